Context: an optimization exercise on an open-source flow, tuned for small area, a short achievable clock period and few clock cycles. The choices shown serve that exercise and are no tape-out recipe.
Only simulation tests tie the RTL to the original design; equivalence was not proved.
Order is by start time. A run may have started before the one above it ended, and the first run may already hold edits.
Not every run is shown, and edits may drop behaviour that the tests do not exercise.
Power and IR drop assume default switching activity.

**flow/config.mk**
```make
export PLATFORM = sky130hd
export DESIGN_NAME = FemtoRV32
export DESIGN_NICKNAME = FemtoRV32
export VERILOG_FILES = /design/flow/design.v
export SDC_FILE = /design/flow/constraint.sdc
export NUM_CORES = 4
export LEC_CHECK = 0
export CAP_MARGIN = 20
export CORE_MARGIN = 2
export CORE_UTILIZATION = 45
export PLACE_DENSITY = 0.6
export SLEW_MARGIN = 20
```
**flow/constraint.sdc**
```tcl
create_clock -name core_clock -period 8.5 [get_ports {clk}]
set_input_delay 1.7000 -clock core_clock [delete_from_list [all_inputs] [get_ports {clk}]]
set_output_delay 1.7000 -clock core_clock [all_outputs]
set_load 0.01 [all_outputs]
```
**flow/design.v**
```verilog
module FemtoRV32(
   input  wire        clk,
   output wire [31:0] mem_addr,   
   output wire [31:0] mem_wdata,  
   output wire [3:0]  mem_wmask,  
   input  wire [31:0] mem_rdata,  
   output wire        mem_rstrb,  
   input  wire        mem_rbusy,  
   input  wire        mem_wbusy,  
   input  wire        reset       
);
   parameter RESET_ADDR       = 32'h00000000;
   parameter ADDR_WIDTH       = 24;
 wire [4:0] rdId = instr[11:7];
 (* onehot *)
 wire [7:0] funct3Is = 8'b00000001 << instr[14:12];
 wire [31:0] Uimm = {    instr[31],   instr[30:12], {12{1'b0}}};
 wire [31:0] Iimm = {{21{instr[31]}}, instr[30:20]};
 /*verilator lint_off UNUSED*/  
 wire [31:0] Simm = {{21{instr[31]}}, instr[30:25],instr[11:7]};
 wire [31:0] Bimm = {{20{instr[31]}}, instr[7],instr[30:25],instr[11:8],1'b0};
 wire [31:0] Jimm = {{12{instr[31]}}, instr[19:12],instr[20],instr[30:21],1'b0};
 /*verilator lint_on UNUSED*/
   wire isLoad    =  (instr[6:2] == 5'b00000);  
   wire isALUimm  =  (instr[6:2] == 5'b00100);  
   wire isAUIPC   =  (instr[6:2] == 5'b00101);  
   wire isStore   =  (instr[6:2] == 5'b01000);  
   wire isALUreg  =  (instr[6:2] == 5'b01100);  
   wire isLUI     =  (instr[6:2] == 5'b01101);  
   wire isBranch  =  (instr[6:2] == 5'b11000);  
   wire isJALR    =  (instr[6:2] == 5'b11001);  
   wire isJAL     =  (instr[6:2] == 5'b11011);  
   wire isSYSTEM  =  (instr[6:2] == 5'b11100);  
   wire isALU = isALUimm | isALUreg;
   reg [31:0] rs1;
   reg [31:0] rs2;
   (* ram_style = "logic" *)
   reg [31:0] registerFile [31:0];
   always @(posedge clk) begin
     if (writeBack)
       if (rdId != 0)
         registerFile[rdId] <= writeBackData;
   end
   wire [31:0] aluIn1 = rs1;
   wire [31:0] aluIn2 = isALUreg | isBranch ? rs2 : Iimm;
   reg  [31:0] aluReg;        
   reg  [4:0]  aluShamt;      
   wire aluBusy = |aluShamt;  
   wire aluWr;                
   wire [31:0] aluPlus = aluIn1 + aluIn2;
   wire [32:0] aluMinus = {1'b1, ~aluIn2} + {1'b0,aluIn1} + 33'b1;
   wire        LT  = (aluIn1[31] ^ aluIn2[31]) ? aluIn1[31] : aluMinus[32];
   wire        LTU = aluMinus[32];
   wire        EQ  = (aluMinus[31:0] == 0);
   wire [31:0] aluOut =
     (funct3Is[0]  ? instr[30] & instr[5] ? aluMinus[31:0] : aluPlus : 32'b0) |
     (funct3Is[2]  ? {31'b0, LT}                                     : 32'b0) |
     (funct3Is[3]  ? {31'b0, LTU}                                    : 32'b0) |
     (funct3Is[4]  ? aluIn1 ^ aluIn2                                 : 32'b0) |
     (funct3Is[6]  ? aluIn1 | aluIn2                                 : 32'b0) |
     (funct3Is[7]  ? aluIn1 & aluIn2                                 : 32'b0) |
     (funct3IsShift ? aluReg                                         : 32'b0) ;
   wire funct3IsShift = funct3Is[1] | funct3Is[5];
   always @(posedge clk) begin
      if(!reset) begin
         aluShamt <= 0;
      end else begin
      if(aluWr) begin
         if (funct3IsShift) begin   
            aluReg <= aluIn1;
            aluShamt <= aluIn2[4:0];
         end
      end
      if (|aluShamt) begin
         aluShamt <= aluShamt - 1;
         aluReg <= funct3Is[1] ? aluReg << 1 :               
                   {instr[30] & aluReg[31], aluReg[31:1]};   
      end
      end
   end
   wire predicate =
        funct3Is[0] &  EQ  |  
        funct3Is[1] & !EQ  |  
        funct3Is[4] &  LT  |  
        funct3Is[5] & !LT  |  
        funct3Is[6] &  LTU |  
        funct3Is[7] & !LTU ;  
   reg  [ADDR_WIDTH-1:0] PC;  
   reg  [31:2] instr;         
   wire [ADDR_WIDTH-1:0] PCplus4 = PC + 4;
   wire [ADDR_WIDTH-1:0] PCplusImm = PC + ( instr[3] ? Jimm[ADDR_WIDTH-1:0] :
                                            instr[4] ? Uimm[ADDR_WIDTH-1:0] :
                                                       Bimm[ADDR_WIDTH-1:0] );
   wire [ADDR_WIDTH-1:0] loadstore_addr = rs1[ADDR_WIDTH-1:0] +
                   (instr[5] ? Simm[ADDR_WIDTH-1:0] : Iimm[ADDR_WIDTH-1:0]);
   /*verilator lint_off WIDTH*/
   assign mem_addr = state[WAIT_INSTR_bit] | state[FETCH_INSTR_bit] ?
                     PC : loadstore_addr ;
   wire [31:0] writeBackData  =
      (isSYSTEM            ? cycles     : 32'b0) |   
      (isLUI               ? Uimm       : 32'b0) |   
      (isALU               ? aluOut     : 32'b0) |   
      (isAUIPC             ? PCplusImm  : 32'b0) |   
      (isJALR   | isJAL    ? PCplus4    : 32'b0) |   
      (isLoad              ? LOAD_data  : 32'b0) ;   
   /*verilator lint_on WIDTH*/
   wire mem_byteAccess     = instr[13:12] == 2'b00;  
   wire mem_halfwordAccess = instr[13:12] == 2'b01;  
   wire LOAD_sign =
        !instr[14] & (mem_byteAccess ? LOAD_byte[7] : LOAD_halfword[15]);
   wire [31:0] LOAD_data =
         mem_byteAccess ? {{24{LOAD_sign}},     LOAD_byte} :
     mem_halfwordAccess ? {{16{LOAD_sign}}, LOAD_halfword} :
                          mem_rdata ;
   wire [15:0] LOAD_halfword =
               loadstore_addr[1] ? mem_rdata[31:16] : mem_rdata[15:0];
   wire  [7:0] LOAD_byte =
               loadstore_addr[0] ? LOAD_halfword[15:8] : LOAD_halfword[7:0];
   assign mem_wdata[ 7: 0] = rs2[7:0];
   assign mem_wdata[15: 8] = loadstore_addr[0] ? rs2[7:0]  : rs2[15: 8];
   assign mem_wdata[23:16] = loadstore_addr[1] ? rs2[7:0]  : rs2[23:16];
   assign mem_wdata[31:24] = loadstore_addr[0] ? rs2[7:0]  :
                             loadstore_addr[1] ? rs2[15:8] : rs2[31:24];
   wire [3:0] STORE_wmask =
              mem_byteAccess      ?
                    (loadstore_addr[1] ?
                          (loadstore_addr[0] ? 4'b1000 : 4'b0100) :
                          (loadstore_addr[0] ? 4'b0010 : 4'b0001)
                    ) :
              mem_halfwordAccess ?
                    (loadstore_addr[1] ? 4'b1100 : 4'b0011) :
              4'b1111;
   localparam FETCH_INSTR_bit     = 0;
   localparam WAIT_INSTR_bit      = 1;
   localparam EXECUTE_bit         = 2;
   localparam WAIT_ALU_OR_MEM_bit = 3;
   localparam NB_STATES           = 4;
   localparam FETCH_INSTR     = 1 << FETCH_INSTR_bit;
   localparam WAIT_INSTR      = 1 << WAIT_INSTR_bit;
   localparam EXECUTE         = 1 << EXECUTE_bit;
   localparam WAIT_ALU_OR_MEM = 1 << WAIT_ALU_OR_MEM_bit;
   (* onehot *)
   reg [NB_STATES-1:0] state;
   wire writeBack = ~(isBranch | isStore ) &
                    (state[EXECUTE_bit] | state[WAIT_ALU_OR_MEM_bit]);
   assign mem_rstrb = state[EXECUTE_bit] & isLoad | state[FETCH_INSTR_bit];
   assign mem_wmask = {4{state[EXECUTE_bit] & isStore}} & STORE_wmask;
   assign aluWr = state[EXECUTE_bit] & isALU;
   wire jumpToPCplusImm = isJAL | (isBranch & predicate);
   wire needToWait = isLoad | isStore | isALU & funct3IsShift;
   always @(posedge clk) begin
      if(!reset) begin
         state      <= WAIT_ALU_OR_MEM;  
         PC         <= RESET_ADDR[ADDR_WIDTH-1:0];
      end else
      case(1'b1)
        state[WAIT_INSTR_bit]: begin
           if(!mem_rbusy) begin  
              rs1 <= (mem_rdata[19:15] == 0) ? 32'b0 : registerFile[mem_rdata[19:15]];
              rs2 <= (mem_rdata[24:20] == 0) ? 32'b0 : registerFile[mem_rdata[24:20]];
              instr <= mem_rdata[31:2];  
              state <= EXECUTE;          
           end
        end
        state[EXECUTE_bit]: begin
           PC <= isJALR          ? {aluPlus[ADDR_WIDTH-1:1],1'b0} :
                 jumpToPCplusImm ? PCplusImm :
                 PCplus4;
           state <= needToWait ? WAIT_ALU_OR_MEM : FETCH_INSTR;
        end
        state[WAIT_ALU_OR_MEM_bit]: begin
           if(!aluBusy & !mem_rbusy & !mem_wbusy) state <= FETCH_INSTR;
        end
        default: begin  
          state <= WAIT_INSTR;
        end
      endcase
   end
   reg [31:0]  cycles;
   always @(posedge clk) begin
      if(!reset) cycles <= 0;
      else cycles <= cycles + 1;
   end
endmodule
```
**flow/run.sh**
```bash
#!/bin/bash
# synth_recipe.tcl (not shown) runs the flow's synth.tcl, then flattens the netlist and writes it again
# the make line also repeats each setting of config.mk as NAME=value (left out here)
make -C /OpenROAD-flow-scripts/flow DESIGN_CONFIG=/design/flow/config.mk WORK_HOME=/design/flow/orfs CLKGATE_MAP_FILE= SYNTH_SCRIPT=/design/flow/synth_recipe.tcl finish
```
==> results.sh, run 1 <==
export IMPL_status="finished clean"
export IMPL_crit_type="reg -> out"
export IMPL_core_um2=145000
export IMPL_r2r_start="instr[3]"
export IMPL_rsz0062_at_grt="false"
export IMPL_fin_crit_sh_pct=94.5
export IMPL_slowest_stage="a21boi_0"
export IMPL_path_cells="mux2_2 > ha_1 > fa_2 > a21o_1 > a21oi_1 > o21ba_2 > o21ai_0 > a21boi_0 > o21ai_0 > o41ai_1 > o211ai_1 > or4_1 > a31oi_1 > xor2_1 > o21ai_0 > clkdlybuf4s50_1"
export IMPL_crit_path_start="instr[5]"
export IMPL_arrival_ns=6.33
export IMPL_grt_first_pass_wirelength_um=338000
export IMPL_dp_cells=6174
export IMPL_drtAntennaViolNets=0
export IMPL_synthCells=4302
export IMPL_setup_tns_ns=0
export IMPL_holdWs_ns=0.480
export IMPL_grtUsageTotal_pct=33.0
export IMPL_ctsResizeCount=0
export IMPL_dr_pass1_iters=9
export IMPL_antenna_found_initial=10
export IMPL_yosys_warnings=1
export IMPL_hold_viol=0
export IMPL_final_cell_count_no_fill=6422
export IMPL_synth_ff_latch_count=1214
export IMPL_vias=43500
export IMPL_cts_tree="yes"
export IMPL_cts_sinks=1214
export IMPL_root_buffer="clkbuf_16"
export IMPL_ys_seq_area_share_pct=54.5
export IMPL_start_kind="flop"
export IMPL_ctsLongestPathBuffers=3
export IMPL_hp_class="reg -> reg"
export IMPL_grt_pass1_vias=42200
export IMPL_nNetsFinal=4578
export IMPL_p_leak_uw=0.0248
export IMPL_die_area_um2=149000
export IMPL_synth_edf_count=1150
export IMPL_rrSetupSlack_ns=1.16
export IMPL_initial_utilization_pct=45.2
export IMPL_cts_setup_buffers=0
export IMPL_clkSlewWorstSetupHoldPaths_ns=0.07
export IMPL_async_flop_share_pct=0
export IMPL_io_pins=105
export IMPL_die_h_um=386
export IMPL_cp_common_cell="o21ai_0"
export IMPL_fin_worst_skew_ns=0.0443
export IMPL_max_stage_delay_ns=0.69
export IMPL_cap_violations=0
export IMPL_power_density_nw_per_um2=201
export IMPL_setup_viol=0
export IMPL_fin_util_pct=50.9
export IMPL_required_ns=6.80
export IMPL_worst_pin_slew_ns=1.24
export IMPL_cp_max_fo=15
export IMPL_yosysTopAreaCellShare_pct=52.5
export IMPL_wl_per_cell_um=38.2
export IMPL_hold_start="cycles[0]"
export IMPL_cts_hold_buf=0
export IMPL_die_width_um=386
export IMPL_wl_um=245000
export IMPL_finalMaxSlewViolations=0
export IMPL_max_vdd_ir_drop_v=0.000207
export IMPL_drt_iter0_drc=6023
export IMPL_crit_buf_inv=1
export IMPL_slew_headroom_pct=17.6
export IMPL_critical_path_endpoint_type="primary output"
export IMPL_clock_fmax_ghz=0.125
export IMPL_port_buffers=96
export IMPL_final_min_clock_period_ns=8.03
export IMPL_insertion_delay_ns=0.80
export IMPL_syn_cell_area_um2=65700
export IMPL_rows=140
export IMPL_yosys_top_cells_count="edfxtp_1 (1150), mux4_2 (640), nor2_1 (249), nand2_1 (226), clkbuf_1 (207)"
export IMPL_cts_inserted_buffers=135
export IMPL_synth_cell_type_count=101
export IMPL_place_congestion=1.06
export IMPL_dp_hpwl_um=161000
export IMPL_layout_area_overhead_vs_synth_pct=12.5
export IMPL_yosysMostFrequentCell="edfxtp_1"
export IMPL_grt_max_degree=107
export IMPL_drcViolationCount=0
export IMPL_drive_above_1_share_pct=25.1
export IMPL_synth_main_ff_cell="edfxtp_1"
export IMPL_crit_family="compound AO/OA/AOI/OAI gates"
export IMPL_power_uw=14900
export IMPL_synth_area_leaders="edfxtp_1 (53%), mux4_2 (22%), ha_1 (2.7%)"
export IMPL_avgViaCountPerCell=6.77
export IMPL_avgSynthCellArea_um2=15.3
export IMPL_synth_area_leader_cell="edfxtp_1"
export IMPL_htree_num_levels=4
export IMPL_grt_overflow_total=0
==> worst paths after layout <==
| check | endpoint | cells after the start |
|---|---|---|
| worst min register to register | cycles[0] | 1 |
| worst max-delay path | mem_addr[22] | 16 |
| worst min-delay path | cycles[0] | 1 |
| worst max register to register | PC[21] | 19 |
==> report_power, final <==
| group | switching [uW] | leakage [uW] | internal [uW] | total, uW |
|---|---|---|---|---|
| logic | 1260 | 0.0115 | 819 | 2080 |
| clock network | 2520 | 0.00213 | 3330 | 5850 |
| registers | 181 | 0.0112 | 6760 | 6940 |
| total | 3960 | 0.0248 | 10900 | 14900 |
==> registers in the layout, summed over array words and instances, names as in the netlist <==
name,flops
state,4
PC,23
registerFile,1024
aluShamt,5
instr,30
rs2,32
cycles,32
aluReg,32
rs1,32
==> cells in the final DEF (no fill, tap or decap), types with 40 or more instances in the layout <==
cell,Yosys,layout
o211ai_1,45,45
mux2_2,43,43
nor2_1,249,213
mux4_2,640,640
inv_1,130,130
and2_1,53,53
conb_1,1,40
clkdlybuf4s50_1,0,85
buf_4,16,126
a21o_1,53,53
edfxtp_1,1150,1150
dfxtp_1,64,64
ha_1,144,144
xor2_1,43,43
nor3_1,47,42
nand2_1,226,226
o21ai_0,188,177
mux2i_1,119,119
clkbuf_16,0,135
a21oi_1,127,127
xnor2_1,105,105
nand3_1,65,65
==> cell type report <==
type | count | area [um2]
timing repair buffer | 228 | 2080
fill | 12100 | 71500
clock buffer | 155 | 3470
sequential | 1214 | 35800
antenna | 5 | 12.5
multi-input combinational | 2681 | 28700
tap | 1917 | 2400
inverter | 134 | 503
clock inverter | 88 | 946
==> logic make-up after synthesis <==
logic type | count (synthesis) | synth area share, %
AO/OA/AOI/OAI | 708 | 7.33
other | 1 | 0.00570
XOR/XNOR | 148 | 1.97
flip-flops | 1214 | 54.5
adder cells (fa/ha/maj) | 148 | 2.86
multiplexers | 803 | 24.5
AND/OR/NAND/NOR | 834 | 6.17
buffers and inverters | 446 | 2.68
==> per-stage QoR <==
stage	worst slack, ns	cell area [um2]
3_3_place_gp	1.26	69500
3_5_place_dp	1.24	69500
4_1_cts	0.575	73900
2_1_floorplan	1.80	65900
5_1_grt	0.109	73900
6_report	0.471	73900
==> per-layer routing <==
metal	vias to the layer above	share of wire, %	wire length [um]	global-route usage (%)
met2	2487	46	113000	51.1
met4	2	5.5	13500	15.6
met3	486	9.5	23400	7.42
met1	22900	39	95200	44.3
li1	17600	-	-	-
met5	-	0.0049	12	0
Testbench counts, summed over its fixed seeds: cycles 101,780.
==> run 2, diff against run 1 <==
==> flow/design.v (replaced) <==
module FemtoRV32(
   input  wire        clk,
   output wire [31:0] mem_addr,   
   output wire [31:0] mem_wdata,  
   output wire [3:0]  mem_wmask,  
   input  wire [31:0] mem_rdata,  
   output wire        mem_rstrb,  
   input  wire        mem_rbusy,  
   input  wire        mem_wbusy,  
   input  wire        reset       
);
   parameter RESET_ADDR       = 32'h00000000;
   parameter ADDR_WIDTH       = 24;
   localparam AW = ADDR_WIDTH;
   reg [AW-1:0] fpc;       
   reg [AW-1:0] dpc;       
   reg          f_pend;    
   reg          f_kill;    
   reg          ev;        
   reg [31:2]   ei;        
   reg [31:0]   e_rs1;
   reg [31:0]   e_rs2;
   reg [AW-1:0] e_pc;
   reg [AW-1:0] e_link;    
   reg e_isLoad, e_isStore, e_isBranch, e_isJAL, e_isJALR;
   reg e_isLUI, e_isAUIPC, e_isALUreg, e_isALUimm, e_isSYS;
   reg e_wr;               
   reg e_sub;              
   reg          wv;
   reg [4:0]    w_rd;
   reg [2:0]    w_f3;
   reg [1:0]    w_a;
   reg [31:0]   cycles;
   reg [31:0] registerFile [31:0];
   wire        rf_we;
   wire [4:0]  rf_wa;
   wire [31:0] rf_wd;
   always @(posedge clk) begin
      if (rf_we)
         registerFile[rf_wa] <= rf_wd;
   end
   wire [4:0] e_rd = ei[11:7];
   wire [2:0] e_f3 = ei[14:12];
   wire [31:0] Uimm = {    ei[31],   ei[30:12], {12{1'b0}}};
   wire [31:0] Iimm = {{21{ei[31]}}, ei[30:20]};
   wire [31:0] Simm = {{21{ei[31]}}, ei[30:25],ei[11:7]};
   wire [31:0] Bimm = {{20{ei[31]}}, ei[7],ei[30:25],ei[11:8],1'b0};
   wire [31:0] Jimm = {{12{ei[31]}}, ei[19:12],ei[20],ei[30:21],1'b0};
   wire e_isMem = e_isLoad | e_isStore;
   wire e_isCT  = e_isBranch | e_isJAL | e_isJALR;
   wire [31:0] aluIn2 = (e_isALUreg | e_isBranch) ? e_rs2 : Iimm;
   wire [32:0] addsub = {1'b0, e_rs1} + {1'b0, aluIn2 ^ {32{e_sub}}} + {32'b0, e_sub};
   wire LTU = ~addsub[32];
   wire LT  = (e_rs1[31] ^ aluIn2[31]) ? e_rs1[31] : LTU;
   wire EQ  = (e_rs1 == e_rs2);
   wire        shl = ~e_f3[2];
   wire [31:0] rs1_rev;
   genvar gi;
   generate for (gi = 0; gi < 32; gi = gi + 1) begin : REV1
      assign rs1_rev[gi] = e_rs1[31-gi];
   end endgenerate
   wire [31:0] sh_in  = shl ? rs1_rev : e_rs1;
   wire        sh_fill = ei[30] & e_rs1[31] & ~shl;    
   wire [31:0] sh_s0 = aluIn2[0] ? {{ 1{sh_fill}}, sh_in[31: 1]} : sh_in;
   wire [31:0] sh_s1 = aluIn2[1] ? {{ 2{sh_fill}}, sh_s0[31: 2]} : sh_s0;
   wire [31:0] sh_s2 = aluIn2[2] ? {{ 4{sh_fill}}, sh_s1[31: 4]} : sh_s1;
   wire [31:0] sh_s3 = aluIn2[3] ? {{ 8{sh_fill}}, sh_s2[31: 8]} : sh_s2;
   wire [31:0] sh_r  = aluIn2[4] ? {{16{sh_fill}}, sh_s3[31:16]} : sh_s3;
   wire [31:0] sh_rev;
   generate for (gi = 0; gi < 32; gi = gi + 1) begin : REV2
      assign sh_rev[gi] = sh_r[31-gi];
   end endgenerate
   wire [31:0] sh_out = shl ? sh_rev : sh_r[31:0];
   reg [31:0] aluOut;
   always @(*) begin
      case (e_f3)
        3'd0: aluOut = addsub[31:0];
        3'd2: aluOut = {31'b0, LT};
        3'd3: aluOut = {31'b0, LTU};
        3'd4: aluOut = e_rs1 ^ aluIn2;
        3'd6: aluOut = e_rs1 | aluIn2;
        3'd7: aluOut = e_rs1 & aluIn2;
        default: aluOut = sh_out;
      endcase
   end
   wire [AW-1:0] pcimm = e_pc + ( ei[3] ? Jimm[AW-1:0] :
                                  ei[4] ? Uimm[AW-1:0] :
                                          Bimm[AW-1:0] );
   wire [AW-1:0] lsa = e_rs1[AW-1:0] + (e_isStore ? Simm[AW-1:0] : Iimm[AW-1:0]);
   /*verilator lint_off WIDTH*/
   wire [31:0] eres =
      (e_isSYS              ? cycles : 32'b0) |
      (e_isLUI              ? Uimm   : 32'b0) |
      ((e_isALUreg|e_isALUimm) ? aluOut : 32'b0) |
      (e_isAUIPC            ? pcimm  : 32'b0) |
      ((e_isJAL|e_isJALR)   ? e_link : 32'b0);
   /*verilator lint_on WIDTH*/
   wire predicate =
        (e_f3 == 3'd0) &  EQ  |
        (e_f3 == 3'd1) & !EQ  |
        (e_f3 == 3'd4) &  LT  |
        (e_f3 == 3'd5) & !LT  |
        (e_f3 == 3'd6) &  LTU |
        (e_f3 == 3'd7) & !LTU ;
   wire taken = e_isJAL | e_isJALR | (e_isBranch & predicate);
   wire bus_free = ~mem_rbusy & ~mem_wbusy;
   wire e_act  = ev & ~wv;              
   wire e_memw = e_act & e_isMem;       
   wire e_go   = e_act & (~e_isMem | bus_free);
   wire f_issue = bus_free & ~e_memw;   
   wire spec    = e_act & e_isCT;       
   wire [AW-1:0] tgt   = e_isJALR ? {lsa[AW-1:1], 1'b0} : pcimm;
   wire [AW-1:0] faddr = spec ? tgt : fpc;
   wire f_arr  = f_pend & ~mem_rbusy;   
   wire e_free = ~ev | e_go;
   wire d_load = f_arr & e_free;
   wire d_valid = d_load & ~f_kill & ~(e_go & taken);
   wire w_done = wv & ~mem_rbusy;
   /*verilator lint_off WIDTH*/
   assign mem_addr  = e_memw ? lsa : faddr;
   /*verilator lint_on WIDTH*/
   assign mem_rstrb = bus_free & (e_memw ? e_isLoad : 1'b1);
   wire [1:0] la = lsa[1:0];
   wire [3:0] STORE_wmask =
              (e_f3[1:0] == 2'b00) ? (la[1] ? (la[0] ? 4'b1000 : 4'b0100) :
                                              (la[0] ? 4'b0010 : 4'b0001)) :
              (e_f3[1:0] == 2'b01) ? (la[1] ? 4'b1100 : 4'b0011) :
                                     4'b1111;
   assign mem_wmask = {4{bus_free & e_memw & e_isStore}} & STORE_wmask;
   assign mem_wdata = (e_f3[1:0] == 2'b00) ? {4{e_rs2[7:0]}} :
                      (e_f3[1:0] == 2'b01) ? {2{e_rs2[15:0]}} :
                                             e_rs2;
   wire [15:0] LOAD_halfword = w_a[1] ? mem_rdata[31:16] : mem_rdata[15:0];
   wire  [7:0] LOAD_byte     = w_a[0] ? LOAD_halfword[15:8] : LOAD_halfword[7:0];
   wire LOAD_sign = ~w_f3[2] & ((w_f3[1:0] == 2'b00) ? LOAD_byte[7] : LOAD_halfword[15]);
   wire [31:0] LOAD_data =
         (w_f3[1:0] == 2'b00) ? {{24{LOAD_sign}}, LOAD_byte} :
         (w_f3[1:0] == 2'b01) ? {{16{LOAD_sign}}, LOAD_halfword} :
                                mem_rdata;
   assign rf_we = wv ? (w_done & (w_rd != 5'd0)) : (e_go & e_wr);
   assign rf_wa = wv ? w_rd : e_rd;
   assign rf_wd = wv ? LOAD_data : eres;
   wire [4:0] d_op  = mem_rdata[6:2];
   wire [2:0] d_f3  = mem_rdata[14:12];
   wire [4:0] d_rd  = mem_rdata[11:7];
   wire [4:0] d_rs1 = mem_rdata[19:15];
   wire [4:0] d_rs2 = mem_rdata[24:20];
   wire d_isLoad   = (d_op == 5'b00000);
   wire d_isALUimm = (d_op == 5'b00100);
   wire d_isAUIPC  = (d_op == 5'b00101);
   wire d_isStore  = (d_op == 5'b01000);
   wire d_isALUreg = (d_op == 5'b01100);
   wire d_isLUI    = (d_op == 5'b01101);
   wire d_isBranch = (d_op == 5'b11000);
   wire d_isJALR   = (d_op == 5'b11001);
   wire d_isJAL    = (d_op == 5'b11011);
   wire d_isSYS    = (d_op == 5'b11100);
   wire d_sub = d_isBranch |
                ((d_isALUreg | d_isALUimm) & (d_f3[2:1] == 2'b01)) |
                (d_isALUreg & (d_f3 == 3'd0) & mem_rdata[30]);
   wire d_wr  = (d_rd != 5'd0) & ~(d_isLoad | d_isStore | d_isBranch);
   wire byp1 = ev & e_wr & (e_rd == d_rs1);
   wire byp2 = ev & e_wr & (e_rd == d_rs2);
   wire [31:0] rf1 = (d_rs1 == 5'd0) ? 32'b0 : registerFile[d_rs1];
   wire [31:0] rf2 = (d_rs2 == 5'd0) ? 32'b0 : registerFile[d_rs2];
   wire patch1 = w_done & (w_rd != 5'd0) & (w_rd == ei[19:15]);
   wire patch2 = w_done & (w_rd != 5'd0) & (w_rd == ei[24:20]);
   always @(posedge clk) begin
      if (d_load) begin
         ei    <= mem_rdata[31:2];
         e_rs1 <= byp1 ? eres : rf1;
         e_rs2 <= byp2 ? eres : rf2;
         e_pc  <= dpc;
         e_link <= fpc;
         e_isLoad   <= d_isLoad;
         e_isStore  <= d_isStore;
         e_isBranch <= d_isBranch;
         e_isJAL    <= d_isJAL;
         e_isJALR   <= d_isJALR;
         e_isLUI    <= d_isLUI;
         e_isAUIPC  <= d_isAUIPC;
         e_isALUreg <= d_isALUreg;
         e_isALUimm <= d_isALUimm;
         e_isSYS    <= d_isSYS;
         e_wr  <= d_wr;
         e_sub <= d_sub;
      end else begin
         if (patch1) e_rs1 <= LOAD_data;
         if (patch2) e_rs2 <= LOAD_data;
      end
      if (e_go & e_isLoad) begin
         w_rd <= e_rd;
         w_f3 <= e_f3;
         w_a  <= la;
      end
   end
   always @(posedge clk) begin
      if (!reset) begin
         fpc    <= RESET_ADDR[AW-1:0];
         f_pend <= 1'b0;
         f_kill <= 1'b0;
         ev     <= 1'b0;
         wv     <= 1'b0;
      end else begin
         if (f_issue) begin
            f_pend <= 1'b1;
            f_kill <= spec & ~taken;
            dpc    <= faddr;
            if (~(spec & ~taken)) fpc <= faddr + 4;
         end else begin
            if (f_arr & (e_free | f_kill)) f_pend <= 1'b0;
            if (e_go & taken) begin
               f_kill <= 1'b1;
               fpc    <= tgt;
            end
         end
         if (d_load)    ev <= d_valid;
         else if (e_go) ev <= 1'b0;
         if (e_go & e_isLoad) wv <= 1'b1;
         else if (w_done)     wv <= 1'b0;
      end
   end
   always @(posedge clk) begin
      if(!reset) cycles <= 0;
      else cycles <= cycles + 1;
   end
endmodule
==> results.sh, run 2 <==
export IMPL_status="finished clean"
export IMPL_r2r_start="e_isBranch"
export IMPL_drt_iter0_drc=7499
export IMPL_setup_viol=0
export IMPL_synth_area_leaders="edfxtp_1 (51%), mux4_2 (17%), mux2i_1 (3.6%)"
export IMPL_regMostFlops="registerFile"
export IMPL_cts_inserted_buffers=141
export IMPL_hold_viol=0
export IMPL_dr_pass1_iters=7
export IMPL_dp_cells=7159
export IMPL_crit_type="reg -> out"
export IMPL_ctsResizeCount=0
export IMPL_drcViolationCount=0
export IMPL_vias=51200
export IMPL_synth_edf_count=1209
export IMPL_slowest_stage="edfxtp_1"
export IMPL_clock_fmax_ghz=0.136
export IMPL_hold_path_endpoint="e_pc[1]"
export IMPL_rows=145
export IMPL_holdWs_ns=0.387
export IMPL_drive_above_1_share_pct=21.0
export IMPL_core_um2=157000
export IMPL_wl_per_cell_um=37.1
export IMPL_layout_area_overhead_vs_synth_pct=11.6
export IMPL_mostFrequentLayoutCell="edfxtp_1"
export IMPL_fin_crit_sh_pct=86.4
export IMPL_avgViaCountPerCell=6.90
export IMPL_start_kind="flop"
export IMPL_setup_tns_ns=0
export IMPL_cap_violations=0
export IMPL_synthCells=5217
export IMPL_syn_cell_area_um2=71100
export IMPL_drtAntennaViolNets=0
export IMPL_cts_setup_buffers=0
export IMPL_avgSynthCellArea_um2=13.6
export IMPL_max_stage_delay_ns=0.73
export IMPL_nNetsFinal=5425
export IMPL_die_area_um2=161000
export IMPL_slew_headroom_pct=13.4
export IMPL_final_cell_mix="edfxtp_1 (1209), mux4_2 (543), nand2_1 (338)"
export IMPL_max_vdd_ir_drop_v=0.000209
export IMPL_hp_class="reg -> reg"
export IMPL_ys_seq_area_share_pct=52.8
export IMPL_insertion_delay_ns=0.80
export IMPL_grtUsageTotal_pct=33.7
export IMPL_whs_path_depth=0
export IMPL_wl_um=275000
export IMPL_synth_area_leader_cell="edfxtp_1"
export IMPL_yosys_top_cells_count="edfxtp_1 (1209), mux4_2 (543), nand2_1 (338), a21oi_1 (328), nor2_1 (313)"
export IMPL_io_pins=105
export IMPL_initial_utilization_pct=45.4
export IMPL_yosysTopAreaCellShare_pct=51.1
export IMPL_ff2ff_path_depth=17
export IMPL_ctsLongestPathBuffers=3
export IMPL_crit_buf_inv=2
export IMPL_die_h_um=401
export IMPL_p_leak_uw=0.0267
export IMPL_final_cell_count_no_fill=7418
export IMPL_htree_num_levels=4
export IMPL_finalMaxSlewViolations=0
export IMPL_synth_ff_latch_count=1269
export IMPL_place_congestion=1.04
export IMPL_power_density_nw_per_um2=182
export IMPL_cts_hold_buf=0
export IMPL_arrival_ns=5.65
export IMPL_r2r_end="registerFile[7][18]"
export IMPL_die_width_um=401
export IMPL_antenna_found_initial=9
export IMPL_synth_cell_type_count=96
export IMPL_rrSetupSlack_ns=1.84
export IMPL_async_flop_share_pct=0
export IMPL_critical_path_endpoint_type="primary output"
export IMPL_synth_main_ff_cell="edfxtp_1"
export IMPL_yosysMostFrequentCell="edfxtp_1"
export IMPL_root_buffer="clkbuf_16"
export IMPL_rsz0062_at_grt="false"
export IMPL_cp_depth=14
export IMPL_path_cells="inv_1 > nor2_1 > a21o_1 > ha_1 > a21oi_1 > o21ai_0 > a31oi_1 > a21oi_1 > o41ai_1 > xor2_1 > a221oi_2 > nand2_1 > o21ai_0 > clkdlybuf4s50_1"
export IMPL_cts_sinks=1269
export IMPL_cts_tree="yes"
export IMPL_power_uw=14500
export IMPL_clkSlewWorstSetupHoldPaths_ns=0.06
export IMPL_final_min_clock_period_ns=7.35
export IMPL_dp_hpwl_um=180000
export IMPL_worst_pin_slew_ns=1.30
export IMPL_grt_overflow_total=0
export IMPL_grt_pass1_vias=48900
export IMPL_required_ns=6.80
export IMPL_fin_util_pct=50.7
export IMPL_grt_first_pass_wirelength_um=382000
export IMPL_grt_max_degree=104
export IMPL_port_buffers=96
export IMPL_hold_start="dpc[1]"
export IMPL_fin_worst_skew_ns=0.0460
export IMPL_crit_family="compound AO/OA/AOI/OAI gates"
export IMPL_yosys_warnings=1
export IMPL_largest_reg_flops=1024
export IMPL_cp_max_fo=15
==> run 2: cell type report <==
class | instances | area [um2]
Fill cell | 13200 | 77200
Clock inverter | 70 | 603
Tap cell | 2058 | 2570
Multi-Input combinational cell | 3438 | 32100
Sequential cell | 1269 | 37500
Inverter | 127 | 482
Antenna cell | 6 | 15.0
Clock buffer | 183 | 3770
Timing Repair Buffer | 267 | 2350
==> run 2: worst max-delay path by stage <==
stage                     from              endpoint  slack [ns]
detailed placement  e_isBranch  registerFile[27][10]        2.00
CTS                  e_isStore          mem_addr[23]        1.24
global placement    e_isBranch  registerFile[31][18]        2.10
global route            ei[31]          mem_addr[20]        0.81
floorplan            mem_rbusy             e_rs2[13]        2.33
finish                  ei[31]          mem_addr[20]        1.15
==> run 2: through the flow <==
step / cell area, um2 / setup slack, ns
floorplan: 71100 / 2.33
global placement: 74900 / 2.10
detailed placement: 75000 / 2.00
CTS: 79300 / 1.24
global route: 79300 / 0.812
finish: 79400 / 1.15
==> run 2: layer usage <==
metal	track usage [%]	wire length (um)	vias up
li1	-	-	21000
met1	45.1	104000	26200
met2	51.4	124000	3323
met3	7.37	29000	659
met4	18.0	16900	2
met5	0	13	-
==> run 2: worst reg2reg max path, delay by kind of cell (launching register included) <==
| kind | cells | cell delay (ns) |
|---|---|---|
| adders and majority gates | 1 | 0.45 |
| muxes | 1 | 0.72 |
| xor gates and xnor gates | 2 | 0.47 |
| buffers and inverters | 3 | 1.06 |
| DFF | 1 | 0.48 |
| AOI/OAI and AO/OA | 8 | 2.86 |
| and+or+nand+nor | 2 | 0.35 |
==> run 2: cells by family after synthesis <==
kind of cell / after synthesis / share of synthesized area [%]
buf+inv: 517 / 2.87
xor+xnor: 179 / 2.20
fa+ha+maj: 145 / 2.58
compound gates: 1215 / 11.0
mux: 876 / 22.0
flops: 1269 / 52.8
other cells: 1 / 0.00527
simple gates: 1015 / 6.52
==> run 2: power breakdown <==
group,switching [uW],internal (uW)
clock network,2580,3320
registers,53.2,6890
logic,1020,594
total,3650,10800
Testbench counts for the RTL of run 2, summed over its fixed seeds: cycles 30,791.
==> run 3, diff against run 2 <==
--- a/flow/design.v
+++ b/flow/design.v
@@ -19,9 +19,13 @@
    reg          ev;        
    reg [31:2]   ei;        
    reg [31:0]   e_rs1;
-   reg [31:0]   e_rs2;
-   reg [AW-1:0] e_pc;
+   reg [31:0]   e_rs2;     
+   reg          e_useRs2;
+   reg [AW-1:0] e_pcimm;   
    reg [AW-1:0] e_link;    
+   reg [11:0]   e_lsimm;   
+   reg [AW-1:0] e_lsa;     
+   reg          e_lsok;    
    reg e_isLoad, e_isStore, e_isBranch, e_isJAL, e_isJALR;
    reg e_isLUI, e_isAUIPC, e_isALUreg, e_isALUimm, e_isSYS;
    reg e_wr;               
@@ -31,14 +35,49 @@
    reg [2:0]    w_f3;
    reg [1:0]    w_a;
    reg [31:0]   cycles;
-   reg [31:0] registerFile [31:0];
    wire        rf_we;
    wire [4:0]  rf_wa;
    wire [31:0] rf_wd;
-   always @(posedge clk) begin
-      if (rf_we)
-         registerFile[rf_wa] <= rf_wd;
-   end
+   wire [32*32-1:0] rf_q;
+   assign rf_q[31:0] = 32'b0;
+   genvar gi;
+   generate for (gi = 1; gi < 32; gi = gi + 1) begin : RF
+      reg [31:0] x;
+      always @(posedge clk) begin
+         if (rf_we & (rf_wa == gi))
+            x <= rf_wd;
+      end
+      assign rf_q[32*gi +: 32] = x;
+   end endgenerate
+   function [31:0] rf_read;
+      input [4:0] idx;
+      input [32*32-1:0] q;
+      integer k;
+      begin
+         rf_read = 32'b0;
+         for (k = 1; k < 32; k = k + 1)
+            rf_read = rf_read | ({32{idx == k}} & q[32*k +: 32]);
+      end
+   endfunction
+   function [32:0] fast_add;
+      input [31:0] a;
+      input [31:0] b;
+      input        cin;
+      reg   [32:0] g, p;
+      integer l, i, j;
+      begin
+         g = {a & b, cin};      
+         p = {a ^ b, 1'b0};
+         for (l = 0; l < 6; l = l + 1)
+            for (i = 0; i < 33; i = i + 1)
+               if ((i >> l) & 1) begin
+                  j = ((i >> l) << l) - 1;
+                  g[i] = g[i] | (p[i] & g[j]);
+                  p[i] = p[i] & p[j];
+               end
+         fast_add = {g[32], (a ^ b) ^ g[31:0]};
+      end
+   endfunction
    wire [4:0] e_rd = ei[11:7];
    wire [2:0] e_f3 = ei[14:12];
    wire [31:0] Uimm = {    ei[31],   ei[30:12], {12{1'b0}}};
@@ -48,14 +87,13 @@
    wire [31:0] Jimm = {{12{ei[31]}}, ei[19:12],ei[20],ei[30:21],1'b0};
    wire e_isMem = e_isLoad | e_isStore;
    wire e_isCT  = e_isBranch | e_isJAL | e_isJALR;
-   wire [31:0] aluIn2 = (e_isALUreg | e_isBranch) ? e_rs2 : Iimm;
-   wire [32:0] addsub = {1'b0, e_rs1} + {1'b0, aluIn2 ^ {32{e_sub}}} + {32'b0, e_sub};
+   wire [31:0] aluIn2 = e_rs2;
+   wire [32:0] addsub = fast_add(e_rs1, aluIn2, e_sub);
    wire LTU = ~addsub[32];
-   wire LT  = (e_rs1[31] ^ aluIn2[31]) ? e_rs1[31] : LTU;
-   wire EQ  = (e_rs1 == e_rs2);
+   wire LT  = (e_rs1[31] ^ ~aluIn2[31]) ? e_rs1[31] : LTU;    
+   wire EQ  = &(e_rs1 ^ e_rs2);                             
    wire        shl = ~e_f3[2];
    wire [31:0] rs1_rev;
-   genvar gi;
    generate for (gi = 0; gi < 32; gi = gi + 1) begin : REV1
       assign rs1_rev[gi] = e_rs1[31-gi];
    end endgenerate
@@ -83,10 +121,8 @@
         default: aluOut = sh_out;
       endcase
    end
-   wire [AW-1:0] pcimm = e_pc + ( ei[3] ? Jimm[AW-1:0] :
-                                  ei[4] ? Uimm[AW-1:0] :
-                                          Bimm[AW-1:0] );
-   wire [AW-1:0] lsa = e_rs1[AW-1:0] + (e_isStore ? Simm[AW-1:0] : Iimm[AW-1:0]);
+   wire [AW-1:0] pcimm = e_pcimm;
+   wire [AW-1:0] lsa = e_lsa;
    /*verilator lint_off WIDTH*/
    wire [31:0] eres =
       (e_isSYS              ? cycles : 32'b0) |
@@ -104,10 +140,11 @@
         (e_f3 == 3'd7) & !LTU ;
    wire taken = e_isJAL | e_isJALR | (e_isBranch & predicate);
    wire bus_free = ~mem_rbusy & ~mem_wbusy;
-   wire e_act  = ev & ~wv;              
+   wire e_recalc = ev & ~wv & ~e_lsok;   
+   wire e_act  = ev & ~wv & e_lsok;     
    wire e_memw = e_act & e_isMem;       
    wire e_go   = e_act & (~e_isMem | bus_free);
-   wire f_issue = bus_free & ~e_memw;   
+   wire f_issue = bus_free & ~e_memw & ~(e_recalc & f_pend);   
    wire spec    = e_act & e_isCT;       
    wire [AW-1:0] tgt   = e_isJALR ? {lsa[AW-1:1], 1'b0} : pcimm;
    wire [AW-1:0] faddr = spec ? tgt : fpc;
@@ -116,10 +153,13 @@
    wire d_load = f_arr & e_free;
    wire d_valid = d_load & ~f_kill & ~(e_go & taken);
    wire w_done = wv & ~mem_rbusy;
+   wire          sel_lsa = e_act & (e_isMem | e_isJALR);
+   wire [AW-1:0] addr_nl = (e_act & (e_isBranch | e_isJAL)) ? pcimm : fpc;
+   wire [AW-1:0] addr_o  = sel_lsa ? {lsa[AW-1:1], lsa[0] & ~e_isJALR} : addr_nl;
    /*verilator lint_off WIDTH*/
-   assign mem_addr  = e_memw ? lsa : faddr;
+   assign mem_addr  = addr_o;
    /*verilator lint_on WIDTH*/
-   assign mem_rstrb = bus_free & (e_memw ? e_isLoad : 1'b1);
+   assign mem_rstrb = bus_free & (e_memw ? e_isLoad : ~(e_recalc & f_pend));
    wire [1:0] la = lsa[1:0];
    wire [3:0] STORE_wmask =
               (e_f3[1:0] == 2'b00) ? (la[1] ? (la[0] ? 4'b1000 : 4'b0100) :
@@ -155,23 +195,43 @@
    wire d_isJALR   = (d_op == 5'b11001);
    wire d_isJAL    = (d_op == 5'b11011);
    wire d_isSYS    = (d_op == 5'b11100);
+   wire [31:0] d_Uimm = {    mem_rdata[31],   mem_rdata[30:12], {12{1'b0}}};
+   wire [31:0] d_Bimm = {{20{mem_rdata[31]}}, mem_rdata[7],mem_rdata[30:25],mem_rdata[11:8],1'b0};
+   wire [31:0] d_Jimm = {{12{mem_rdata[31]}}, mem_rdata[19:12],mem_rdata[20],mem_rdata[30:21],1'b0};
+   wire [31:0] d_imm = mem_rdata[3] ? d_Jimm : mem_rdata[4] ? d_Uimm : d_Bimm;
+   wire [32:0] d_pcimm_sum = fast_add({{(32-AW){1'b0}}, dpc}, d_imm, 1'b0);
+   wire [AW-1:0] d_pcimm = d_pcimm_sum[AW-1:0];
+   wire [11:0] d_lsimm = d_isStore ? {mem_rdata[31:25], mem_rdata[11:7]} : mem_rdata[31:20];
    wire d_sub = d_isBranch |
                 ((d_isALUreg | d_isALUimm) & (d_f3[2:1] == 2'b01)) |
                 (d_isALUreg & (d_f3 == 3'd0) & mem_rdata[30]);
+   wire d_useRs2 = d_isALUreg | d_isBranch | d_isStore;
+   wire [31:0] d_Iimm = {{21{mem_rdata[31]}}, mem_rdata[30:20]};
    wire d_wr  = (d_rd != 5'd0) & ~(d_isLoad | d_isStore | d_isBranch);
    wire byp1 = ev & e_wr & (e_rd == d_rs1);
    wire byp2 = ev & e_wr & (e_rd == d_rs2);
-   wire [31:0] rf1 = (d_rs1 == 5'd0) ? 32'b0 : registerFile[d_rs1];
-   wire [31:0] rf2 = (d_rs2 == 5'd0) ? 32'b0 : registerFile[d_rs2];
+   wire [31:0] rf1 = rf_read(d_rs1, rf_q);
+   wire [31:0] rf2 = rf_read(d_rs2, rf_q);
    wire patch1 = w_done & (w_rd != 5'd0) & (w_rd == ei[19:15]);
-   wire patch2 = w_done & (w_rd != 5'd0) & (w_rd == ei[24:20]);
+   wire patch2 = w_done & (w_rd != 5'd0) & (w_rd == ei[24:20]) & e_useRs2;
+   wire [31:0] d_rs1v   = byp1 ? eres : rf1;
+   wire [31:0] lsa_rs1  = e_recalc ? e_rs1 : rf1;
+   wire [11:0] lsa_imm  = e_recalc ? e_lsimm : d_lsimm;
+   wire d_useLsa = d_isLoad | d_isStore | d_isJALR;
+   wire [32:0] lsa_sum  = fast_add({{(32-AW){1'b0}}, lsa_rs1[AW-1:0]},
+                                   {{(32-12){lsa_imm[11]}}, lsa_imm}, 1'b0);
+   wire [AW-1:0] lsa_next = lsa_sum[AW-1:0];
    always @(posedge clk) begin
       if (d_load) begin
          ei    <= mem_rdata[31:2];
-         e_rs1 <= byp1 ? eres : rf1;
-         e_rs2 <= byp2 ? eres : rf2;
-         e_pc  <= dpc;
-         e_link <= fpc;
+         e_rs1 <= d_rs1v;
+         e_lsa <= lsa_next;
+         e_lsok <= ~(byp1 & d_useLsa);
+         e_rs2 <= (~d_useRs2 ? d_Iimm : byp2 ? eres : rf2) ^ {32{d_sub}};
+         e_useRs2 <= d_useRs2;
+         e_pcimm <= d_pcimm;
+         e_link  <= fpc;
+         e_lsimm <= d_lsimm;
          e_isLoad   <= d_isLoad;
          e_isStore  <= d_isStore;
          e_isBranch <= d_isBranch;
@@ -185,8 +245,15 @@
          e_wr  <= d_wr;
          e_sub <= d_sub;
       end else begin
-         if (patch1) e_rs1 <= LOAD_data;
-         if (patch2) e_rs2 <= LOAD_data;
+         if (patch1) begin
+            e_rs1 <= LOAD_data;
+            if (e_isMem | e_isJALR) e_lsok <= 1'b0;
+         end
+         if (e_recalc) begin
+            e_lsa  <= lsa_next;
+            e_lsok <= 1'b1;
+         end
+         if (patch2) e_rs2 <= LOAD_data ^ {32{e_sub}};
       end
       if (e_go & e_isLoad) begin
          w_rd <= e_rd;
--- a/flow/config.mk
+++ b/flow/config.mk
@@ -5,8 +5,10 @@
 export SDC_FILE = /design/flow/constraint.sdc
 export NUM_CORES = 4
 export LEC_CHECK = 0
+export ABC_CLOCK_PERIOD_IN_PS = 3500
 export CAP_MARGIN = 20
 export CORE_MARGIN = 2
-export CORE_UTILIZATION = 45
-export PLACE_DENSITY = 0.6
+export CORE_UTILIZATION = 35
+export PLACE_DENSITY = 0.5
+export SETUP_SLACK_MARGIN = 4.0
 export SLEW_MARGIN = 20
==> results.sh, run 3 <==
export IMPL_status="finished clean"
export IMPL_cts_inserted_buffers=144
export IMPL_antenna_found_initial=16
export IMPL_yosys_top_cells_count="edfxtp_1 (1206), a22oi_1 (852), nand2_1 (537), nor2_1 (445), clkbuf_1 (311)"
export IMPL_vias=60600
export IMPL_place_congestion=1.02
export IMPL_grt_overflow_total=0
export IMPL_yosysTopAreaCellShare_pct=55.1
export IMPL_dp_hpwl_um=242000
export IMPL_slew_headroom_pct=17.1
export IMPL_multi_input_area_um2=28500
export IMPL_ctsLongestPathBuffers=3
export IMPL_cp_max_fo=17
export IMPL_cts_sinks=1266
export IMPL_busiest_layer="met2"
export IMPL_met3_usage_pct=12.5
export IMPL_critical_path_endpoint_type="flop"
export IMPL_regMostFlops="RF.x"
export IMPL_wl_per_cell_um=43.0
export IMPL_setup_tns_ns=0
export IMPL_largest_reg_flops=992
export IMPL_ys_seq_area_share_pct=57.0
export IMPL_root_buffer="clkbuf_16"
export IMPL_drive_above_1_share_pct=22.1
export IMPL_rows=159
export IMPL_register_area_um2=37400
export IMPL_initial_utilization_pct=35.1
export IMPL_final_cell_mix="edfxtp_1 (1206), a22oi_1 (848), nand2_1 (522)"
export IMPL_synth_edf_count=1206
export IMPL_arrival_ns=5.74
export IMPL_drcViolationCount=0
export IMPL_hp_class="reg -> reg"
export IMPL_avgViaCountPerCell=6.92
export IMPL_grt_pass1_vias=56500
export IMPL_cts_tree="yes"
export IMPL_fin_crit_sh_pct=61.1
export IMPL_yosys_warnings=1
export IMPL_port_buffers=96
export IMPL_pwr_share_seq_pct=45.7
export IMPL_worst_pin_slew_ns=1.24
export IMPL_yosysMostFrequentCell="edfxtp_1"
export IMPL_power_density_nw_per_um2=187
export IMPL_grt_max_degree=112
export IMPL_synth_fa_ha_area_share_pct=2.55
export IMPL_synthSimpleGateAreaFrac_pct=10.8
export IMPL_wl_um=377000
export IMPL_avgSynthCellArea_um2=11.6
export IMPL_p_leak_uw=0.0284
export IMPL_synth_main_ff_cell="edfxtp_1"
export IMPL_rsz0062_at_grt="true"
export IMPL_start_kind="input pin"
export IMPL_fill_cells=17300
export IMPL_clkSlewWorstSetupHoldPaths_ns=0.06
export IMPL_synth_area_leaders="edfxtp_1 (55%), a22oi_1 (9.7%), nand2_1 (3.1%)"
export IMPL_cap_violations=0
export IMPL_p_int_uw=11200
export IMPL_htree_num_levels=4
export IMPL_synth_xor_area_share_pct=2.07
export IMPL_holdWs_ns=0.453
export IMPL_io_pins=105
export IMPL_drtAntennaViolNets=0
export IMPL_core_um2=187000
export IMPL_power_switching_uw=4090
export IMPL_grt_first_pass_wirelength_um=500000
export IMPL_pwr_share_comb_pct=12.5
export IMPL_synth_cell_type_count=96
export IMPL_layout_area_overhead_vs_synth_pct=24.6
export IMPL_async_flop_share_pct=0
export IMPL_grtUsageTotal_pct=38.2
export IMPL_nNetsFinal=6306
export IMPL_setup_viol=0
export IMPL_max_stage_delay_ns=0.47
export IMPL_synth_mux_area_share_pct=4.63
export IMPL_switching_share_pct=26.7
export IMPL_required_ns=9.05
export IMPL_clock_fmax_ghz=0.193
export IMPL_drt_iter0_drc=11500
export IMPL_mostFrequentLayoutCell="edfxtp_1"
export IMPL_p_clk_share_pct=41.7
export IMPL_hold_viol=0
export IMPL_cts_hold_buf=0
export IMPL_die_width_um=437
export IMPL_die_area_um2=191000
export IMPL_power_uw=15300
export IMPL_syn_cell_area_um2=65700
export IMPL_synth_top_family_by_area="compound AO/OA/AOI/OAI gates"
export IMPL_crit_type="in -> reg"
export IMPL_max_vdd_ir_drop_v=0.000165
export IMPL_slowest_stage="or4_1"
export IMPL_finalMaxSlewViolations=0
export IMPL_met1_usage_pct=47.4
export IMPL_final_min_clock_period_ns=5.19
export IMPL_path_cells="buf_12 > buf_12 > or2_4 > buf_6 > nor2_4 > buf_6 > buf_4 > a22oi_1 > and4_1 > nand4_1 > or4_1 > nor2_1 > a21oi_1 > ha_1 > nand3_1 > nand2_1 > nor3_2 > o21bai_1 > a21oi_1 > xnor2_1"
export IMPL_synth_ff_latch_count=1266
export IMPL_fin_worst_skew_ns=0.0508
export IMPL_insertion_delay_ns=0.83
export IMPL_synthCells=5669
export IMPL_die_h_um=437
export IMPL_dr_pass1_iters=14
export IMPL_synth_area_leader_cell="edfxtp_1"
export IMPL_use_met2_pct=56.5
export IMPL_synth_compound_area_share_pct=19.4
==> run 3: worst max-delay path, delay by kind of cell <==
kind / cells / cell delay [ns]
AOI/OAI and AO/OA: 4 / 0.81
xor gates and xnor gates: 1 / 0.08
adders and majority gates: 1 / 0.36
buffers and inverters: 5 / 1.08
and+or+nand+nor: 9 / 1.65
==> run 3: through the flow <==
step	area [um2]	util, %	cells	worst slack (ns)
2_1_floorplan	66200	-	5676	3.11
3_3_place_gp	71400	38.1	8114	1.35
3_5_place_dp	71700	38.3	8126	1.34
4_1_cts	80400	42.9	8683	3.39
5_1_grt	81800	43.7	8756	3.23
6_report	81800	43.7	8760	3.31
==> run 3: final cells by class <==
class | instances | share of cell area [%]
sequential | 1266 | 45.7
multi-input combinational | 3846 | 34.8
timing repair buffer | 745 | 9.19
clock buffer | 177 | 4.67
tap | 2495 | 3.82
clock inverter | 85 | 1.12
inverter | 141 | 0.680
antenna | 4 | 0.0122
timing repair inverter | 1 | 0.00612
==> run 3: repair_timing <==
item                                    in CTS  in global routing
endpoints found under the setup margin    1358                507
pin swaps                                  122                 82
setup buffers                              277                 65
cloned                                      18                  4
gates resized for setup                    403                178
==> run 3: metal layers <==
| metal | share of wire [%] | vias to the layer above |
|---|---|---|
| met1 | 36 | 30000 |
| met5 | 0.088 | - |
| met2 | 42 | 5571 |
| li1 | - | 23400 |
| met4 | 8.8 | 20 |
| met3 | 13 | 1591 |
==> run 3: power groups by stage <==
| stage | registers [uW] | clock network, uW | logic (uW) |
|---|---|---|---|
| floorplan | 7090 | 0 | 861 |
| global placement | 7140 | 0 | 1540 |
| detailed placement | 7140 | 0 | 1540 |
| CTS | 6990 | 6390 | 1740 |
| global route | 7000 | 6640 | 1970 |
| finish | 7000 | 6390 | 1920 |
==> run 3: cells by family (layout without fill, tap and decap cells) <==
logic type | count (synthesis) | in the layout
simple gates | 1539 | 1543
compound gates | 1797 | 1803
other cells | 1 | 12
mux | 212 | 212
flops | 1266 | 1266
xor+xnor | 155 | 155
fa+ha+maj | 125 | 125
buf+inv | 574 | 1149
==> run 3: final timing paths <==
check / from / cells after the start / slack, ns / endpoint
min reg2reg: dpc[0] / 0 / 0.45 / e_pcimm[0]
max: mem_rdata[16] / 20 / 3.31 / e_lsa[23]
max reg2reg: e_rs1[17] / 20 / 3.80 / RF[20].x[31]
min: dpc[0] / 0 / 0.45 / e_pcimm[0]
Testbench counts for the RTL of run 3, summed over its fixed seeds: cycles 31,047.
==> run 4, diff against run 3 <==
--- a/flow/design.v
+++ b/flow/design.v
@@ -148,6 +148,7 @@
    wire spec    = e_act & e_isCT;       
    wire [AW-1:0] tgt   = e_isJALR ? {lsa[AW-1:1], 1'b0} : pcimm;
    wire [AW-1:0] faddr = spec ? tgt : fpc;
+   wire [32:0]   faddr_p4 = fast_add({{(32-AW){1'b0}}, faddr}, 32'd4, 1'b0);
    wire f_arr  = f_pend & ~mem_rbusy;   
    wire e_free = ~ev | e_go;
    wire d_load = f_arr & e_free;
@@ -218,9 +219,15 @@
    wire [31:0] lsa_rs1  = e_recalc ? e_rs1 : rf1;
    wire [11:0] lsa_imm  = e_recalc ? e_lsimm : d_lsimm;
    wire d_useLsa = d_isLoad | d_isStore | d_isJALR;
-   wire [32:0] lsa_sum  = fast_add({{(32-AW){1'b0}}, lsa_rs1[AW-1:0]},
-                                   {{(32-12){lsa_imm[11]}}, lsa_imm}, 1'b0);
-   wire [AW-1:0] lsa_next = lsa_sum[AW-1:0];
+   wire [32:0] lsa_lo   = fast_add({20'b0, lsa_rs1[11:0]}, {20'b0, lsa_imm}, 1'b0);
+   wire [AW-13:0] lsa_hi   = lsa_rs1[AW-1:12];
+   wire [32:0] lsa_hi_p = fast_add({{(44-AW){1'b0}}, lsa_hi}, 32'b0, 1'b1);
+   wire [32:0] lsa_hi_m = fast_add({{(44-AW){1'b0}}, lsa_hi}, 32'hffffffff, 1'b0);
+   wire [AW-13:0] lsa_hip1 = lsa_hi_p[AW-13:0];
+   wire [AW-13:0] lsa_him1 = lsa_hi_m[AW-13:0];
+   wire [AW-13:0] lsa_hsel = (lsa_lo[12] == lsa_imm[11]) ? lsa_hi :
+                             lsa_lo[12] ? lsa_hip1 : lsa_him1;
+   wire [AW-1:0] lsa_next = {lsa_hsel, lsa_lo[11:0]};
    always @(posedge clk) begin
       if (d_load) begin
          ei    <= mem_rdata[31:2];
@@ -273,7 +280,7 @@
             f_pend <= 1'b1;
             f_kill <= spec & ~taken;
             dpc    <= faddr;
-            if (~(spec & ~taken)) fpc <= faddr + 4;
+            if (~(spec & ~taken)) fpc <= faddr_p4[AW-1:0];
          end else begin
             if (f_arr & (e_free | f_kill)) f_pend <= 1'b0;
             if (e_go & taken) begin
==> flow/config.mk (replaced) <==
export PLATFORM = sky130hd
export DESIGN_NAME = FemtoRV32
export DESIGN_NICKNAME = FemtoRV32
export VERILOG_FILES = /design/flow/design.v
export SDC_FILE = /design/flow/constraint.sdc
export NUM_CORES = 4
export LEC_CHECK = 0
export CAP_MARGIN = 20
export CORE_MARGIN = 2
export CORE_UTILIZATION = 35
export PLACE_DENSITY = 0.5
export SETUP_SLACK_MARGIN = 3.8
export SLEW_MARGIN = 20
==> results.sh, run 4 <==
export IMPL_antenna_found_initial=29
export IMPL_yosys_warnings=1
export IMPL_drtAntennaViolNets=0
export IMPL_clkSlewWorstSetupHoldPaths_ns=0.06
export IMPL_power_density_nw_per_um2=186
export IMPL_wl_per_cell_um=45.4
export IMPL_grt_pass1_vias=57200
export IMPL_rrSetupSlack_ns=3.73
export IMPL_max_stage_delay_ns=0.69
export IMPL_dr_pass1_iters=10
export IMPL_final_cell_mix="edfxtp_1 (1206), a22oi_1 (753), nand2_1 (524)"
export IMPL_cts_hold_buf=0
export IMPL_cts_tree="yes"
export IMPL_setup_tns_ns=0
export IMPL_mostFrequentLayoutCell="edfxtp_1"
export IMPL_yosysTopAreaCellShare_pct=54.2
export IMPL_drcViolationCount=0
export IMPL_crit_type="in -> reg"
export IMPL_slew_headroom_pct=-22.7
export IMPL_synth_top_family_by_area="compound AO/OA/AOI/OAI gates"
export IMPL_die_width_um=441
export IMPL_cts_inserted_buffers=146
export IMPL_layout_area_overhead_vs_synth_pct=22.5
export IMPL_synthSimpleGateAreaFrac_pct=12.3
export IMPL_rsz0062_at_grt="true"
export IMPL_cap_violations=1
export IMPL_so_faults="capacitance limit, slew limit"
export IMPL_drive_above_1_share_pct=20.7
export IMPL_critical_path_endpoint_type="flop"
export IMPL_cp_common_cell="buf_6"
export IMPL_root_buffer="clkbuf_16"
export IMPL_slowest_stage="or4_1"
export IMPL_die_h_um=441
export IMPL_grtUsageTotal_pct=39.7
export IMPL_vias=61700
export IMPL_synth_mux_area_share_pct=5.20
export IMPL_hp_class="reg -> reg"
export IMPL_fin_util_pct=43.1
export IMPL_synth_main_ff_cell="edfxtp_1"
export IMPL_start_kind="input pin"
export IMPL_ctsLongestPathBuffers=3
export IMPL_dp_cells=8226
export IMPL_status="finished with violations"
export IMPL_r2r_start="e_rs2[2]"
export IMPL_nNetsFinal=6327
export IMPL_required_ns=9.05
export IMPL_crit_path_start="mem_rdata[17]"
export IMPL_fin_crit_sh_pct=61.6
export IMPL_r2r_end="fpc[23]"
export IMPL_ys_seq_area_share_pct=56.0
export IMPL_synth_area_leaders="edfxtp_1 (54%), a22oi_1 (8.7%), nand2_1 (3.0%)"
export IMPL_synth_ff_latch_count=1266
export IMPL_largest_reg_flops=992
export IMPL_place_congestion=1.01
export IMPL_core_um2=190000
export IMPL_final_cell_count_no_fill=8809
export IMPL_synth_area_leader_cell="edfxtp_1"
export IMPL_grt_overflow_total=0
export IMPL_worst_pin_slew_ns=1.84
export IMPL_path_cells="buf_6 > buf_6 > and3b_2 > and3_1 > a2111oi_0 > nand3_1 > or4_1 > o21ai_2 > nor3b_1 > and4b_1 > mux2i_1 > xnor2_1"
export IMPL_setup_slack_ns=3.27
export IMPL_dp_hpwl_um=255000
export IMPL_arrival_ns=5.78
export IMPL_max_vdd_ir_drop_v=0.000168
export IMPL_hold_viol=0
export IMPL_p_leak_uw=0.0288
export IMPL_cp_max_fo=35
export IMPL_final_min_clock_period_ns=5.23
export IMPL_die_area_um2=194000
export IMPL_syn_cell_area_um2=66800
export IMPL_critPathCapture="e_lsa[23]"
export IMPL_crit_family="simple AND/OR/NAND/NOR gates"
export IMPL_insertion_delay_ns=0.83
export IMPL_port_buffers=96
export IMPL_clock_fmax_ghz=0.191
export IMPL_htree_num_levels=4
export IMPL_yosys_top_cells_count="edfxtp_1 (1206), a22oi_1 (770), nand2_1 (538), nor2_1 (352), clkbuf_1 (289)"
export IMPL_regMostFlops="RF.x"
export IMPL_synthCells=5762
export IMPL_setup_viol=0
export IMPL_wl_um=399000
export IMPL_drt_iter0_drc=11300
export IMPL_synth_xor_area_share_pct=1.94
export IMPL_avgViaCountPerCell=7.01
export IMPL_synth_cell_type_count=103
export IMPL_fin_worst_skew_ns=0.0657
export IMPL_ff2ff_path_depth=24
export IMPL_grt_first_pass_wirelength_um=522000
export IMPL_io_pins=105
export IMPL_async_flop_share_pct=0
export IMPL_cts_sinks=1266
export IMPL_synth_compound_area_share_pct=18.6
export IMPL_cp_depth=12
export IMPL_grt_max_degree=106
export IMPL_initial_utilization_pct=35.2
export IMPL_power_uw=15200
export IMPL_avgSynthCellArea_um2=11.6
export IMPL_synth_edf_count=1206
export IMPL_yosysMostFrequentCell="edfxtp_1"
export IMPL_synth_fa_ha_area_share_pct=2.42
export IMPL_crit_buf_inv=2
export IMPL_finalMaxSlewViolations=5
export IMPL_rows=160
export IMPL_post_place_ws_ns=0.751
-- run 4: changes by cell type after synthesis, moves of 22 or more --
| cell | delta |
|---|---|
| nor2_1 | -93 |
| a22oi_1 | -82 |
| and3_1 | +66 |
| nand3_1 | +63 |
| and2_1 | +46 |
| nor4_1 | +29 |
| a21oi_1 | -27 |
| o21ai_0 | +26 |
| buf_2 | +25 |
| mux2_2 | +23 |
| o21ai_1 | -23 |
| a211oi_1 | -22 |
| clkbuf_1 | -22 |
-- run 4: timing repair --
action                      CTS  global route
gates cloned                 22             6
setup buffers               209            67
pin swaps                    81            78
setup endpoints to repair  1470           683
resized for setup           253           178
-- run 4: area by class of cell --
type | instances | area [um2]
Antenna cell | 12 | 30.0
Clock buffer | 174 | 3870
Clock inverter | 90 | 866
Fill cell | 17800 | 108000
Inverter | 140 | 553
Multi-Input combinational cell | 3944 | 29200
Sequential cell | 1266 | 37400
Tap cell | 2511 | 3140
Timing Repair Buffer | 672 | 6740
-- run 4: where the power goes --
part	switching [uW]	leakage (uW)	internal, uW
clock network	2810	0.00232	3640
logic	1210	0.0151	596
registers	75.7	0.0114	6920
total	4090	0.0288	11100
-- run 4: how the worst min path moves through the flow --
stage,startpoint,to,cells after the start,slack [ns]
5_1_grt,dpc[0],e_pcimm[0],0,0.42
3_3_place_gp,dpc[0],e_pcimm[0],0,0.40
4_1_cts,dpc[0],e_pcimm[0],0,0.42
3_5_place_dp,dpc[0],e_pcimm[0],0,0.41
2_1_floorplan,dpc[0],e_pcimm[0],0,0.40
6_report,dpc[0],e_pcimm[0],0,0.42
-- run 4: stage by stage --
step           hold WS (ns)  cell area [um2]
2_1_floorplan         0.400            67200
3_3_place_gp          0.403            72300
3_5_place_dp          0.410            72400
4_1_cts               0.424            80400
5_1_grt               0.424            81800
6_report              0.425            81800
-- run 4: logic make-up (layout without fill, tap and decap cells) --
kind of cell	after synthesis	count (layout)
multiplexers	244	245
AND/OR/NAND/NOR	1672	1683
flip-flops	1266	1266
AO/OA/AOI/OAI	1733	1739
adder cells (fa/ha/maj)	121	121
buffers and inverters	577	1076
XOR/XNOR	148	148
other	1	20
-- run 4: routing by layer --
layer	GRT usage [%]	wire (um)	up-vias	part of all wire (%)
met2	58.9	169000	5550	42
met5	0.769	339	-	0.085
li1	-	-	23600	-
met4	26.7	34300	22	8.6
met1	49.8	145000	30900	36
met3	12.1	50400	1652	13
-- run 4: worst register-to-register path: cells and delay by family, from the launching register on --
kind            cells  cell delay, ns
compound gates     11            2.02
simple gates        4            0.58
buf+inv             6            0.84
xor+xnor            1            0.14
fa+ha+maj           2            0.61
flops               1            0.48
Testbench counts for the RTL of run 4, summed over its fixed seeds: cycles 31,047.
==> run 5, diff against run 4 <==
--- a/flow/design.v
+++ b/flow/design.v
@@ -23,12 +23,12 @@
    reg          e_useRs2;
    reg [AW-1:0] e_pcimm;   
    reg [AW-1:0] e_link;    
-   reg [11:0]   e_lsimm;   
    reg [AW-1:0] e_lsa;     
    reg          e_lsok;    
    reg e_isLoad, e_isStore, e_isBranch, e_isJAL, e_isJALR;
    reg e_isLUI, e_isAUIPC, e_isALUreg, e_isALUimm, e_isSYS;
    reg e_wr;               
+   reg r_add, r_lt, r_ltu, r_xor, r_or, r_and, r_sh;    
    reg e_sub;              
    reg          wv;
    reg [4:0]    w_rd;
@@ -78,6 +78,19 @@
          fast_add = {g[32], (a ^ b) ^ g[31:0]};
       end
    endfunction
+   function [AW-1:0] rs1_plus_imm;
+      input [AW-1:0] r;
+      input [11:0]   imm;
+      reg   [32:0]   lo, hp, hm;
+      begin
+         lo = fast_add({20'b0, r[11:0]}, {20'b0, imm}, 1'b0);
+         hp = fast_add({{(44-AW){1'b0}}, r[AW-1:12]}, 32'b0, 1'b1);
+         hm = fast_add({{(44-AW){1'b0}}, r[AW-1:12]}, 32'hffffffff, 1'b0);
+         rs1_plus_imm[11:0] = lo[11:0];
+         rs1_plus_imm[AW-1:12] = (lo[12] == imm[11]) ? r[AW-1:12] :
+                                 lo[12] ? hp[AW-13:0] : hm[AW-13:0];
+      end
+   endfunction
    wire [4:0] e_rd = ei[11:7];
    wire [2:0] e_f3 = ei[14:12];
    wire [31:0] Uimm = {    ei[31],   ei[30:12], {12{1'b0}}};
@@ -109,27 +122,21 @@
       assign sh_rev[gi] = sh_r[31-gi];
    end endgenerate
    wire [31:0] sh_out = shl ? sh_rev : sh_r[31:0];
-   reg [31:0] aluOut;
-   always @(*) begin
-      case (e_f3)
-        3'd0: aluOut = addsub[31:0];
-        3'd2: aluOut = {31'b0, LT};
-        3'd3: aluOut = {31'b0, LTU};
-        3'd4: aluOut = e_rs1 ^ aluIn2;
-        3'd6: aluOut = e_rs1 | aluIn2;
-        3'd7: aluOut = e_rs1 & aluIn2;
-        default: aluOut = sh_out;
-      endcase
-   end
    wire [AW-1:0] pcimm = e_pcimm;
    wire [AW-1:0] lsa = e_lsa;
    /*verilator lint_off WIDTH*/
    wire [31:0] eres =
-      (e_isSYS              ? cycles : 32'b0) |
-      (e_isLUI              ? Uimm   : 32'b0) |
-      ((e_isALUreg|e_isALUimm) ? aluOut : 32'b0) |
-      (e_isAUIPC            ? pcimm  : 32'b0) |
-      ((e_isJAL|e_isJALR)   ? e_link : 32'b0);
+      ({32{r_add}}  & addsub[31:0])      |
+      {31'b0, r_lt  & LT}                |
+      {31'b0, r_ltu & LTU}               |
+      ({32{r_xor}}  & (e_rs1 ^ aluIn2))  |
+      ({32{r_or}}   & (e_rs1 | aluIn2))  |
+      ({32{r_and}}  & (e_rs1 & aluIn2))  |
+      ({32{r_sh}}   & sh_out)            |
+      ({32{e_isSYS}}   & cycles)         |
+      ({32{e_isLUI}}   & Uimm)           |
+      ({32{e_isAUIPC}} & pcimm)          |
+      ({32{e_isJAL | e_isJALR}} & e_link);
    /*verilator lint_on WIDTH*/
    wire predicate =
         (e_f3 == 3'd0) &  EQ  |
@@ -168,9 +175,7 @@
               (e_f3[1:0] == 2'b01) ? (la[1] ? 4'b1100 : 4'b0011) :
                                      4'b1111;
    assign mem_wmask = {4{bus_free & e_memw & e_isStore}} & STORE_wmask;
-   assign mem_wdata = (e_f3[1:0] == 2'b00) ? {4{e_rs2[7:0]}} :
-                      (e_f3[1:0] == 2'b01) ? {2{e_rs2[15:0]}} :
-                                             e_rs2;
+   assign mem_wdata = e_rs2;    
    wire [15:0] LOAD_halfword = w_a[1] ? mem_rdata[31:16] : mem_rdata[15:0];
    wire  [7:0] LOAD_byte     = w_a[0] ? LOAD_halfword[15:8] : LOAD_halfword[7:0];
    wire LOAD_sign = ~w_f3[2] & ((w_f3[1:0] == 2'b00) ? LOAD_byte[7] : LOAD_halfword[15]);
@@ -203,6 +208,7 @@
    wire [32:0] d_pcimm_sum = fast_add({{(32-AW){1'b0}}, dpc}, d_imm, 1'b0);
    wire [AW-1:0] d_pcimm = d_pcimm_sum[AW-1:0];
    wire [11:0] d_lsimm = d_isStore ? {mem_rdata[31:25], mem_rdata[11:7]} : mem_rdata[31:20];
+   wire d_isALU = d_isALUreg | d_isALUimm;
    wire d_sub = d_isBranch |
                 ((d_isALUreg | d_isALUimm) & (d_f3[2:1] == 2'b01)) |
                 (d_isALUreg & (d_f3 == 3'd0) & mem_rdata[30]);
@@ -216,29 +222,27 @@
    wire patch1 = w_done & (w_rd != 5'd0) & (w_rd == ei[19:15]);
    wire patch2 = w_done & (w_rd != 5'd0) & (w_rd == ei[24:20]) & e_useRs2;
    wire [31:0] d_rs1v   = byp1 ? eres : rf1;
-   wire [31:0] lsa_rs1  = e_recalc ? e_rs1 : rf1;
-   wire [11:0] lsa_imm  = e_recalc ? e_lsimm : d_lsimm;
+   wire [11:0] e_lsimm  = e_isStore ? {ei[31:25], ei[11:7]} : ei[31:20];
    wire d_useLsa = d_isLoad | d_isStore | d_isJALR;
-   wire [32:0] lsa_lo   = fast_add({20'b0, lsa_rs1[11:0]}, {20'b0, lsa_imm}, 1'b0);
-   wire [AW-13:0] lsa_hi   = lsa_rs1[AW-1:12];
-   wire [32:0] lsa_hi_p = fast_add({{(44-AW){1'b0}}, lsa_hi}, 32'b0, 1'b1);
-   wire [32:0] lsa_hi_m = fast_add({{(44-AW){1'b0}}, lsa_hi}, 32'hffffffff, 1'b0);
-   wire [AW-13:0] lsa_hip1 = lsa_hi_p[AW-13:0];
-   wire [AW-13:0] lsa_him1 = lsa_hi_m[AW-13:0];
-   wire [AW-13:0] lsa_hsel = (lsa_lo[12] == lsa_imm[11]) ? lsa_hi :
-                             lsa_lo[12] ? lsa_hip1 : lsa_him1;
-   wire [AW-1:0] lsa_next = {lsa_hsel, lsa_lo[11:0]};
+   wire [AW-1:0] lsa_d = rs1_plus_imm(rf1[AW-1:0], d_lsimm);
+   wire [AW-1:0] lsa_e = rs1_plus_imm(e_rs1[AW-1:0], e_lsimm);
+   wire [31:0] d_rs2v = ~d_useRs2 ? d_Iimm : byp2 ? eres : rf2;
+   function [31:0] store_lanes;
+      input [31:0] v;
+      input [1:0]  sz;
+      store_lanes = (sz == 2'b00) ? {4{v[7:0]}} :
+                    (sz == 2'b01) ? {2{v[15:0]}} : v;
+   endfunction
    always @(posedge clk) begin
       if (d_load) begin
          ei    <= mem_rdata[31:2];
          e_rs1 <= d_rs1v;
-         e_lsa <= lsa_next;
+         e_lsa <= lsa_d;
          e_lsok <= ~(byp1 & d_useLsa);
-         e_rs2 <= (~d_useRs2 ? d_Iimm : byp2 ? eres : rf2) ^ {32{d_sub}};
+         e_rs2 <= d_isStore ? store_lanes(d_rs2v, d_f3[1:0]) : d_rs2v ^ {32{d_sub}};
          e_useRs2 <= d_useRs2;
          e_pcimm <= d_pcimm;
          e_link  <= fpc;
-         e_lsimm <= d_lsimm;
          e_isLoad   <= d_isLoad;
          e_isStore  <= d_isStore;
          e_isBranch <= d_isBranch;
@@ -251,16 +255,23 @@
          e_isSYS    <= d_isSYS;
          e_wr  <= d_wr;
          e_sub <= d_sub;
+         r_add <= d_isALU & (d_f3 == 3'd0);
+         r_lt  <= d_isALU & (d_f3 == 3'd2);
+         r_ltu <= d_isALU & (d_f3 == 3'd3);
+         r_xor <= d_isALU & (d_f3 == 3'd4);
+         r_or  <= d_isALU & (d_f3 == 3'd6);
+         r_and <= d_isALU & (d_f3 == 3'd7);
+         r_sh  <= d_isALU & (d_f3[1:0] == 2'b01);
       end else begin
          if (patch1) begin
             e_rs1 <= LOAD_data;
             if (e_isMem | e_isJALR) e_lsok <= 1'b0;
          end
          if (e_recalc) begin
-            e_lsa  <= lsa_next;
+            e_lsa  <= lsa_e;
             e_lsok <= 1'b1;
          end
-         if (patch2) e_rs2 <= LOAD_data ^ {32{e_sub}};
+         if (patch2) e_rs2 <= e_isStore ? store_lanes(LOAD_data, e_f3[1:0]) : LOAD_data ^ {32{e_sub}};
       end
       if (e_go & e_isLoad) begin
          w_rd <= e_rd;
==> flow/config.mk (replaced) <==
export PLATFORM = sky130hd
export DESIGN_NAME = FemtoRV32
export DESIGN_NICKNAME = FemtoRV32
export VERILOG_FILES = /design/flow/design.v
export SDC_FILE = /design/flow/constraint.sdc
export NUM_CORES = 4
export LEC_CHECK = 0
export CAP_MARGIN = 30
export CORE_MARGIN = 2
export CORE_UTILIZATION = 35
export PLACE_DENSITY = 0.5
export SETUP_SLACK_MARGIN = 4.0
export SLEW_MARGIN = 30
export TNS_END_PERCENT = 5
==> results.sh, run 5 <==
export IMPL_status="finished clean"
export IMPL_die_h_um=447
export IMPL_grtUsageTotal_pct=42.2
export IMPL_cp_max_fo=7
export IMPL_final_cell_mix="edfxtp_1 (1206), a22oi_1 (653), buf_4 (505)"
export IMPL_mostFrequentLayoutCell="edfxtp_1"
export IMPL_dr_pass1_iters=13
export IMPL_power_density_nw_per_um2=180
export IMPL_fin_crit_sh_pct=60.7
export IMPL_clock_fmax_ghz=0.194
export IMPL_cts_sinks=1266
export IMPL_power_switching_uw=4150
export IMPL_die_area_um2=200000
export IMPL_io_pins=105
export IMPL_synth_area_leaders="edfxtp_1 (53%), a22oi_1 (7.2%), nand2_1 (2.6%)"
export IMPL_synth_edf_count=1206
export IMPL_nNetsFinal=6737
export IMPL_pwr_share_comb_pct=12.0
export IMPL_wl_met1_um=150000
export IMPL_fin_worst_skew_ns=0.100
export IMPL_wl_per_cell_um=46.5
export IMPL_arrival_ns=5.72
export IMPL_wl_met3_um=56100
export IMPL_synth_cell_type_count=95
export IMPL_start_kind="input pin"
export IMPL_place_area_um2=75100
export IMPL_critical_path_endpoint_type="flop"
export IMPL_yosys_top_cells_count="edfxtp_1 (1206), a22oi_1 (660), nand2_1 (482), nor2_1 (366), nand3_1 (356)"
export IMPL_register_area_um2=37400
export IMPL_grt_pass1_vias=61200
export IMPL_fin_util_pct=43.8
export IMPL_syn_cell_area_um2=68800
export IMPL_antenna_found_initial=36
export IMPL_cap_violations=0
export IMPL_grt_overflow_total=0
export IMPL_avgViaCountPerCell=7.10
export IMPL_insertion_delay_ns=0.87
export IMPL_final_min_clock_period_ns=5.16
export IMPL_drt_iter0_drc=12000
export IMPL_synth_ff_latch_count=1266
export IMPL_setup_viol=0
export IMPL_hp_class="reg -> reg"
export IMPL_switching_share_pct=26.9
export IMPL_port_buffers=96
export IMPL_required_ns=9.05
export IMPL_highest_layer="met5"
export IMPL_regMostFlops="RF.x"
export IMPL_synthCells=6100
export IMPL_initial_utilization_pct=35.2
export IMPL_layout_area_overhead_vs_synth_pct=24.3
export IMPL_p_clk_share_pct=43.0
export IMPL_post_place_ws_ns=0.976
export IMPL_root_buffer="clkbuf_16"
export IMPL_ctsLongestPathBuffers=3
export IMPL_multi_input_area_um2=31500
export IMPL_cts_inserted_buffers=148
export IMPL_rsz0062_at_grt="true"
export IMPL_clkSlewWorstSetupHoldPaths_ns=0.06
export IMPL_avgSynthCellArea_um2=11.3
export IMPL_cts_tree="yes"
export IMPL_core_um2=195000
export IMPL_postLayoutCellArea_um2=85500
export IMPL_ys_seq_area_share_pct=54.4
export IMPL_drcViolationCount=0
export IMPL_finalMaxSlewViolations=0
export IMPL_wl_um=434000
export IMPL_synth_main_ff_cell="edfxtp_1"
export IMPL_p_leak_uw=0.0302
export IMPL_drive_above_1_share_pct=21.9
export IMPL_worst_pin_slew_ns=1.18
export IMPL_crit_type="in -> reg"
export IMPL_htree_num_levels=4
export IMPL_async_flop_share_pct=0
export IMPL_vias=66300
export IMPL_pwr_share_seq_pct=45.0
export IMPL_place_congestion=1.03
export IMPL_grt_first_pass_wirelength_um=567000
export IMPL_fill_cells=18200
export IMPL_p_int_uw=11300
export IMPL_setup_tns_ns=0
export IMPL_synth_area_leader_cell="edfxtp_1"
export IMPL_drtAntennaViolNets=0
export IMPL_max_vdd_ir_drop_v=0.000273
export IMPL_rows=162
export IMPL_dp_hpwl_um=283000
export IMPL_dr_wl_met2_um=184000
export IMPL_slew_headroom_pct=21.3
export IMPL_yosysTopAreaCellShare_pct=52.6
export IMPL_yosys_warnings=1
export IMPL_die_width_um=447
export IMPL_setup_slack_ns=3.34
export IMPL_power_uw=15400
export IMPL_grt_max_degree=65
export IMPL_hold_viol=0
export IMPL_largest_reg_flops=992
export IMPL_yosysMostFrequentCell="edfxtp_1"
-- run 5: power by group through the flow --
stage          logic, uW  registers (uW)  clock network (uW)
6_report            1850            6940                6630
5_1_grt             1880            6930                6880
4_1_cts             1730            6940                6620
3_5_place_dp        1500            7070                   0
3_3_place_gp        1500            7070                   0
2_1_floorplan        804            7030                   0
-- run 5: worst paths after layout --
| kind | startpoint | endpoint | slack, ns | cells after the start |
|---|---|---|---|---|
| hold reg to reg | dpc[0] | e_pcimm[0] | 0.42 | 0 |
| setup reg to reg | e_rs1[24] | fpc[14] | 3.64 | 18 |
| setup / recovery | mem_rdata[17] | e_lsa[21] | 3.34 | 20 |
| hold / removal | dpc[0] | e_pcimm[0] | 0.42 | 0 |
-- run 5: area by class of cell --
class	instances	share of cell area, %
diodes	32	0.0937
clock buffers	185	4.69
clock inverters	84	1.08
inverters	133	0.675
multi-input cells	4243	36.9
flip-flops and latches	1266	43.8
well taps	2624	3.84
repair buffers	765	8.97
repair inverters	2	0.0205
-- run 5: what timing repair did --
item	in CTS	in global routing
setup buffers	304	24
gates cloned	19	6
setup endpoints to repair	1566	846
hold buffers	0	0
resized for setup	442	53
pin swaps	163	29
-- run 5: worst max-delay path, stage by stage --
cell and delay (ns):
buf_12 0.12, buf_12 0.13, nand3b_1 0.12, buf_6 0.18, nor2_4 0.09, buf_6 0.13, a222oi_1 0.42, nand3_1 0.15
nor2_2 0.15, nand2_2 0.18, ha_4 0.35, nand2_2 0.05, o211ai_1 0.27, or3b_4 0.46, a31oi_4 0.21, buf_12 0.15
buf_8 0.12, nand4_1 0.13, o2111a_1 0.31, a221o_1 0.26
-- run 5: layer usage --
metal / vias up / GRT usage (%)
met5: - / 0.0488
met1: 33000 / 50.1
li1: 25200 / -
met4: 24 / 32.9
met3: 1932 / 14.2
met2: 6147 / 62.7
-- run 5: cell families after synthesis --
| kind of cell | share of synthesized area, % |
|---|---|
| buffers and inverters | 3.54 |
| AND/OR/NAND/NOR | 14.4 |
| XOR/XNOR | 1.79 |
| multiplexers | 5.39 |
| other | 0.00545 |
| flip-flops | 54.4 |
| AO/OA/AOI/OAI | 17.7 |
| adder cells (fa/ha/maj) | 2.77 |
-- run 5: metrics by stage --
step | hold WS, ns | instances
2_1_floorplan | 0.400 | 6107
3_3_place_gp | 0.403 | 8664
3_5_place_dp | 0.407 | 8675
4_1_cts | 0.421 | 9267
5_1_grt | 0.437 | 9311
6_report | 0.418 | 9334
Testbench counts for the RTL of run 5, summed over its fixed seeds: cycles 31,047.
==> run 6, diff against run 5 <==
--- a/flow/design.v
+++ b/flow/design.v
@@ -23,7 +23,8 @@
    reg          e_useRs2;
    reg [AW-1:0] e_pcimm;   
    reg [AW-1:0] e_link;    
-   reg [AW-1:0] e_lsa;     
+   localparam LW = 2 + 3*(AW-12) + 12;
+   reg [LW-1:0] e_lsp;
    reg          e_lsok;    
    reg e_isLoad, e_isStore, e_isBranch, e_isJAL, e_isJALR;
    reg e_isLUI, e_isAUIPC, e_isALUreg, e_isALUimm, e_isSYS;
@@ -78,7 +79,7 @@
          fast_add = {g[32], (a ^ b) ^ g[31:0]};
       end
    endfunction
-   function [AW-1:0] rs1_plus_imm;
+   function [LW-1:0] rs1_plus_imm;
       input [AW-1:0] r;
       input [11:0]   imm;
       reg   [32:0]   lo, hp, hm;
@@ -86,9 +87,8 @@
          lo = fast_add({20'b0, r[11:0]}, {20'b0, imm}, 1'b0);
          hp = fast_add({{(44-AW){1'b0}}, r[AW-1:12]}, 32'b0, 1'b1);
          hm = fast_add({{(44-AW){1'b0}}, r[AW-1:12]}, 32'hffffffff, 1'b0);
-         rs1_plus_imm[11:0] = lo[11:0];
-         rs1_plus_imm[AW-1:12] = (lo[12] == imm[11]) ? r[AW-1:12] :
-                                 lo[12] ? hp[AW-13:0] : hm[AW-13:0];
+         rs1_plus_imm = {lo[12] & ~imm[11], ~lo[12] & imm[11],
+                         hp[AW-13:0], hm[AW-13:0], r[AW-1:12], lo[11:0]};
       end
    endfunction
    wire [4:0] e_rd = ei[11:7];
@@ -123,7 +123,12 @@
    end endgenerate
    wire [31:0] sh_out = shl ? sh_rev : sh_r[31:0];
    wire [AW-1:0] pcimm = e_pcimm;
-   wire [AW-1:0] lsa = e_lsa;
+   wire          lsa_selp = e_lsp[LW-1];
+   wire          lsa_selm = e_lsp[LW-2];
+   wire [AW-13:0] lsa_hp  = e_lsp[12+3*(AW-12)-1 : 12+2*(AW-12)];
+   wire [AW-13:0] lsa_hm  = e_lsp[12+2*(AW-12)-1 : 12+(AW-12)];
+   wire [AW-13:0] lsa_h0  = e_lsp[12+(AW-12)-1 : 12];
+   wire [AW-1:0] lsa = {lsa_selp ? lsa_hp : lsa_selm ? lsa_hm : lsa_h0, e_lsp[11:0]};
    /*verilator lint_off WIDTH*/
    wire [31:0] eres =
       ({32{r_add}}  & addsub[31:0])      |
@@ -224,8 +229,8 @@
    wire [31:0] d_rs1v   = byp1 ? eres : rf1;
    wire [11:0] e_lsimm  = e_isStore ? {ei[31:25], ei[11:7]} : ei[31:20];
    wire d_useLsa = d_isLoad | d_isStore | d_isJALR;
-   wire [AW-1:0] lsa_d = rs1_plus_imm(rf1[AW-1:0], d_lsimm);
-   wire [AW-1:0] lsa_e = rs1_plus_imm(e_rs1[AW-1:0], e_lsimm);
+   wire [LW-1:0] lsa_d = rs1_plus_imm(rf1[AW-1:0], d_lsimm);
+   wire [LW-1:0] lsa_e = rs1_plus_imm(e_rs1[AW-1:0], e_lsimm);
    wire [31:0] d_rs2v = ~d_useRs2 ? d_Iimm : byp2 ? eres : rf2;
    function [31:0] store_lanes;
       input [31:0] v;
@@ -237,7 +242,7 @@
       if (d_load) begin
          ei    <= mem_rdata[31:2];
          e_rs1 <= d_rs1v;
-         e_lsa <= lsa_d;
+         e_lsp <= lsa_d;
          e_lsok <= ~(byp1 & d_useLsa);
          e_rs2 <= d_isStore ? store_lanes(d_rs2v, d_f3[1:0]) : d_rs2v ^ {32{d_sub}};
          e_useRs2 <= d_useRs2;
@@ -268,7 +273,7 @@
             if (e_isMem | e_isJALR) e_lsok <= 1'b0;
          end
          if (e_recalc) begin
-            e_lsa  <= lsa_e;
+            e_lsp  <= lsa_e;
             e_lsok <= 1'b1;
          end
          if (patch2) e_rs2 <= e_isStore ? store_lanes(LOAD_data, e_f3[1:0]) : LOAD_data ^ {32{e_sub}};
--- a/flow/config.mk
+++ b/flow/config.mk
@@ -8,6 +8,8 @@
 export CAP_MARGIN = 30
 export CORE_MARGIN = 2
 export CORE_UTILIZATION = 35
+export CTS_BUF_LIST = sky130_fd_sc_hd__clkbuf_8
+export CTS_CLUSTER_SIZE = 20
 export PLACE_DENSITY = 0.5
 export SETUP_SLACK_MARGIN = 4.0
 export SLEW_MARGIN = 30
==> results.sh, run 6 <==
export IMPL_dr_pass1_iters=10
export IMPL_postLayoutCellArea_um2=84500
export IMPL_htree_num_levels=4
export IMPL_io_pins=105
export IMPL_top_regs="RF.x: 992 flops, e_lsp: 49 flops"
export IMPL_cts_sinks=1291
export IMPL_vias=66300
export IMPL_worst_pin_slew_ns=1.11
export IMPL_holdWs_ns=0.430
export IMPL_grt_pass1_vias=61600
export IMPL_synth_main_ff_cell="edfxtp_1"
export IMPL_synthCells=6196
export IMPL_yosysMostFrequentCell="edfxtp_1"
export IMPL_rsz0062_at_grt="true"
export IMPL_hp_class="reg -> reg"
export IMPL_hold_viol=0
export IMPL_rrSetupSlack_ns=3.37
export IMPL_clock_fmax_ghz=0.195
export IMPL_ctsLongestPathBuffers=3
export IMPL_register_area_um2=38200
export IMPL_synth_edf_count=1231
export IMPL_arrival_ns=5.95
export IMPL_ff2ff_path_depth=21
export IMPL_p_leak_uw=0.0294
export IMPL_insertion_delay_ns=1.11
export IMPL_yosysTopAreaCellShare_pct=52.9
export IMPL_nNetsFinal=6781
export IMPL_drt_iter0_drc=12300
export IMPL_cts_tree="yes"
export IMPL_drive_above_1_share_pct=20.3
export IMPL_multi_input_area_um2=31300
export IMPL_whs_path_depth=0
export IMPL_cp_max_fo=7
export IMPL_initial_utilization_pct=35.1
export IMPL_final_min_clock_period_ns=5.13
export IMPL_finalMaxSlewViolations=0
export IMPL_regMostFlops="RF.x"
export IMPL_largest_reg_flops=992
export IMPL_grt_max_degree=86
export IMPL_place_congestion=1.05
export IMPL_required_ns=9.32
export IMPL_cts_inserted_buffers=222
export IMPL_wl_um=418000
export IMPL_power_density_nw_per_um2=177
export IMPL_antenna_found_initial=26
export IMPL_die_h_um=451
export IMPL_synth_ff_latch_count=1291
export IMPL_status="finished clean"
export IMPL_syn_cell_area_um2=69900
export IMPL_yosys_warnings=1
export IMPL_wl_per_cell_um=44.1
export IMPL_core_um2=199000
export IMPL_die_area_um2=203000
export IMPL_r2r_start="e_rs1[22]"
export IMPL_post_place_ws_ns=1.20
export IMPL_final_cell_mix="edfxtp_1 (1231), a22oi_1 (702), nand2_1 (494)"
export IMPL_grt_first_pass_wirelength_um=549000
export IMPL_port_buffers=96
export IMPL_die_width_um=451
export IMPL_place_area_um2=75900
export IMPL_setup_slack_ns=3.37
export IMPL_ys_seq_area_share_pct=54.6
export IMPL_rows=164
export IMPL_hold_start="dpc[0]"
export IMPL_mostFrequentLayoutCell="edfxtp_1"
export IMPL_async_flop_share_pct=0
export IMPL_slew_headroom_pct=25.5
export IMPL_crit_type="reg -> reg"
export IMPL_fin_crit_sh_pct=60.4
export IMPL_root_buffer="clkbuf_8"
export IMPL_dp_hpwl_um=276000
export IMPL_r2r_end="e_rs2[24]"
export IMPL_max_vdd_ir_drop_v=0.000181
export IMPL_grtUsageTotal_pct=39.4
export IMPL_cap_violations=0
export IMPL_avgViaCountPerCell=7.00
export IMPL_drtAntennaViolNets=0
export IMPL_hold_path_endpoint="e_pcimm[0]"
export IMPL_critical_path_endpoint_type="flop"
export IMPL_avgSynthCellArea_um2=11.3
export IMPL_start_kind="flop"
export IMPL_grt_overflow_total=0
export IMPL_synth_area_leaders="edfxtp_1 (53%), a22oi_1 (7.5%), nand2_1 (2.7%)"
export IMPL_synth_cell_type_count=110
export IMPL_layout_area_overhead_vs_synth_pct=20.8
export IMPL_fin_worst_skew_ns=0.107
export IMPL_clkSlewWorstSetupHoldPaths_ns=0.06
export IMPL_yosys_top_cells_count="edfxtp_1 (1231), a22oi_1 (702), nand2_1 (499), nor2_1 (345), nand3_1 (319)"
export IMPL_setup_tns_ns=0
export IMPL_drcViolationCount=0
export IMPL_setup_viol=0
export IMPL_cts_hold_buf=0
export IMPL_synth_area_leader_cell="edfxtp_1"
export IMPL_fill_cells=18800
-- run 6: cell types whose count changed after synthesis, sizes merged, moves of 16 or more --
cell / change
buf: +60
clkbuf: -52
o21ai: +52
a22oi: +42
and3: -38
nand3: -37
edfxtp: +25
a21o: +22
mux4: -18
nand2: +18
a211oi: +17
nor2: -16
-- run 6: routing by layer --
| metal | GRT usage [%] | wire length, um |
|---|---|---|
| met5 | 0 | 149 |
| met2 | 58.4 | 176000 |
| met4 | 28.5 | 38300 |
| met3 | 12.5 | 54700 |
| met1 | 48.4 | 148000 |
-- run 6: area by class of cell --
class,instances,area share [%]
antenna,20,0.0593
clock buffer,230,3.75
clock inverter,190,1.65
inverter,141,0.707
multi-input combinational,4297,37.1
sequential,1291,45.2
tap,2656,3.93
timing repair buffer,650,7.62
-- run 6: worst max path at each step --
stage,startpoint,end,slack (ns),depth (start not counted)
2_1_floorplan,mem_rdata[15],e_lsp[49],3.21,21
3_3_place_gp,mem_rdata[17],e_lsp[49],1.31,18
3_5_place_dp,mem_rdata[17],e_lsp[49],1.20,18
4_1_cts,mem_rdata[23],e_rs2[28],3.41,11
5_1_grt,e_rs1[23],e_rs2[8],3.25,20
6_report,e_rs1[22],e_rs2[24],3.37,21
-- run 6: per-stage QoR --
step                      total power (uW)  util [%]  instances
after floorplan                       8050         -       6203
after global placement                8800      37.9       8780
after detailed placement              8810      38.2       8800
after CTS                            14800      41.9       9403
after global routing                 15200      42.4       9460
final                                14900      42.4       9475
-- run 6: power breakdown --
| group | internal [uW] | switching (uW) | total [uW] |
|---|---|---|---|
| clock | 3050 | 2940 | 5980 |
| combinational | 596 | 1250 | 1850 |
| sequential | 7000 | 78.9 | 7080 |
| total | 10600 | 4270 | 14900 |
-- run 6: repair_timing --
item / in CTS / in global routing
setup buffers: 168 / 43
setup endpoints to repair: 1056 / 1016
endpoints found under the hold margin: 0 / 0
gates resized for setup: 335 / 125
gates cloned: 15 / 4
pin swaps: 63 / 28
-- run 6: cells by family after synthesis --
kind of cell	after synthesis	synth area share, %
buf+inv	625	3.75
mux	246	4.50
other cells	1	0.00536
flops	1291	54.6
simple gates	1958	14.1
xor+xnor	151	1.89
fa+ha+maj	142	2.72
compound gates	1782	18.4
-- run 6: critical path, stage by stage, from the launching register on --
cell,delay [ns]
edfxtp_1,0.42
clkinvlp_4,0.25
ha_4,0.40
nand4_1,0.17
nor4_2,0.32
nand4_1,0.18
o21ai_4,0.26
o41ai_4,0.10
o21bai_1,0.14
a21o_1,0.18
inv_2,0.05
fa_2,0.35
a22o_1,0.21
a221oi_2,0.26
o211ai_1,0.16
a211oi_2,0.33
o2111ai_2,0.26
a31oi_4,0.34
buf_4,0.17
nand2_1,0.06
a21oi_2,0.19
nor4_2,0.10
Testbench counts for the RTL of run 6, summed over its fixed seeds: cycles 31,047.
==> run 7, diff against run 6 <==
==> flow/design.v: back to that of run 3 <==
--- a/flow/config.mk
+++ b/flow/config.mk
@@ -5,6 +5,7 @@
 export SDC_FILE = /design/flow/constraint.sdc
 export NUM_CORES = 4
 export LEC_CHECK = 0
+export ABC_CLOCK_PERIOD_IN_PS = 3500
 export CAP_MARGIN = 30
 export CORE_MARGIN = 2
 export CORE_UTILIZATION = 35
==> results.sh, run 7 <==
export IMPL_finalMaxSlewViolations=0
export IMPL_initial_utilization_pct=35.1
export IMPL_cts_sinks=1266
export IMPL_status="finished clean"
export IMPL_grt_pass1_vias=57000
export IMPL_insertion_delay_ns=1.04
export IMPL_required_ns=9.25
export IMPL_layout_area_overhead_vs_synth_pct=21.8
export IMPL_cts_tree="yes"
export IMPL_setup_slack_ns=3.55
export IMPL_ys_seq_area_share_pct=57.0
export IMPL_avgSynthCellArea_um2=11.6
export IMPL_port_buffers=96
export IMPL_synthCells=5669
export IMPL_hold_start="dpc[0]"
export IMPL_drcViolationCount=0
export IMPL_final_cell_mix="edfxtp_1 (1206), a22oi_1 (846), nand2_1 (530)"
export IMPL_syn_cell_area_um2=65700
export IMPL_post_place_ws_ns=0.940
export IMPL_final_min_clock_period_ns=4.95
export IMPL_async_flop_share_pct=0
export IMPL_synth_ff_latch_count=1266
export IMPL_dr_pass1_iters=12
export IMPL_arrival_ns=5.70
export IMPL_antenna_found_initial=14
export IMPL_regMostFlops="RF.x"
export IMPL_grt_overflow_total=0
export IMPL_synth_area_leaders="edfxtp_1 (55%), a22oi_1 (9.7%), nand2_1 (3.1%)"
export IMPL_synth_main_ff_cell="edfxtp_1"
export IMPL_crit_type="in -> reg"
export IMPL_grt_first_pass_wirelength_um=493000
export IMPL_power_uw=14400
export IMPL_die_area_um2=191000
export IMPL_drive_above_1_share_pct=20.6
export IMPL_grtUsageTotal_pct=37.4
export IMPL_avgViaCountPerCell=6.84
export IMPL_p_leak_uw=0.0278
export IMPL_clkSlewWorstSetupHoldPaths_ns=0.07
export IMPL_place_congestion=1.01
export IMPL_holdWs_ns=0.410
export IMPL_power_density_nw_per_um2=180
export IMPL_nNetsFinal=6307
export IMPL_rows=159
export IMPL_critical_path_endpoint_type="flop"
export IMPL_clock_fmax_ghz=0.202
export IMPL_max_vdd_ir_drop_v=0.000186
export IMPL_fin_util_pct=42.7
export IMPL_cap_violations=0
export IMPL_grt_max_degree=90
export IMPL_ff2ff_path_depth=12
export IMPL_synth_area_leader_cell="edfxtp_1"
export IMPL_worst_pin_slew_ns=1.16
export IMPL_synth_edf_count=1206
export IMPL_wl_per_cell_um=42.0
export IMPL_cp_max_fo=9
export IMPL_rsz0062_at_grt="true"
export IMPL_yosysMostFrequentCell="edfxtp_1"
export IMPL_dp_hpwl_um=245000
export IMPL_rrSetupSlack_ns=3.66
export IMPL_vias=60400
export IMPL_slew_headroom_pct=22.7
export IMPL_wl_um=371000
export IMPL_drtAntennaViolNets=0
export IMPL_io_pins=105
export IMPL_whs_path_depth=0
export IMPL_setup_tns_ns=0
export IMPL_yosys_warnings=1
export IMPL_ctsLongestPathBuffers=3
export IMPL_mostFrequentLayoutCell="edfxtp_1"
export IMPL_synth_cell_type_count=96
export IMPL_hold_path_endpoint="e_pcimm[0]"
export IMPL_largest_reg_flops=992
export IMPL_yosysTopAreaCellShare_pct=55.1
export IMPL_r2r_start="ei[14]"
export IMPL_die_width_um=437
export IMPL_setup_viol=0
export IMPL_die_h_um=437
export IMPL_cts_inserted_buffers=217
export IMPL_fin_worst_skew_ns=0.116
export IMPL_yosys_top_cells_count="edfxtp_1 (1206), a22oi_1 (852), nand2_1 (537), nor2_1 (445), clkbuf_1 (311)"
export IMPL_start_kind="input pin"
export IMPL_htree_num_levels=4
export IMPL_fin_crit_sh_pct=58.3
export IMPL_core_um2=187000
export IMPL_drt_iter0_drc=11700
export IMPL_r2r_end="RF[29].x[30]"
export IMPL_cts_hold_buf=0
export IMPL_fill_cells=17600
export IMPL_root_buffer="clkbuf_8"
export IMPL_hold_viol=0
export IMPL_hp_class="reg -> reg"
-- run 7: cell count changes after synthesis, sizes merged, moves of 47 or more --
cell	delta
a2111oi	-47
a22oi	+150
and3	-177
buf	-63
nand3	-200
nand4	-53
nor2	+97
-- run 7: worst max-delay path by stage --
stage,from,cells after the start,endpoint
2_1_floorplan,e_rs2[2],19,RF[10].x[0]
3_3_place_gp,mem_rdata[16],20,e_lsa[23]
3_5_place_dp,mem_rdata[16],20,e_lsa[18]
4_1_cts,e_isJALR,6,mem_addr[12]
5_1_grt,mem_rdata[15],24,e_lsa[23]
6_report,mem_rdata[15],24,e_lsa[16]
-- run 7: cells by family after synthesis --
kind of cell             count (synthesis)  synth area share (%)
multiplexers                           212                  4.63
XOR/XNOR                               155                  2.07
adder cells (fa/ha/maj)                125                  2.55
buffers and inverters                  574                  3.58
other                                    1               0.00571
flip-flops                            1266                  57.0
AO/OA/AOI/OAI                         1797                  19.4
AND/OR/NAND/NOR                       1539                  10.8
-- run 7: worst max-delay path: stages --
cell and delay, ns:
buf_12 0.10, buf_8 0.13, or2_4 0.17, buf_4 0.13, buf_12 0.10, nor2_4 0.04, buf_4 0.18, buf_4 0.22
a22oi_1 0.21, nand2_1 0.08, nor2_1 0.11, nand4_1 0.09, or4_4 0.47, nor2_1 0.10, a21oi_1 0.10, ha_1 0.38
and3_1 0.17, nand3_2 0.09, o21ai_4 0.22, o21a_1 0.16, a21oi_2 0.06, buf_4 0.13, fa_1 0.39, xnor2_1 0.14
-- run 7: stage by stage --
stage / instances / instance area (um2)
final: 8835 / 80000
after global routing: 8825 / 80000
after CTS: 8792 / 79300
after detailed placement: 8165 / 72100
after global placement: 8143 / 71500
after floorplan: 5676 / 66000
-- run 7: repair_timing --
| action | CTS | global route |
|---|---|---|
| gates resized for setup | 259 | 88 |
| cloned | 4 | 4 |
| pin swaps | 104 | 34 |
| buffers inserted | 222 | 19 |
| endpoints found under the setup margin | 1085 | 692 |
-- run 7: final cells by class --
cell class / count / area (um2) / area share [%]
clock buffer: 219 / 3010 / 3.77
tap: 2495 / 3120 / 3.90
clock inverter: 182 / 1210 / 1.52
timing repair inverter: 1 / 5.00 / 0.00625
multi-input combinational: 3837 / 27800 / 34.8
antenna: 12 / 30.0 / 0.0375
timing repair buffer: 682 / 6850 / 8.56
inverter: 141 / 556 / 0.694
sequential: 1266 / 37400 / 46.8
-- run 7: metal layers --
layer  global-route usage, %  vias to the layer above  share of wire (%)
li1                        -                    23400                  -
met4                    25.5                       12                9.1
met2                    55.2                     5606                 42
met5                   0.706                        -              0.065
met3                    12.1                     1705                 13
met1                    46.6                    29700                 36
-- run 7: power breakdown --
| group | total (uW) | switching (uW) | internal (uW) | leakage [uW] |
|---|---|---|---|---|
| combinational | 1800 | 1190 | 608 | 0.0141 |
| clock | 5590 | 2770 | 2820 | 0.00234 |
| sequential | 6990 | 66.7 | 6930 | 0.0114 |
| total | 14400 | 4030 | 10400 | 0.0278 |
Testbench counts for the RTL of run 7, summed over its fixed seeds: cycles 31,047.
==> run 8, diff against run 7 <==
--- a/flow/design.v
+++ b/flow/design.v
@@ -23,7 +23,6 @@
    reg          e_useRs2;
    reg [AW-1:0] e_pcimm;   
    reg [AW-1:0] e_link;    
-   reg [11:0]   e_lsimm;   
    reg [AW-1:0] e_lsa;     
    reg          e_lsok;    
    reg e_isLoad, e_isStore, e_isBranch, e_isJAL, e_isJALR;
@@ -216,6 +215,7 @@
    wire patch2 = w_done & (w_rd != 5'd0) & (w_rd == ei[24:20]) & e_useRs2;
    wire [31:0] d_rs1v   = byp1 ? eres : rf1;
    wire [31:0] lsa_rs1  = e_recalc ? e_rs1 : rf1;
+   wire [11:0] e_lsimm  = e_isStore ? {ei[31:25], ei[11:7]} : ei[31:20];   
    wire [11:0] lsa_imm  = e_recalc ? e_lsimm : d_lsimm;
    wire d_useLsa = d_isLoad | d_isStore | d_isJALR;
    wire [32:0] lsa_sum  = fast_add({{(32-AW){1'b0}}, lsa_rs1[AW-1:0]},
@@ -231,7 +231,6 @@
          e_useRs2 <= d_useRs2;
          e_pcimm <= d_pcimm;
          e_link  <= fpc;
-         e_lsimm <= d_lsimm;
          e_isLoad   <= d_isLoad;
          e_isStore  <= d_isStore;
          e_isBranch <= d_isBranch;
==> results.sh, run 8 <==
export IMPL_whs_path_depth=0
export IMPL_avgSynthCellArea_um2=11.6
export IMPL_synthCells=5651
export IMPL_nNetsFinal=6263
export IMPL_die_width_um=437
export IMPL_hold_start="dpc[0]"
export IMPL_synth_area_leaders="edfxtp_1 (55%), a22oi_1 (9.8%), nand2_1 (2.9%)"
export IMPL_max_vdd_ir_drop_v=0.000122
export IMPL_grt_max_degree=97
export IMPL_finalMaxSlewViolations=0
export IMPL_mostFrequentLayoutCell="edfxtp_1"
export IMPL_worst_pin_slew_ns=1.15
export IMPL_core_um2=187000
export IMPL_cts_hold_buf=0
export IMPL_async_flop_share_pct=0
export IMPL_wl_met1_um=132000
export IMPL_hold_path_endpoint="e_pcimm[0]"
export IMPL_wl_per_cell_um=42.1
export IMPL_arrival_ns=5.48
export IMPL_cp_max_fo=22
export IMPL_final_min_clock_period_ns=4.88
export IMPL_place_congestion=1.00
export IMPL_crit_path_start="mem_wbusy"
export IMPL_dp_hpwl_um=239000
export IMPL_synth_edf_count=1201
export IMPL_cts_tree="yes"
export IMPL_power_density_nw_per_um2=179
export IMPL_synth_ff_latch_count=1261
export IMPL_largest_reg_flops=992
export IMPL_post_place_ws_ns=1.01
export IMPL_critical_path_endpoint_type="flop"
export IMPL_highest_layer="met5"
export IMPL_clkSlewWorstSetupHoldPaths_ns=0.06
export IMPL_avgViaCountPerCell=6.87
export IMPL_antenna_found_initial=29
export IMPL_hold_viol=0
export IMPL_htree_num_levels=4
export IMPL_final_cell_mix="edfxtp_1 (1201), a22oi_1 (848), nand2_1 (498)"
export IMPL_synth_cell_type_count=94
export IMPL_die_h_um=437
export IMPL_cts_sinks=1261
export IMPL_drt_iter0_drc=11800
export IMPL_crit_type="in -> reg"
export IMPL_port_buffers=96
export IMPL_yosysMostFrequentCell="edfxtp_1"
export IMPL_drcViolationCount=0
export IMPL_regMostFlops="RF.x"
export IMPL_grt_pass1_vias=55900
export IMPL_rsz0062_at_grt="true"
export IMPL_ff2ff_path_depth=16
export IMPL_fin_crit_sh_pct=57.4
export IMPL_grt_overflow_total=0
export IMPL_drtAntennaViolNets=0
export IMPL_grt_first_pass_wirelength_um=490000
export IMPL_p_leak_uw=0.0277
export IMPL_clock_fmax_ghz=0.205
export IMPL_required_ns=9.10
export IMPL_slew_headroom_pct=23.3
export IMPL_setup_tns_ns=0
export IMPL_insertion_delay_ns=1.05
export IMPL_synth_area_leader_cell="edfxtp_1"
export IMPL_cts_inserted_buffers=215
export IMPL_yosys_warnings=1
export IMPL_io_pins=105
export IMPL_yosys_top_cells_count="edfxtp_1 (1201), a22oi_1 (857), nand2_1 (507), nor2_1 (423), clkbuf_1 (283)"
export IMPL_die_area_um2=191000
export IMPL_status="finished clean"
export IMPL_wl_um=370000
export IMPL_syn_cell_area_um2=65700
export IMPL_rows=159
export IMPL_root_buffer="clkbuf_8"
export IMPL_yosysTopAreaCellShare_pct=54.9
export IMPL_r2r_start="e_rs1[6]"
export IMPL_rrSetupSlack_ns=3.65
export IMPL_cap_violations=0
export IMPL_ys_seq_area_share_pct=56.7
export IMPL_hp_class="reg -> reg"
export IMPL_layout_area_overhead_vs_synth_pct=21.9
export IMPL_dr_wl_met2_um=156000
export IMPL_start_kind="input pin"
export IMPL_dr_pass1_iters=13
export IMPL_synth_main_ff_cell="edfxtp_1"
export IMPL_drive_above_1_share_pct=21.0
export IMPL_vias=60300
export IMPL_ctsLongestPathBuffers=3
export IMPL_r2r_end="RF[11].x[16]"
export IMPL_wl_met3_um=49500
export IMPL_setup_slack_ns=3.62
export IMPL_initial_utilization_pct=35.1
export IMPL_fin_worst_skew_ns=0.128
export IMPL_setup_viol=0
export IMPL_grtUsageTotal_pct=37.2
## run 8: layer usage
metal / up-vias / GRT usage [%]
li1: 23300 / -
met1: 29600 / 46.4
met2: 5735 / 55.6
met3: 1687 / 11.9
met4: 24 / 24.0
met5: - / 0.0252
## run 8: what timing repair did
item	4_1_cts	5_1_grt
setup endpoints to repair	1277	967
gates cloned	16	3
pin swaps	101	71
gates resized for setup	333	115
buffers inserted	200	60
## run 8: final cells by class
| type | instances | area, um2 |
|---|---|---|
| multi-input combinational | 3845 | 28300 |
| timing repair buffer | 645 | 6670 |
| inverter | 134 | 527 |
| fill | 17500 | 107000 |
| sequential | 1261 | 37300 |
| clock inverter | 166 | 1060 |
| clock buffer | 226 | 3110 |
| tap | 2495 | 3120 |
| antenna | 8 | 20.0 |
## run 8: cells by family after synthesis
| family | synth area share [%] |
|---|---|
| buf+inv | 3.52 |
| simple gates | 10.7 |
| xor+xnor | 1.99 |
| fa+ha+maj | 2.55 |
| flops | 56.7 |
| other cells | 0.00571 |
| mux | 5.32 |
| compound gates | 19.2 |
## run 8: how the worst max path moves through the flow
stage / to / slack, ns / cells after the start
detailed placement: e_lsa[23] / 1.01 / 17
floorplan: e_lsa[23] / 3.15 / 22
global route: e_lsa[23] / 3.56 / 21
finish: RF[24].x[6] / 3.62 / 10
CTS: mem_wdata[24] / 3.70 / 5
global placement: e_lsa[23] / 0.94 / 20
## run 8: critical path: stages
cell	delay, ns
clkdlybuf4s50_1	0.44
nor2_4	0.16
buf_4	0.15
nor2_1	0.05
nor2_1	0.31
nand2_1	0.09
o32ai_1	0.36
nand2_1	0.49
nor2_4	0.94
buf_4	0.75
## run 8: power by group
| part | leakage, uW | internal, uW | switching (uW) |
|---|---|---|---|
| Combinational | 0.0140 | 621 | 1200 |
| Clock | 0.00232 | 2760 | 2760 |
| Sequential | 0.0113 | 6900 | 77.0 |
## run 8: through the flow
| stage | power [uW] | area, um2 | hold WS [ns] | instances | util, % |
|---|---|---|---|---|---|
| floorplan | 7910 | 66100 | 0.400 | 5658 | - |
| global placement | 8610 | 71100 | 0.402 | 8079 | 38.0 |
| detailed placement | 8620 | 71500 | 0.428 | 8100 | 38.2 |
| CTS | 14200 | 79100 | 0.431 | 8708 | 42.2 |
| global route | 14600 | 80100 | 0.452 | 8774 | 42.8 |
| finish | 14300 | 80100 | 0.424 | 8780 | 42.8 |
Testbench counts for the RTL of run 8, summed over its fixed seeds: cycles 31,047.
==> run 9, diff against run 8 <==
--- a/flow/design.v
+++ b/flow/design.v
@@ -23,6 +23,7 @@
    reg          e_useRs2;
    reg [AW-1:0] e_pcimm;   
    reg [AW-1:0] e_link;    
+   reg [11:0]   e_lsimm;   
    reg [AW-1:0] e_lsa;     
    reg          e_lsok;    
    reg e_isLoad, e_isStore, e_isBranch, e_isJAL, e_isJALR;
@@ -215,7 +216,6 @@
    wire patch2 = w_done & (w_rd != 5'd0) & (w_rd == ei[24:20]) & e_useRs2;
    wire [31:0] d_rs1v   = byp1 ? eres : rf1;
    wire [31:0] lsa_rs1  = e_recalc ? e_rs1 : rf1;
-   wire [11:0] e_lsimm  = e_isStore ? {ei[31:25], ei[11:7]} : ei[31:20];   
    wire [11:0] lsa_imm  = e_recalc ? e_lsimm : d_lsimm;
    wire d_useLsa = d_isLoad | d_isStore | d_isJALR;
    wire [32:0] lsa_sum  = fast_add({{(32-AW){1'b0}}, lsa_rs1[AW-1:0]},
@@ -231,6 +231,7 @@
          e_useRs2 <= d_useRs2;
          e_pcimm <= d_pcimm;
          e_link  <= fpc;
+         e_lsimm <= d_lsimm;
          e_isLoad   <= d_isLoad;
          e_isStore  <= d_isStore;
          e_isBranch <= d_isBranch;
--- a/flow/config.mk
+++ b/flow/config.mk
@@ -12,6 +12,6 @@
 export CTS_BUF_LIST = sky130_fd_sc_hd__clkbuf_8
 export CTS_CLUSTER_SIZE = 20
 export PLACE_DENSITY = 0.5
-export SETUP_SLACK_MARGIN = 4.0
+export SETUP_SLACK_MARGIN = 3.7
 export SLEW_MARGIN = 30
 export TNS_END_PERCENT = 5
==> results.sh, run 9 <==
export IMPL_post_place_ws_ns=1.01
export IMPL_die_width_um=437
export IMPL_avgViaCountPerCell=6.84
export IMPL_cts_inserted_buffers=216
export IMPL_initial_utilization_pct=35.1
export IMPL_p_leak_uw=0.0275
export IMPL_status="finished clean"
export IMPL_yosysMostFrequentCell="edfxtp_1"
export IMPL_fill_cells=17500
export IMPL_async_flop_share_pct=0
export IMPL_synth_edf_count=1206
export IMPL_final_min_clock_period_ns=4.98
export IMPL_grt_pass1_vias=56000
export IMPL_synth_area_leader_cell="edfxtp_1"
export IMPL_avgSynthCellArea_um2=11.6
export IMPL_clock_fmax_ghz=0.201
export IMPL_wl_um=370000
export IMPL_r2r_start="e_rs1[27]"
export IMPL_ctsLongestPathBuffers=3
export IMPL_dp_hpwl_um=245000
export IMPL_worst_pin_slew_ns=1.13
export IMPL_die_area_um2=191000
export IMPL_grt_overflow_total=0
export IMPL_wl_per_cell_um=42.1
export IMPL_grt_first_pass_wirelength_um=491000
export IMPL_antenna_found_initial=20
export IMPL_synth_area_leaders="edfxtp_1 (55%), a22oi_1 (9.7%), nand2_1 (3.1%)"
export IMPL_hold_start="dpc[0]"
export IMPL_ys_seq_area_share_pct=57.0
export IMPL_synth_main_ff_cell="edfxtp_1"
export IMPL_cts_tree="yes"
export IMPL_vias=60100
export IMPL_synth_ff_latch_count=1266
export IMPL_rrSetupSlack_ns=3.67
export IMPL_yosys_top_cells_count="edfxtp_1 (1206), a22oi_1 (852), nand2_1 (537), nor2_1 (445), clkbuf_1 (311)"
export IMPL_place_congestion=1.01
export IMPL_arrival_ns=5.78
export IMPL_yosysTopAreaCellShare_pct=55.1
export IMPL_root_buffer="clkbuf_8"
export IMPL_grtUsageTotal_pct=37.4
export IMPL_drt_iter0_drc=10900
export IMPL_finalMaxSlewViolations=0
export IMPL_cp_max_fo=12
export IMPL_port_buffers=96
export IMPL_drcViolationCount=0
export IMPL_cts_hold_buf=0
export IMPL_hp_class="reg -> reg"
export IMPL_mostFrequentLayoutCell="edfxtp_1"
export IMPL_htree_num_levels=4
export IMPL_cts_sinks=1266
export IMPL_die_h_um=437
export IMPL_max_vdd_ir_drop_v=0.000140
export IMPL_start_kind="input pin"
export IMPL_cap_violations=0
export IMPL_largest_reg_flops=992
export IMPL_dr_pass1_iters=10
export IMPL_io_pins=105
export IMPL_final_cell_mix="edfxtp_1 (1206), a22oi_1 (847), nand2_1 (534)"
export IMPL_power_density_nw_per_um2=183
export IMPL_insertion_delay_ns=1.08
export IMPL_core_um2=187000
export IMPL_fin_crit_sh_pct=58.5
export IMPL_crit_path_start="mem_rdata[17]"
export IMPL_rsz0062_at_grt="true"
export IMPL_yosys_warnings=1
export IMPL_grt_max_degree=110
export IMPL_syn_cell_area_um2=65700
export IMPL_nNetsFinal=6255
export IMPL_clkSlewWorstSetupHoldPaths_ns=0.06
export IMPL_drtAntennaViolNets=0
export IMPL_synth_cell_type_count=96
export IMPL_regMostFlops="RF.x"
export IMPL_slew_headroom_pct=24.7
export IMPL_setup_tns_ns=0
export IMPL_rows=159
export IMPL_setup_viol=0
export IMPL_setup_slack_ns=3.52
export IMPL_critical_path_endpoint_type="flop"
export IMPL_fin_worst_skew_ns=0.112
export IMPL_layout_area_overhead_vs_synth_pct=20.8
export IMPL_synthCells=5669
export IMPL_drive_above_1_share_pct=19.2
export IMPL_hold_viol=0
export IMPL_crit_type="in -> reg"
export IMPL_required_ns=9.30
[run 9: changes by cell type after synthesis, sizes merged, moves of 9 or more]
cell    before  now
and3        52   22
nand2      507  537
clkbuf     283  312
mux2        46   21
nor2       424  447
buf        143  121
mux2i      142  121
o211ai      47   32
a221oi      44   57
o221ai       7   16
[run 9: worst paths after layout]
kind | cells past startpoint | to
setup / recovery | 19 | e_lsa[22]
hold / removal | 0 | e_pcimm[0]
setup reg to reg | 16 | e_rs2[31]
hold reg to reg | 0 | e_pcimm[0]
[run 9: final cells by class]
cell class | instances | area (um2) | area share, %
multi-input combinational | 3840 | 27600 | 34.8
inverter | 141 | 549 | 0.692
tap | 2495 | 3120 | 3.94
clock inverter | 173 | 1290 | 1.62
timing repair inverter | 1 | 5.00 | 0.00631
clock buffer | 223 | 3070 | 3.87
sequential | 1266 | 37400 | 47.2
antenna | 20 | 50.0 | 0.0631
timing repair buffer | 628 | 6250 | 7.87
[run 9: routing by layer]
metal | wire length [um] | global-route usage (%)
met1 | 135000 | 47.0
met2 | 158000 | 56.0
met3 | 47000 | 11.6
met4 | 29300 | 22.9
met5 | 295 | 0
[run 9: metrics by stage]
stage / total power (uW) / instances / hold WS, ns / utilization (%) / instance area (um2)
CTS: 14400 / 8705 / 0.430 / 41.8 / 78300
detailed placement: 8680 / 8144 / 0.423 / 38.4 / 72000
finish: 14500 / 8787 / 0.437 / 42.4 / 79300
floorplan: 7940 / 5676 / 0.400 / - / 65900
global route: 14900 / 8770 / 0.438 / 42.4 / 79300
global placement: 8670 / 8118 / 0.406 / 38.1 / 71300
[run 9: logic make-up (layout without fill, tap and decap cells)]
logic type               Yosys count  in the layout  synth area share, %
AO/OA/AOI/OAI                   1797           1797                 19.4
AND/OR/NAND/NOR                 1539           1543                 10.8
flip-flops                      1266           1266                 57.0
buffers and inverters            574           1166                 3.58
multiplexers                     212            212                 4.63
XOR/XNOR                         155            155                 2.07
adder cells (fa/ha/maj)          125            125                 2.55
other                              1             28              0.00571
[run 9: critical path: stages]
cell and delay (ns):
buf_16 0.12, nand3b_1 0.19, buf_4 0.18, nor2_4 0.39
buf_4 0.41, a22oi_1 0.14, and4_1 0.21, nand4_1 0.10
or3_1 0.47, nor2_1 0.10, a21oi_1 0.15, ha_1 0.31
and4_1 0.18, a211oi_1 0.37, a21oi_2 0.12, nor3_2 0.20
o21bai_2 0.13, buf_4 0.15, xor2_1 0.13
[run 9: what timing repair did]
| action | 4_1_cts | 5_1_grt |
|---|---|---|
| cloned | 2 | 5 |
| endpoints found under the setup margin | 638 | 544 |
| setup buffers | 163 | 51 |
| resized for setup | 161 | 78 |
| pin swaps | 70 | 43 |
[run 9: power by group]
group	internal, uW	leakage [uW]	switching, uW
Combinational	575	0.0137	1180
Clock	2980	0.00243	2790
Sequential	6930	0.0114	68.9
Testbench counts for the RTL of run 9, summed over its fixed seeds: cycles 31,047.

static timing again, ports no longer ideal:
In the flow no input, the clock included, has a driving cell. The finished layouts below were timed again as built, in two steps.
Step 1, drivers: a clkbuf_16 drives clk and a buf_2 each remaining input, both assumed.
Step 2, shift: input delay + t, output delay - t, t = (earliest + latest rising clock arrival at the registers) / 2. This alone moves slack from input paths to output paths.
a / b / c = ideal ports / drivers / drivers and shift; a / b = the first two.
run	t, ns	setup WS [ns]	worst setup path after step 2	worst slew at a driven data input, ns	pins driven straight from the clock port
run 1	0.863	0.471 / 0.388 / 1.158	register to register	0.09	1
run 2	0.866	1.153 / 1.065 / 1.836	register to register	0.06	1
run 3	0.892	3.308 / 3.356 / 2.464	input to register	0.06	1
run 4	0.881	3.268 / 3.272 / 2.391	input to register	0.11	1
run 5	0.903	3.337 / 3.101 / 2.198	input to register	0.37	1
run 6	1.136	3.369 / 3.369 / 2.553	input to register	0.10	1
run 7	1.072	3.545 / 3.490 / 2.499	input to register	0.12	1
run 8	1.069	3.618 / 3.488 / 2.419	input to register	0.33	1
run 9	1.116	3.524 / 3.451 / 2.379	input to register	0.19	1
For run 8, which loses most, drivers alone change the setup slack by -0.130 ns; drivers and shift together by -1.199 ns.
